This is an optimization exercise on Yosys and OpenROAD, whose aim is small area and a short achievable clock period, not a production implementation. RTL that was checked went through simulation tests only; none was proved equivalent to the original. Order is by start time. A run may have started before the one above it ended, and the first run may already hold edits. Not every run is shown, and edits may drop behaviour that the tests do not exercise. For runs 2 and 3, only the layout was checked, not whether the RTL still works. No driver is modelled on the clock port, so clocking that relies on it looks cheaper here than on a real chip. No activity file was given, so power comes from the tool's default toggle rates.

## flow/design.v

```verilog
module ALU(                              
    input [31:0]  Input1,
    input [31:0]  Input2,
    input [3:0]   Ctrl,                   
    output        Zero,                   
    output reg [31:0] result
    );
    always @(*)
        case(Ctrl[3:0])
            4'b0000: result = Input1 & Input2;           
            4'b0001: result = Input1 | Input2;           
            4'b0010: result = Input1 + Input2;           
            4'b0110: result = Input1 - Input2;           
            4'b0111:                                     
               begin
                   if(Input1 < Input2)
                      result = 32'd1;
                  else result = 32'd0;
               end
            4'b1111:
                result = Input1 ^ Input2;                
            default: result = 32'b0;
        endcase
    assign Zero = (result == 0);
 endmodule
module Extender(
    input [15:0]  shortNum,                
    input [1:0]   EXTOp,                   
    output reg [31:0] result               
    );
    always@(*)
        if(EXTOp == 2'b00)                   
            result = {16'b0 , shortNum};
        else if(EXTOp == 2'b10)              
            result = {{16{shortNum[15]}},shortNum};
        else if(EXTOp == 2'b01)              
            result = {shortNum,16'b0};
        else
            result = {16'b0 , shortNum};
endmodule
module Reg_Mux(                 
	input [4:0]  R,             
	input [4:0]  W,             
	input        ctrl,          
	output reg [4:0] result
);
	always @(*)
		if(ctrl == 1'b0)
			result = R;
		else
			result = W;
endmodule
module Mux(                     
	input [31:0]  Input1,
	input [31:0]  Input2,
	input         Ctrl,
	output reg [31:0] Output
);
	always @(*)
		if(Ctrl == 1'b0)
			Output = Input1;
		else
			Output = Input2;
endmodule
module RegFile(
    input [4:0] Rreg1,                 
    input [4:0] Rreg2,                 
    input [4:0] Wreg,                  
    input [31:0] Wdata,                
    input Wenable,                     
    input clk,
    input rst,
    output [31:0] Rdata1,
    output [31:0] Rdata2
    );
    reg [31:0] Registers[31:0];        
    integer i;
    always @(posedge clk or posedge rst)
    begin
        if(rst)
            for(i=0;i<32;i=i+1)
                Registers[i] <= 32'b0;
        else if(Wenable)
            Registers[Wreg] <= Wdata;
    end
    assign Rdata1 = (Rreg1 != 0)? Registers[Rreg1] : 0;
    assign Rdata2 = (Rreg2 != 0)? Registers[Rreg2] : 0;
endmodule
module PC(NPC,PC,CLK,RST);
	input [31:2] NPC;                  
	input        CLK;
	input        RST;
	output [31:2] PC;                  
	reg [31:2] PC;
	always @(posedge CLK or posedge RST)
	begin
		if(RST)
			PC <= 30'h0c00;            
		else
			PC <= NPC;
	end
endmodule
module ALUControl(
    input [1:0] ALUop,
    input [5:0] funct,
    output reg [3:0] ALUCtrl
);
    parameter LW = 2'b00, Branch = 2'b01, R = 2'b10;
    parameter And = 4'b0000,
            Or  = 4'b0001,
            Add = 4'b0010,
            Sub = 4'b0110,
            Slt = 4'b0111,
            Nor = 4'b1111,
            Zer = 4'b1000;
    always @(*)
        begin
            if(ALUop == LW)  
                ALUCtrl = Add;
            else if(ALUop == 2'b11)  
                ALUCtrl = Or;
            else if(ALUop == Branch)
                ALUCtrl = Sub;
            else
            begin
                case(funct[3:0])
                4'b0000: ALUCtrl = Add;
                4'b0010: ALUCtrl = Sub;
                4'b0100: ALUCtrl = And;
                4'b0101: ALUCtrl = Or;
                4'b0110: ALUCtrl = Nor;      
                4'b1010: ALUCtrl = Slt;
                default: ALUCtrl = Zer;      
                endcase
            end
        end
endmodule
module Controller(
    input [31:26] Instruction,
    output reg [1:0] WB,
    output reg [2:0] M,
    output reg [3:0] EX,
    output reg [1:0] EXTOp
);
    parameter R_ = 6'b000000,
    Addi_ = 6'b001000,
    Addiu_ = 6'b001001,
    Lui_ = 6'b001111,
    Lw_ = 6'b100011,
    Sw_ = 6'b101011,
    Branch_ = 6'b000100,
    Ori_ = 6'b001101;
    always @(*)
        begin
            WB = 2'b00;
            M = 3'b000;
            EX = 4'b0000;
            EXTOp = 2'b00;
            case(Instruction)
            R_:      begin WB = 2'b01; EX = 4'b1001; end
            Addi_:   begin WB = 2'b01; EX = 4'b0010; EXTOp = 2'b10; end
            Addiu_:  begin WB = 2'b01; EX = 4'b0010; EXTOp = 2'b10; end
            Lui_:    begin WB = 2'b01; EX = 4'b1110; EXTOp = 2'b01; end
            Ori_:    begin WB = 2'b01; EX = 4'b1110; EXTOp = 2'b00; end
            Lw_:     begin WB = 2'b11; M = 3'b010; EX = 4'b0010; EXTOp = 2'b10; end
            Sw_:     begin M = 3'b100; EX = 4'b0010; EXTOp = 2'b10; end
            Branch_: begin M = 3'b001; EX = 4'b0100; EXTOp = 2'b10; end
            default: ;
            endcase
        end
endmodule
module IF_ID(
    input clk,
    input rst,
    input [31:2] PC_4_,
    input [31:0] Instructions_OUT_,
    output reg [31:2] PC_4,
    output reg [31:0] Instructions_OUT
    );
    always @(posedge clk)
        PC_4 <= PC_4_;
    always @(posedge clk or posedge rst)
        if (rst)
            Instructions_OUT <= 32'b0;           
        else
            Instructions_OUT <= Instructions_OUT_;
endmodule
module ID_EX(
    input clk,
    input rst,
    input [31:2] PC_4_,
    input [31:0] ReadData1_,
    input [31:0] ReadData2_,
    input [31:0] extended_offset_,
    input [20:16] WriteChoice1_,
    input [15:11] WriteChoice2_,
    input [1:0] WB_,
    input [2:0] M_,
    input [3:0] EX_,
    input [5:0] funct_,
    output reg [31:2] PC_4,
    output reg [31:0] ReadData1,
    output reg [31:0] ReadData2,
    output reg [31:0] extended_offset,
    output reg [20:16] WriteChoice1,
    output reg [15:11] WriteChoice2,
    output reg [1:0] WB,
    output reg [2:0] M,
    output reg RegDst,
    output reg ALUSrc,
    output reg [1:0] ALUOp,
    output reg [5:0] funct
    );
    always@(posedge clk)
    begin
        PC_4 <= PC_4_;
        ReadData1 <= ReadData1_;
        ReadData2 <= ReadData2_;
        extended_offset <= extended_offset_;
        WriteChoice1 <= WriteChoice1_;
        WriteChoice2 <= WriteChoice2_;
        funct <= funct_;
        RegDst <= EX_[0];
        ALUSrc <= EX_[1];
        ALUOp <= EX_[3:2];
    end
    always@(posedge clk or posedge rst)
        if (rst) begin
            WB <= 2'b0;
            M <= 3'b0;
        end else begin
            WB <= WB_;
            M <= M_;
        end
endmodule
module EX_MEM(
    input clk,
    input rst,
    input [31:2] PC_4,
    input [31:0] immediate,
    input Zero_,
    input [31:0] ALU_result_,
    input [31:0] ReadData2_,
    input [4:0] Write_Destination_,
    input [1:0] WB_,
    input [2:0] M_,
    output reg [31:2] Branch_dst,
    output reg Zero,
    output reg [31:0] ALU_result,
    output reg [31:0] ReadData2,
    output reg [4:0] Write_Destination,
    output reg [1:0] WB,
    output reg Branch,
    output reg MemWrite,
    output reg MemRead
);
    always @(posedge clk)
        begin
            Branch_dst <= PC_4 + immediate[29:0];    
            Zero <= Zero_;
            ALU_result <= ALU_result_;
            ReadData2 <= ReadData2_;
            Write_Destination <= Write_Destination_;
        end
    always @(posedge clk or posedge rst)
        if (rst) begin
            WB <= 2'b0;
            Branch <= 1'b0;
            MemRead <= 1'b0;
            MemWrite <= 1'b0;
        end else begin
            WB <= WB_;
            Branch <= M_[0];
            MemRead <= M_[1];
            MemWrite <= M_[2];
        end
endmodule
module MEM_WB(
    input clk,
    input rst,
    input [31:0] ReadData_,
    input [31:0] ALU_Result_,
    input [4:0] Write_Destination_,
    input [1:0] WB,
    output reg [31:0] ReadData,
    output reg [31:0] ALU_Result,
    output reg [4:0] Write_Destination,
    output reg RegWrite,
    output reg MemtoReg
    );
    always @(posedge clk)
    begin
        ReadData <= ReadData_;
        ALU_Result <= ALU_Result_;
        Write_Destination <= Write_Destination_;
        MemtoReg <= WB[1];
    end
    always @(posedge clk or posedge rst)
        if (rst)
            RegWrite <= 1'b0;
        else
            RegWrite <= WB[0];
endmodule
module DataPath(
    input CLK,
    input RST,
    output [31:0] imem_addr,
    input  [31:0] imem_rdata,
    output [31:0] dmem_addr,
    output [31:0] dmem_wdata,
    output        dmem_we,
    output        dmem_re,
    input  [31:0] dmem_rdata
    );
    wire [31:2] PC;
    wire [31:2] NPC_if;
    wire [31:2] NPC_next;
    wire [31:2] NPC_id;
    wire [31:0] Instruction_id;
    wire [31:0] ReadData1_id;
    wire [31:0] ReadData2_id;
    wire [31:0] Bigoffset_id;
    wire [1:0] WB_id;
    wire [2:0] M_id;
    wire [3:0] EX_id;
    wire [1:0] EXTOp;
    wire [31:2] NPC_ex;
    wire [31:0] ReadData1_ex;
    wire [31:0] ReadData2_ex;
    wire [31:0] Bigoffset_ex;
    wire [1:0] WB_ex;
    wire [2:0] M_ex;
    wire [5:0] funct_ex;
    wire RegDst;
    wire ALUSrc;
    wire [1:0] ALUOp;
    wire [3:0] ALUCtrl;
    wire Zero_ex;
    wire [31:0] ALU_result_ex;
    wire [31:0] ALUInput2;
    wire [4:0] RegDst_1;
    wire [4:0] RegDst_2;
    wire [4:0] WriteRegister_ex;
    wire [1:0] WB_mem;
    wire Branch;
    wire MemWrite;
    wire MemRead;
    wire PCSrc;
    wire Zero_mem;
    wire [31:2] NPC_mem;
    wire [31:0] ALU_result_mem;
    wire [31:0] ReadData2_mem;
    wire [4:0] WriteRegister_mem;
    wire [31:0] ReadData_wb;
    wire [31:0] ALU_result_wb;
    wire [31:0] WriteData_wb;
    wire [4:0] WriteRegister_wb;
    wire RegWrite;
    wire MemtoReg;
    assign NPC_if = PC + 30'd1;
    Mux30 mux_pc(.Input1(NPC_if), .Input2(NPC_mem), .Ctrl(PCSrc), .Output(NPC_next));
    PC pc(.NPC(NPC_next),.PC(PC),.CLK(CLK),.RST(RST));
    assign imem_addr = {PC, 2'b00};
    IF_ID if_id(.clk(CLK), .rst(RST), .PC_4_(NPC_if), .Instructions_OUT_(imem_rdata), .PC_4(NPC_id), .Instructions_OUT(Instruction_id));
    Controller controller(.Instruction(Instruction_id[31:26]), .WB(WB_id), .M(M_id), .EX(EX_id), .EXTOp(EXTOp));
    RegFile regfile(.Rreg1(Instruction_id[25:21]), .Rreg2(Instruction_id[20:16]), .Wreg(WriteRegister_wb), .Wdata(WriteData_wb),
                    .Wenable(RegWrite), .clk(CLK), .rst(RST), .Rdata1(ReadData1_id), .Rdata2(ReadData2_id));
    Extender extender(.shortNum(Instruction_id[15:0]), .EXTOp(EXTOp), .result(Bigoffset_id));
    ID_EX id_ex(.clk(CLK), .rst(RST), .PC_4_(NPC_id), .ReadData1_(ReadData1_id), .ReadData2_(ReadData2_id), .extended_offset_(Bigoffset_id),
                .WriteChoice1_(Instruction_id[20:16]), .WriteChoice2_(Instruction_id[15:11]), .WB_(WB_id), .M_(M_id), .EX_(EX_id),
                .funct_(Instruction_id[5:0]),
                .PC_4(NPC_ex), .ReadData1(ReadData1_ex), .ReadData2(ReadData2_ex), .extended_offset(Bigoffset_ex),
                .WriteChoice1(RegDst_1), .WriteChoice2(RegDst_2), .WB(WB_ex), .M(M_ex),
                .RegDst(RegDst), .ALUSrc(ALUSrc), .ALUOp(ALUOp), .funct(funct_ex));
    ALUControl alucontrol(.ALUop(ALUOp), .funct(funct_ex), .ALUCtrl(ALUCtrl));
    Mux mux_alu(.Input1(ReadData2_ex), .Input2(Bigoffset_ex), .Ctrl(ALUSrc), .Output(ALUInput2));
    ALU alu(.Input1(ReadData1_ex), .Input2(ALUInput2), .Ctrl(ALUCtrl), .Zero(Zero_ex), .result(ALU_result_ex));
    Reg_Mux mux_regdst(.R(RegDst_1), .W(RegDst_2), .ctrl(RegDst), .result(WriteRegister_ex));
    EX_MEM ex_mem(.clk(CLK), .rst(RST), .PC_4(NPC_ex), .immediate(Bigoffset_ex), .Zero_(Zero_ex), .ALU_result_(ALU_result_ex),
                  .ReadData2_(ReadData2_ex), .Write_Destination_(WriteRegister_ex), .WB_(WB_ex), .M_(M_ex),
                  .Branch_dst(NPC_mem), .Zero(Zero_mem), .ALU_result(ALU_result_mem), .ReadData2(ReadData2_mem),
                  .Write_Destination(WriteRegister_mem), .WB(WB_mem), .Branch(Branch), .MemWrite(MemWrite), .MemRead(MemRead));
    assign PCSrc = Branch & Zero_mem;
    assign dmem_addr = ALU_result_mem;
    assign dmem_wdata = ReadData2_mem;
    assign dmem_we = MemWrite;
    assign dmem_re = MemRead;
    MEM_WB mem_wb(.clk(CLK), .rst(RST), .ReadData_(dmem_rdata), .ALU_Result_(ALU_result_mem), .Write_Destination_(WriteRegister_mem), .WB(WB_mem),
                  .ReadData(ReadData_wb), .ALU_Result(ALU_result_wb), .Write_Destination(WriteRegister_wb), .RegWrite(RegWrite), .MemtoReg(MemtoReg));
    Mux mux_writedata(.Input1(ALU_result_wb), .Input2(ReadData_wb), .Ctrl(MemtoReg), .Output(WriteData_wb));
endmodule
module Mux30(
	input [31:2]  Input1,
	input [31:2]  Input2,
	input         Ctrl,
	output [31:2] Output
);
	assign Output = Ctrl ? Input2 : Input1;
endmodule
module mips(
    input clk,
    input rst,
    output [31:0] imem_addr,
    input  [31:0] imem_rdata,
    output [31:0] dmem_addr,
    output [31:0] dmem_wdata,
    output        dmem_we,
    output        dmem_re,
    input  [31:0] dmem_rdata
);
    DataPath datapath(.CLK(clk), .RST(rst),
        .imem_addr(imem_addr), .imem_rdata(imem_rdata),
        .dmem_addr(dmem_addr), .dmem_wdata(dmem_wdata), .dmem_we(dmem_we), .dmem_re(dmem_re),
        .dmem_rdata(dmem_rdata));
endmodule
```

## flow/run.sh

```bash
#!/bin/bash
# synth_recipe.tcl (not shown) runs the flow's synth.tcl, then flattens the netlist and writes it again
# the make line also repeats each setting of config.mk as NAME=value (left out here)
make -C /OpenROAD-flow-scripts/flow DESIGN_CONFIG=/design/flow/config.mk WORK_HOME=/design/flow/orfs CLKGATE_MAP_FILE= SYNTH_SCRIPT=/design/flow/synth_recipe.tcl finish
```

## flow/config.mk

```make
export PLATFORM = sky130hd
export DESIGN_NAME = mips
export DESIGN_NICKNAME = mips
export VERILOG_FILES = /design/flow/design.v
export SDC_FILE = /design/flow/constraint.sdc
export NUM_CORES = 8
export LEC_CHECK = 0
export CAP_MARGIN = 20
export CORE_MARGIN = 2
export CORE_UTILIZATION = 35
export SLEW_MARGIN = 20
```

## flow/constraint.sdc

```tcl
create_clock -name core_clock -period 6.2 [get_ports {clk}]
set_input_delay 1.2400 -clock core_clock [delete_from_list [all_inputs] [get_ports {clk}]]
set_output_delay 1.2400 -clock core_clock [all_outputs]
set_load 0.01 [all_outputs]
```

==> results.sh, run 1 <==
export IMPL_status="complete, no violations"
export IMPL_postCtsSetupRepairBufs=0
export IMPL_ys_ff_latch=1409
export IMPL_synth_edf_count=0
export IMPL_ioPinCount=164
export IMPL_io_buffers=161
export IMPL_syn_inst=6562
export IMPL_drt_iter0_markers=9497
export IMPL_final_common_cell="dfrtp_1"
export IMPL_cp_data_arrival_time_ns=5.89
export IMPL_globalRoute_totalOverflow=0
export IMPL_grt_start_max_net_pins=143
export IMPL_clk_latency_ns=0.83
export IMPL_slowest_delay_ns=0.55
export IMPL_holdBufCountCts=0
export IMPL_setup_viol=0
export IMPL_cp_end_kind="flop"
export IMPL_cts_clk_slew_worst_paths_ns=0.06
export IMPL_dieArea_um2=184000
export IMPL_placed_area_um2=67900
export IMPL_grtUsageTotal_pct=32.0
export IMPL_synthSimpleGateAreaFrac_pct=12.9
export IMPL_fin_skew_ns=0.0272
export IMPL_p_leak_uw=0.0312
export IMPL_post_drt_wl_per_cell_um=33.7
export IMPL_slew_viol_final=0
export IMPL_cp_top_family="simple AND/OR/NAND/NOR gates"
export IMPL_cts_sinks=1409
export IMPL_relSlewSlack_pct=12.7
export IMPL_hold_path_class="flop to flop"
export IMPL_tightest_slew_ns=1.31
export IMPL_worst_path_buf_inv=1
export IMPL_period_share_pct=83.6
export IMPL_worstPathRequired_ns=6.91
export IMPL_cp_slowest_cell="buf_4"
export IMPL_grt_pass1_vias=55406
export IMPL_final_nets=6695
export IMPL_core_area_um2=179000
export IMPL_synth_adder_area_share_pct=2.77
export IMPL_path_cells="buf_4 -> mux2i_1 -> ha_1 -> nor2b_1 -> nand3_1 -> a211oi_1 -> nor2_1 -> xnor2_1 -> a221o_1 -> nor4_1 -> nand4b_1 -> nor4b_2 -> nand4bb_1 -> nor4b_2"
export IMPL_drc=0
export IMPL_timing_critical_path_mode_cell="nor4b_2"
export IMPL_drive_gt1_share_pct=9.42
export IMPL_area_delta_synth_final_pct=15.7
export IMPL_vias=58357
export IMPL_finalCriticalPeriod_ns=5.18
export IMPL_synth_cell_types=99
export IMPL_synth_xor_area_share_pct=0.942
export IMPL_vias_per_cell=6.49
export IMPL_hpwl_mm=175
export IMPL_synth_compound_area_share_pct=24.6
export IMPL_synth_top_family_by_area="compound AO/OA/AOI/OAI gates"
export IMPL_synthMuxAreaShare_pct=1.67
export IMPL_synth_warnings=13
export IMPL_stdcell_area_um2=73100
export IMPL_root_buffer="clkbuf_16"
export IMPL_num_rows=155
export IMPL_synth_top_flop_cell="dfrtp_1"
export IMPL_clockBufferDepth=3
export IMPL_cts_tree="yes"
export IMPL_die_y_um=429
export IMPL_drt_first_pass_iters=12
export IMPL_drt_wl_total_mm=303
export IMPL_start_kind="flop"
export IMPL_gp_congestion=0.939
export IMPL_power_density_nw_per_um2=338
export IMPL_crit_type="flop to flop"
export IMPL_netlist_area_um2=63200
export IMPL_grt_pass1_wl_mm=423
export IMPL_layout_common_cells="1,063 x dfrtp_1, 639 x nor2_1, 631 x a21oi_1"
export IMPL_ys_seq_area_share_pct=53.1
export IMPL_die_w_um=429
export IMPL_whs_ns=0.323
export IMPL_final_setup_tns_ns=0
export IMPL_cts_buffers=150
export IMPL_h_tree_depth=4
export IMPL_async_flop_share_pct=75.6
export IMPL_worst_path_max_fanout=24
export IMPL_grt_antenna_before_repair=31
export IMPL_max_freq_ghz=0.193
export IMPL_ant_nets=0
export IMPL_synth_avg_cell_area_um2=9.63
export IMPL_start_util_pct=35.3
export IMPL_ir_drop_mv=0.216
export IMPL_post_cts_resized=0
export IMPL_finalHoldViolations=0
export IMPL_cap_violations=0
export IMPL_rsz0062_at_grt="false"
-- routing by layer --
layer | vias up | part of all wire (%) | GRT usage [%]
met4 | 36 | 7.5 | 19.3
met5 | - | 0.091 | 0.963
met3 | 1457 | 15 | 13.1
li1 | 23967 | - | -
met2 | 4656 | 41 | 46.5
met1 | 28241 | 36 | 39.6
-- cells by family (layout without fill, tap and decap cells) --
| group | count (synthesis) | after routing |
|---|---|---|
| xor gates and xnor gates | 68 | 68 |
| other | 1 | 29 |
| adders and majority gates | 138 | 138 |
| muxes | 101 | 101 |
| DFF | 1409 | 1409 |
| buffers and inverters | 674 | 726 |
| and+or+nand+nor | 1814 | 1814 |
| AOI/OAI and AO/OA | 2357 | 2357 |
-- synthesized netlist by cell type (all sizes together) (34+ instances only) --
cell type / count / area [um^2]
nor2: 713 / 2680
ha: 135 / 1690
clkbuf: 507 / 1900
xnor2: 49 / 429
a221oi: 146 / 1280
inv: 120 / 450
a21oi: 632 / 3170
nand3: 181 / 906
a222oi: 67 / 671
buf: 47 / 205
mux2: 34 / 383
dfxtp: 344 / 6890
nand4: 119 / 744
nand2: 549 / 2060
dfrtp: 1063 / 26600
a22o: 138 / 1210
o21ai: 517 / 2590
a21o: 47 / 354
mux2i: 67 / 671
a22oi: 626 / 4700
or4: 58 / 439
-- final cells by class --
type	instances	area, um^2
multi-input combinational	4480	27900
timing repair buffer	330	3080
tap	2355	2950
antenna	27	67.6
clock buffer	204	4260
inverter	120	454
fill	17259	106000
sequential	1409	33500
clock inverter	72	822
-- state kept, by name (all words and copies together) (netlist names), 2 cells and up --
register / count
datapath.id_ex.ReadData1: 32
datapath.ex_mem.WB: 2
datapath.ex_mem.ReadData2: 32
datapath.ex_mem.ALU_result: 32
datapath.id_ex.WriteChoice1: 5
datapath.id_ex.ALUOp: 2
datapath.id_ex.ReadData2: 32
datapath.id_ex.PC_4: 30
datapath.if_id.Instructions_OUT: 32
datapath.ex_mem.Branch_dst: 30
datapath.id_ex.extended_offset: 32
datapath.if_id.PC_4: 30
datapath.regfile.Registers: 992
datapath.id_ex.WriteChoice2: 5
datapath.mem_wb.ReadData: 32
datapath.id_ex.WB: 2
datapath.id_ex.M: 3
datapath.id_ex.funct: 4
datapath.mem_wb.ALU_Result: 32
datapath.pc.PC: 30
datapath.ex_mem.Write_Destination: 5
datapath.mem_wb.Write_Destination: 5
-- stage by stage --
stage	utilization (%)	worst slack, ns	total power [uW]	std cells
after floorplan	-	-9.73	13400	6563
after global placement	37.9	1.17	15200	8690
after detailed placement	37.9	1.02	15300	8691
after CTS	40.8	0.992	24600	8967
after global routing	40.8	0.779	25500	8983
final	40.8	1.02	24700	8997
-- where the power goes --
| part | switching, uW | internal (uW) |
|---|---|---|
| logic | 2710 | 1430 |
| clock network | 4040 | 5400 |
| registers | 987 | 10200 |
| total | 7730 | 17000 |
-- worst paths after layout --
check / depth (start not counted) / start / to / slack (ns)
worst min-delay path: 0 / datapath.if_id.PC_4[22]$_DFF_P_ / datapath.id_ex.PC_4[22]$_DFF_P_ / 0.32
worst max-delay path: 14 / datapath.id_ex.ALUSrc$_DFF_P_ / datapath.ex_mem.Zero$_DFF_P_ / 1.02
worst max register to register: 14 / datapath.id_ex.ALUSrc$_DFF_P_ / datapath.ex_mem.Zero$_DFF_P_ / 1.02
worst min register to register: 0 / datapath.if_id.PC_4[22]$_DFF_P_ / datapath.id_ex.PC_4[22]$_DFF_P_ / 0.32
max in group asynchronous: 3 / rst / datapath.if_id.Instructions_OUT[29]$_DFF_PP0_ / 3.83
min in group asynchronous: 2 / rst / datapath.regfile.Registers[2][12]$_DFFE_PP0P_ / 0.95
==> run 2, diff against run 1 <==
==> flow/design.v (replaced) <==
module mips(
    input clk,
    input rst,
    output [31:0] imem_addr,
    input  [31:0] imem_rdata,
    output [31:0] dmem_addr,
    output [31:0] dmem_wdata,
    output        dmem_we,
    output        dmem_re,
    input  [31:0] dmem_rdata
);
    reg  [31:2] pc;
    wire [31:2] pc_inc = pc + 30'd1;
    reg  [31:0] m_res;           
    reg         m_taken;
    always @(posedge clk or posedge rst)
        if (rst) pc <= 30'h0c00;
        else     pc <= m_taken ? m_res[31:2] : pc_inc;
    assign imem_addr = {pc, 2'b00};
    reg [31:0] ir;
    reg [31:2] d_pc1;
    always @(posedge clk or posedge rst)
        if (rst) ir <= 32'b0;
        else     ir <= imem_rdata;
    always @(posedge clk)
        d_pc1 <= pc_inc;
    wire [5:0] op = ir[31:26];
    wire [4:0] rs = ir[25:21];
    wire [4:0] rt = ir[20:16];
    wire [4:0] rd = ir[15:11];
    wire [15:0] imm = ir[15:0];
    wire [3:0] fn = ir[3:0];
    wire is_r    = (op == 6'h00);
    wire is_addi = (op == 6'h08) | (op == 6'h09);
    wire is_ori  = (op == 6'h0d);
    wire is_lui  = (op == 6'h0f);
    wire is_lw   = (op == 6'h23);
    wire is_sw   = (op == 6'h2b);
    wire is_beq  = (op == 6'h04);
    wire [31:0] sext = {{16{imm[15]}}, imm};
    wire [31:2] br_tgt = d_pc1 + sext[29:0];
    wire [31:0] x_id = is_beq ? {br_tgt, 2'b00} :
                       is_ori ? {16'b0, imm} :
                       is_lui ? {imm, 16'b0} : sext;
    reg  [31:0] rf [1:31];
    reg  [31:1] rf_v;
    reg  [31:0] w_data;
    reg  [4:0]  w_dst;
    reg         w_we;
    integer i;
    always @(posedge clk)
        for (i = 1; i < 32; i = i + 1)
            if (w_we && w_dst == i) rf[i] <= w_data;
    always @(posedge clk or posedge rst)
        if (rst) rf_v <= 31'b0;
        else for (i = 1; i < 32; i = i + 1)
            if (w_we && w_dst == i) rf_v[i] <= 1'b1;
    reg [31:0] rs_val, rt_val;
    always @(*) begin
        rs_val = 32'b0;
        rt_val = 32'b0;
        for (i = 1; i < 32; i = i + 1) begin
            if (rs == i && rf_v[i]) rs_val = rs_val | rf[i];
            if (rt == i && rf_v[i]) rt_val = rt_val | rf[i];
        end
    end
    reg [31:0] e_a, e_b, e_x;
    reg [4:0]  e_dst;
    reg        e_imm, e_sub, e_arith, e_and, e_or, e_xor, e_slt, e_pass;
    reg        e_we, e_re, e_rw, e_br;
    always @(posedge clk) begin
        e_a   <= rs_val;
        e_b   <= rt_val;
        e_x   <= x_id;
        e_dst <= is_r ? rd : rt;
        e_imm <= ~is_r;
        e_sub <= is_r & ((fn == 4'b0010) | (fn == 4'b1010));
        e_arith <= (is_r & ((fn == 4'b0000) | (fn == 4'b0010))) | is_addi | is_lw | is_sw;
        e_and <= is_r & (fn == 4'b0100);
        e_or  <= (is_r & (fn == 4'b0101)) | is_ori | is_lui;
        e_xor <= is_r & (fn == 4'b0110);
        e_slt <= is_r & (fn == 4'b1010);
        e_pass <= is_beq;
    end
    always @(posedge clk or posedge rst)
        if (rst) begin
            e_we <= 1'b0; e_re <= 1'b0; e_rw <= 1'b0; e_br <= 1'b0;
        end else begin
            e_we <= is_sw;
            e_re <= is_lw;
            e_rw <= is_r | is_addi | is_ori | is_lui | is_lw;
            e_br <= is_beq;
        end
    wire [31:0] opb = e_imm ? e_x : e_b;
    wire [32:0] sum = {1'b0, e_a} + {1'b0, opb ^ {32{e_sub}}} + {32'b0, e_sub};
    wire        ltu = ~sum[32];
    wire [31:0] res = ({32{e_arith}} & sum[31:0]) |
                      ({32{e_and}} & (e_a & opb)) |
                      ({32{e_or}}  & (e_a | opb)) |
                      ({32{e_xor}} & (e_a ^ opb)) |
                      {31'b0, e_slt & ltu} |
                      ({32{e_pass}} & e_x);
    wire        eq = (e_a == e_b);
    reg [31:0] m_sd;
    reg [4:0]  m_dst;
    reg        m_we, m_re, m_rw;
    always @(posedge clk) begin
        m_res <= res;
        m_sd  <= e_b;
        m_dst <= e_dst;
    end
    always @(posedge clk or posedge rst)
        if (rst) begin
            m_we <= 1'b0; m_re <= 1'b0; m_rw <= 1'b0; m_taken <= 1'b0;
        end else begin
            m_we <= e_we; m_re <= e_re; m_rw <= e_rw; m_taken <= e_br & eq;
        end
    assign dmem_addr  = m_res;
    assign dmem_wdata = m_sd;
    assign dmem_we    = m_we;
    assign dmem_re    = m_re;
    always @(posedge clk) begin
        w_data <= m_re ? dmem_rdata : m_res;
        w_dst  <= m_dst;
    end
    always @(posedge clk or posedge rst)
        if (rst) w_we <= 1'b0;
        else     w_we <= m_rw;
endmodule
--- a/flow/config.mk
+++ b/flow/config.mk
@@ -7,2 +7,3 @@
 export LEC_CHECK = 0
+export ABC_CLOCK_PERIOD_IN_PS = 2600
 export CAP_MARGIN = 20
@@ -10,2 +11,3 @@
 export CORE_UTILIZATION = 35
+export SETUP_SLACK_MARGIN = 3.5
 export SLEW_MARGIN = 20
==> run 2 against run 1 <==
  * Highest routed layer unchanged
  * Still clean
  * Fmax up 61%
  * Core utilization rose by 2.5 points
  * Wire length shrank 9.6%
  * Register-to-register slack improved by 2.0 ns
  * Clock-buffer cell count down 19
  * First-iteration DRC count is 18% higher
  * Critical path type unchanged
  * Hold slack better by 0.0032 ns
  * Synthesized area shrank 11%
==> results.sh, run 2 <==
export IMPL_final_nets=4648
export IMPL_vias=47114
export IMPL_hpwl_mm=143
export IMPL_placed_area_um2=61000
export IMPL_synth_common_cells="992 x edfxtp_1, 580 x a22oi_1, 265 x clkbuf_1, 250 x nand3_1, 245 x dfxtp_1"
export IMPL_cap_violations=0
export IMPL_cts_buffers=138
export IMPL_globalRoute_totalOverflow=0
export IMPL_cts_sinks=1339
export IMPL_hold_path_class="flop to flop"
export IMPL_drt_iter0_markers=11253
export IMPL_post_drt_wl_per_cell_um=40.5
export IMPL_die_w_um=406
export IMPL_ir_drop_mv=0.305
export IMPL_whs_ns=0.326
export IMPL_crit_type="flop to flop"
export IMPL_clk_latency_ns=0.81
export IMPL_drt_first_pass_iters=14
export IMPL_io_buffers=161
export IMPL_cp_data_arrival_time_ns=3.94
export IMPL_grtUsageTotal_pct=32.0
export IMPL_drc=0
export IMPL_power_density_nw_per_um2=293
export IMPL_ys_seq_area_share_pct=66.0
export IMPL_h_tree_depth=4
export IMPL_final_common_cell="edfxtp_1"
export IMPL_relSlewSlack_pct=19.7
export IMPL_synth_top_area_share_pct=52.8
export IMPL_clockBufferDepth=3
export IMPL_largest_register_ffs=992
export IMPL_num_rows=147
export IMPL_worst_path_max_fanout=6
export IMPL_ioPinCount=164
export IMPL_max_freq_ghz=0.311
export IMPL_regMostFlops="rf"
export IMPL_status="complete, no violations"
export IMPL_synth_area_leader_cell="edfxtp_1"
export IMPL_tightest_slew_ns=1.20
export IMPL_gp_congestion=0.968
export IMPL_setup_viol=0
export IMPL_grt_start_max_net_pins=58
export IMPL_rsz0062_at_grt="true"
export IMPL_finalCriticalPeriod_ns=3.22
export IMPL_synth_top_flop_cell="edfxtp_1"
export IMPL_slew_viol_final=0
export IMPL_layout_common_cells="992 x edfxtp_1, 580 x a22oi_1, 256 x buf_4"
export IMPL_r2r_start="e_imm$_DFF_P_"
export IMPL_vias_per_cell=6.96
export IMPL_start_kind="flop"
export IMPL_synth_cell_types=72
export IMPL_synth_edf_count=992
export IMPL_cts_tree="yes"
export IMPL_synth_warnings=2
export IMPL_async_flop_share_pct=7.62
export IMPL_worstPathRequired_ns=6.92
export IMPL_synth_avg_cell_area_um2=13.8
export IMPL_yosysMostFrequentCell="edfxtp_1"
export IMPL_ff2ff_setup_slack_ns=2.98
export IMPL_period_share_pct=51.9
export IMPL_drive_gt1_share_pct=22.7
export IMPL_r2r_cells=14
export IMPL_grt_pass1_vias=43800
export IMPL_n_fill_cell=14373
export IMPL_syn_inst=4101
export IMPL_grt_pass1_wl_mm=361
export IMPL_stdcell_area_um2=69500
export IMPL_drt_wl_total_mm=274
export IMPL_finalHoldViolations=0
export IMPL_min_to="m_dst[2]$_DFF_P_"
export IMPL_hold_depth=0
export IMPL_start_util_pct=35.2
export IMPL_worstReg2RegEnd="m_res[29]$_DFF_P_"
export IMPL_cts_clk_slew_worst_paths_ns=0.06
export IMPL_ys_ff_latch=1339
export IMPL_die_y_um=406
export IMPL_fin_skew_ns=0.0471
export IMPL_area_delta_synth_final_pct=23.2
export IMPL_root_buffer="clkbuf_16"
export IMPL_synth_area_top_cells="edfxtp_1 53%, dfxtp_1 8.7%, a22oi_1 7.7%, dfrtp_1 4.4%, a221oi_1 2.8%"
export IMPL_grt_antenna_before_repair=31
export IMPL_dieArea_um2=164000
export IMPL_cp_end_kind="flop"
export IMPL_core_area_um2=160000
export IMPL_netlist_area_um2=56400
export IMPL_ant_nets=0
export IMPL_p_leak_uw=0.0251
export IMPL_final_setup_tns_ns=0
export IMPL_hp_start="e_dst[2]$_DFF_P_"
## run 2: worst max path at each step
stage	from	endpoint	slack (ns)	depth (start not counted)
after detailed placement	e_imm$_DFF_P_	m_res[25]$_DFF_P_	2.03	12
after floorplan	e_imm$_DFF_P_	m_res[29]$_DFF_P_	3.19	14
after CTS	e_imm$_DFF_P_	m_res[27]$_DFF_P_	3.06	13
after global placement	e_imm$_DFF_P_	m_res[25]$_DFF_P_	2.03	12
final	e_imm$_DFF_P_	m_res[29]$_DFF_P_	2.98	14
after global routing	e_imm$_DFF_P_	m_res[25]$_DFF_P_	2.86	13
## run 2: metal layers
metal  track usage (%)  wire length (um)  vias up
li1                  -                 -    17422
met1              36.6             88000    22595
met2              45.0            109000     5403
met3              18.0             50300     1664
met4              22.0             26300       30
met5              1.19               516        -
## run 2: per-stage QoR
stage                     cells  total power (uW)  utilization [%]  setup slack, ns
after CTS                  6641             20100             42.4             3.06
after detailed placement   6236             11500             38.1             2.03
after global placement     6234             11500             38.0             2.03
after global routing       6745             20800             43.3             2.86
after floorplan            4102             10900                -             3.19
final                      6768             20300             43.3             2.98
## run 2: worst max-delay path: stages (launching register included)
cell	delay, ns
dfxtp_4	0.40
buf_4	0.13
buf_12	0.13
mux2i_4	0.24
xnor2_1	0.15
ha_1	0.28
a21o_1	0.20
nand2_1	0.09
a21oi_2	0.07
or4_1	0.41
a31oi_2	0.23
o21ai_4	0.13
nor4b_4	0.15
or4_1	0.46
nand3_1	0.08
## run 2: final cells by class
class                           instances  area [um^2]  area share, %
Multi-Input combinational cell       2384        19500           28.0
Sequential cell                      1339        37400           53.7
Clock buffer                          185         3880           5.58
Tap cell                             2160         2700           3.89
Clock inverter                         72          808           1.16
Inverter                               92          349          0.502
Timing Repair Buffer                  500         4840           6.96
Antenna cell                           36         90.1          0.130
## run 2: report_power, final
group          switching [uW]  internal (uW)
Clock                    3730           4950
Combinational             859            683
Sequential                318           9810
Total                    4910          15400
## run 2: repair_timing
item | in CTS | in global routing
endpoints found under the setup margin | 432 | 170
pin swaps | 77 | 69
buffers inserted | 138 | 86
gates resized for setup | 455 | 183
cloned | 10 | 4
hold buffers | 0 | 0
## run 2: logic make-up after synthesis
group	Yosys count	synth area share (%)
AOI/OAI and AO/OA	1275	17.4
xor gates and xnor gates	140	2.17
adders and majority gates	127	2.84
buffers and inverters	392	2.63
DFF	1339	66.0
muxes	101	1.96
other	1	0.00665
and+or+nand+nor	726	6.95
==> run 3, diff against run 2 <==
--- a/flow/design.v
+++ b/flow/design.v
@@ -11,2 +11,3 @@
 );
+    integer i;
     reg  [31:2] pc;
@@ -21,2 +22,4 @@
     reg [31:2] d_pc1;
+    reg [3:0]  d_rs_lo, d_rt_lo;
+    reg [7:0]  d_rs_hi, d_rt_hi;
     always @(posedge clk or posedge rst)
@@ -24,6 +27,14 @@
         else     ir <= imem_rdata;
-    always @(posedge clk)
+    always @(posedge clk) begin
         d_pc1 <= pc_inc;
+        for (i = 0; i < 4; i = i + 1) begin
+            d_rs_lo[i] <= (imem_rdata[22:21] == i);
+            d_rt_lo[i] <= (imem_rdata[17:16] == i);
+        end
+        for (i = 0; i < 8; i = i + 1) begin
+            d_rs_hi[i] <= (imem_rdata[25:23] == i);
+            d_rt_hi[i] <= (imem_rdata[20:18] == i);
+        end
+    end
     wire [5:0] op = ir[31:26];
-    wire [4:0] rs = ir[25:21];
     wire [4:0] rt = ir[20:16];
@@ -39,2 +50,3 @@
     wire is_beq  = (op == 6'h04);
+    wire r_sub   = is_r & ((fn == 4'b0010) | (fn == 4'b1010));
     wire [31:0] sext = {{16{imm[15]}}, imm};
@@ -47,12 +59,14 @@
     reg  [31:0] w_data;
-    reg  [4:0]  w_dst;
-    reg         w_we;
-    integer i;
-    always @(posedge clk)
-        for (i = 1; i < 32; i = i + 1)
-            if (w_we && w_dst == i) rf[i] <= w_data;
+    reg  [3:0]  w_lo;            
+    reg  [7:0]  w_hi;            
+    wire [31:1] w_en;
+    genvar g;
+    generate for (g = 1; g < 32; g = g + 1) begin : wr
+        assign w_en[g] = w_lo[g % 4] & w_hi[g / 4];
+        always @(posedge clk)
+            if (w_en[g]) rf[g] <= w_data;
+    end endgenerate
     always @(posedge clk or posedge rst)
         if (rst) rf_v <= 31'b0;
-        else for (i = 1; i < 32; i = i + 1)
-            if (w_we && w_dst == i) rf_v[i] <= 1'b1;
+        else     rf_v <= rf_v | w_en;
     reg [31:0] rs_val, rt_val;
@@ -62,9 +76,10 @@
         for (i = 1; i < 32; i = i + 1) begin
-            if (rs == i && rf_v[i]) rs_val = rs_val | rf[i];
-            if (rt == i && rf_v[i]) rt_val = rt_val | rf[i];
+            rs_val = rs_val | ({32{d_rs_lo[i % 4] & d_rs_hi[i / 4] & rf_v[i]}} & rf[i]);
+            rt_val = rt_val | ({32{d_rt_lo[i % 4] & d_rt_hi[i / 4] & rf_v[i]}} & rf[i]);
         end
     end
-    reg [31:0] e_a, e_b, e_x;
+    wire [31:0] opb_id = r_sub ? ~rt_val : (is_r ? rt_val : x_id);
+    reg [31:0] e_a, e_b, e_o;
     reg [4:0]  e_dst;
-    reg        e_imm, e_sub, e_arith, e_and, e_or, e_xor, e_slt, e_pass;
+    reg        e_sub, e_arith, e_and, e_or, e_xor, e_slt, e_pass;
     reg        e_we, e_re, e_rw, e_br;
@@ -73,6 +88,5 @@
         e_b   <= rt_val;
-        e_x   <= x_id;
+        e_o   <= opb_id;
         e_dst <= is_r ? rd : rt;
-        e_imm <= ~is_r;
-        e_sub <= is_r & ((fn == 4'b0010) | (fn == 4'b1010));
+        e_sub <= r_sub;
         e_arith <= (is_r & ((fn == 4'b0000) | (fn == 4'b0010))) | is_addi | is_lw | is_sw;
@@ -93,11 +107,10 @@
         end
-    wire [31:0] opb = e_imm ? e_x : e_b;
-    wire [32:0] sum = {1'b0, e_a} + {1'b0, opb ^ {32{e_sub}}} + {32'b0, e_sub};
+    wire [32:0] sum = {1'b0, e_a} + {1'b0, e_o} + {32'b0, e_sub};
     wire        ltu = ~sum[32];
     wire [31:0] res = ({32{e_arith}} & sum[31:0]) |
-                      ({32{e_and}} & (e_a & opb)) |
-                      ({32{e_or}}  & (e_a | opb)) |
-                      ({32{e_xor}} & (e_a ^ opb)) |
+                      ({32{e_and}} & (e_a & e_o)) |
+                      ({32{e_or}}  & (e_a | e_o)) |
+                      ({32{e_xor}} & (e_a ^ e_o)) |
                       {31'b0, e_slt & ltu} |
-                      ({32{e_pass}} & e_x);
+                      ({32{e_pass}} & e_o);
     wire        eq = (e_a == e_b);
@@ -123,7 +136,9 @@
         w_data <= m_re ? dmem_rdata : m_res;
-        w_dst  <= m_dst;
+        for (i = 0; i < 4; i = i + 1)
+            w_lo[i] <= (m_dst[1:0] == i);
     end
     always @(posedge clk or posedge rst)
-        if (rst) w_we <= 1'b0;
-        else     w_we <= m_rw;
+        if (rst) w_hi <= 8'b0;
+        else for (i = 0; i < 8; i = i + 1)
+            w_hi[i] <= m_rw & (m_dst[4:2] == i);
 endmodule
==> flow/flow/run.sh (new file) <==
#!/bin/bash
set -euo pipefail
bash standard.sh MATCH_CELL_FOOTPRINT=0 finish > flow_make.log 2>&1
==> flow/standard.sh (new file) <==
#!/bin/bash
# synth_recipe.tcl (not shown) runs the flow's synth.tcl, then flattens the netlist and writes it again
# the make line also repeats each setting of config.mk as NAME=value (left out here)
make -C /OpenROAD-flow-scripts/flow DESIGN_CONFIG=/design/flow/config.mk WORK_HOME=/design/flow/orfs CLKGATE_MAP_FILE= SYNTH_SCRIPT=/design/flow/synth_recipe.tcl "${@:-finish}"
--- a/flow/config.mk
+++ b/flow/config.mk
@@ -7,3 +7,3 @@
 export LEC_CHECK = 0
-export ABC_CLOCK_PERIOD_IN_PS = 2600
+export ABC_CLOCK_PERIOD_IN_PS = 2500
 export CAP_MARGIN = 20
@@ -11,3 +11,3 @@
 export CORE_UTILIZATION = 35
-export SETUP_SLACK_MARGIN = 3.5
+export SETUP_SLACK_MARGIN = 3.7
 export SLEW_MARGIN = 20
removed: flow/run.sh
==> run 3 against run 2 <==
  * Combinational power increased by 15%
  * Still clean
  * Cell area increased by 1.3%
  * Core utilization increased by 0.55 points
  * Die area increased by 0.16%
  * Fmax increased by 13%
  * Global-route usage increased by 0.85 points
  * Non-clock buffer count increased by 29
  * Total power increased by 3.5%
  * Worst setup slack improved by 0.36 ns
  * Sequential cell count increased by 24
  * Clock power increased by 2.9%
==> results.sh, run 3 <==
export IMPL_synth_area_top_cells="edfxtp_1 53%, dfxtp_1 9.5%, a22oi_1 8.6%, dfrtp_1 4.5%, a221oi_1 2.2%"
export IMPL_ant_nets=0
export IMPL_worst_path_buf_inv=2
export IMPL_yosysMostFrequentCell="edfxtp_1"
export IMPL_post_drt_wl_per_cell_um=41.9
export IMPL_final_setup_tns_ns=0
export IMPL_final_nets=4693
export IMPL_cts_tree="yes"
export IMPL_ir_drop_mv=0.319
export IMPL_grtUsageTotal_pct=32.8
export IMPL_p_clk_share_pct=42.4
export IMPL_cap_violations=0
export IMPL_r2r_cells=8
export IMPL_drt_iter0_markers=12801
export IMPL_tightest_slew_ns=1.30
export IMPL_max_freq_ghz=0.350
export IMPL_final_common_cell="edfxtp_1"
export IMPL_place_inst=6269
export IMPL_worst_path_max_fanout=16
export IMPL_vias=48713
export IMPL_critPathLaunch="rf_v[17]$_DFF_PP0_"
export IMPL_num_rows=147
export IMPL_synth_common_cells="992 x edfxtp_1, 646 x a22oi_1, 267 x dfxtp_1, 257 x clkbuf_1, 207 x nand3_1"
export IMPL_clockBufferDepth=3
export IMPL_status="complete, no violations"
export IMPL_gp_congestion=0.964
export IMPL_synth_cell_types=78
export IMPL_clk_latency_ns=0.83
export IMPL_synth_area_leader_cell="edfxtp_1"
export IMPL_power_uw=21100
export IMPL_power_density_nw_per_um2=299
export IMPL_synth_top_area_share_pct=52.7
export IMPL_start_kind="flop"
export IMPL_hpwl_mm=140
export IMPL_p_int_uw=15900
export IMPL_worstPathRequired_ns=6.87
export IMPL_finalHoldViolations=0
export IMPL_ff2ff_setup_slack_ns=3.34
export IMPL_pre_cts_slack_ns=2.57
export IMPL_cp_data_arrival_time_ns=3.53
export IMPL_async_flop_share_pct=7.63
export IMPL_layout_common_cells="992 x edfxtp_1, 633 x a22oi_1, 244 x buf_4"
export IMPL_cp_end_kind="flop"
export IMPL_relSlewSlack_pct=13.5
export IMPL_synth_warnings=2
export IMPL_ys_ff_latch=1363
export IMPL_netSwitchingFraction_pct=24.3
export IMPL_seq_power_share_pct=49.2
export IMPL_start_util_pct=35.2
export IMPL_r2r_start="rf_v[17]$_DFF_PP0_"
export IMPL_ys_seq_area_share_pct=66.8
export IMPL_path_cells="and3_4 -> buf_4 -> clkbuf_16 -> a22oi_2 -> nand3_2 -> or4_4 -> a222oi_1 -> mux2i_1"
export IMPL_combPwrFrac_pct=8.4
export IMPL_worstReg2RegEnd="e_o[5]$_DFF_P_"
export IMPL_hp_start="e_dst[0]$_DFF_P_"
export IMPL_drt_wl_total_mm=286
export IMPL_core_area_um2=160000
export IMPL_h_tree_depth=4
export IMPL_finalNonFillerCells=6822
export IMPL_ioPinCount=164
export IMPL_min_to="m_dst[0]$_DFF_P_"
export IMPL_grt_pass1_vias=44523
export IMPL_cts_buffers=141
export IMPL_fin_ws_ns=3.34
export IMPL_setup_viol=0
export IMPL_io_buffers=161
export IMPL_p_switching_uw=5120
export IMPL_synth_avg_cell_area_um2=13.6
export IMPL_dieArea_um2=165000
export IMPL_synth_top_flop_cell="edfxtp_1"
export IMPL_netlist_area_um2=56500
export IMPL_period_share_pct=46.1
export IMPL_rsz0062_at_grt="true"
export IMPL_cts_sinks=1363
export IMPL_grt_start_max_net_pins=59
export IMPL_fin_skew_ns=0.0443
export IMPL_vias_per_cell=7.14
export IMPL_finalCriticalPeriod_ns=2.86
export IMPL_grt_antenna_before_repair=30
export IMPL_synth_edf_count=992
export IMPL_regMostFlops="rf"
export IMPL_drc=0
export IMPL_root_buffer="clkbuf_16"
export IMPL_cts_clk_slew_worst_paths_ns=0.06
export IMPL_area_delta_synth_final_pct=24.6
export IMPL_die_y_um=406
export IMPL_syn_inst=4142
export IMPL_drive_gt1_share_pct=26.5
export IMPL_p_leak_uw=0.0254
export IMPL_hold_depth=0
export IMPL_slew_viol_final=0
export IMPL_n_fill_cell=14136
export IMPL_largest_register_ffs=992
export IMPL_grt_pass1_wl_mm=370
export IMPL_drt_first_pass_iters=13
export IMPL_cp_top_family="simple AND/OR/NAND/NOR gates"
export IMPL_hold_path_class="flop to flop"
export IMPL_globalRoute_totalOverflow=0
export IMPL_fin_util_pct=43.9
export IMPL_cp_slowest_cell="or4_4"
export IMPL_crit_type="flop to flop"
export IMPL_slowest_delay_ns=0.63
export IMPL_die_w_um=406
[run 3: cell count changes after synthesis, sizes merged, moves of 24 or more]
cell / change
a21oi: +26
a221oi: -38
a22o: -33
a22oi: +66
and2: +28
ha: -31
mux2i: -28
nand2: +28
nand3: -43
nand4: +44
o22ai: -24
xor2: -25
[run 3: cells by family (layout without fill, tap and decap cells)]
logic type                 count (synthesis)  in the layout  share of synthesized area, %
DFF                                     1363           1363                          66.8
AOI/OAI and AO/OA                       1342           1342                          18.0
and+or+nand+nor                          781            789                          7.54
buffers and inverters                    396            893                          2.69
adders and majority gates                 97             97                          2.19
xor gates and xnor gates                  94             94                          1.46
muxes                                     68             68                          1.35
other                                      1             16                       0.00664
[run 3: final cells by class]
type	instances	area [um^2]	share of cell area, %
Sequential cell	1363	38000	53.9
Multi-Input combinational cell	2392	19100	27.2
Timing Repair Buffer	529	5360	7.62
Clock buffer	196	4070	5.79
Tap cell	2160	2700	3.84
Clock inverter	65	752	1.07
Inverter	102	400	0.569
Antenna cell	14	35.0	0.0498
Timing Repair inverter	1	5.00	0.00711
[run 3: power by group through the flow]
stage | registers [uW] | clock network (uW) | logic (uW)
6_report | 10400 | 8930 | 1770
4_1_cts | 10300 | 8900 | 1550
2_1_floorplan | 10400 | 0 | 727
3_5_place_dp | 10500 | 0 | 1280
3_3_place_gp | 10500 | 0 | 1280
5_1_grt | 10400 | 9260 | 1820
[run 3: how the worst max path moves through the flow]
stage | cells after the start | slack [ns] | end
after floorplan | 1 | 3.61 | ir[15]$_DFF_PP0_
after global placement | 8 | 2.64 | e_o[27]$_DFF_P_
after detailed placement | 9 | 2.57 | e_o[10]$_DFF_P_
after CTS | 12 | 3.43 | m_res[23]$_DFF_P_
after global routing | 12 | 3.29 | e_o[31]$_DFF_P_
final | 8 | 3.34 | e_o[5]$_DFF_P_
[run 3: metal layers]
| layer | vias up | track usage, % | wire length, um |
|---|---|---|---|
| met2 | 5821 | 45.3 | 112000 |
| met1 | 23418 | 38.0 | 90500 |
| met5 | - | 1.25 | 827 |
| met4 | 43 | 24.5 | 29800 |
| li1 | 17617 | - | - |
| met3 | 1814 | 17.8 | 52800 |
[run 3: what timing repair did]
action,CTS,global route
buffers inserted,206,52
pin swaps,138,125
gates resized for setup,749,225
setup endpoints to repair,224,162
hold buffers,0,0
cloned,12,8
[run 3: per-stage QoR]
step | instance area (um^2) | hold WS [ns]
after floorplan | 56600 | 0.310
after global placement | 60700 | 0.312
after detailed placement | 60700 | 0.319
after CTS | 68800 | 0.331
after global routing | 70400 | 0.331
final | 70400 | 0.331
==> run 4, diff against run 3 <==
==> flow/design.v (replaced) <==
module mips(
    input clk,
    input rst,
    output [31:0] imem_addr,
    input  [31:0] imem_rdata,
    output [31:0] dmem_addr,
    output [31:0] dmem_wdata,
    output        dmem_we,
    output        dmem_re,
    input  [31:0] dmem_rdata
);
    integer i;
    reg  [31:2] pc;
    wire [31:2] pc_inc = pc + 30'd1;
    reg  [31:0] m_res;           
    reg         m_taken;
    always @(posedge clk or posedge rst)
        if (rst) pc <= 30'h0c00;
        else     pc <= m_taken ? m_res[31:2] : pc_inc;
    assign imem_addr = {pc, 2'b00};
    reg  [31:0] rf [1:31];
    reg  [31:1] rf_v;
    wire [31:1] w_en;
    wire [31:0] w_data;
    genvar g;
    generate for (g = 1; g < 32; g = g + 1) begin : wr
        always @(posedge clk)
            if (w_en[g]) rf[g] <= w_data;
    end endgenerate
    always @(posedge clk or posedge rst)
        if (rst) rf_v <= 31'b0;
        else     rf_v <= rf_v | w_en;
    reg [31:0] rs_val, rt_val;
    always @(*) begin
        rs_val = 32'b0;
        rt_val = 32'b0;
        for (i = 1; i < 32; i = i + 1) begin
            rs_val = rs_val | ({32{(imem_rdata[25:21] == i) & rf_v[i]}} & rf[i]);
            rt_val = rt_val | ({32{(imem_rdata[20:16] == i) & rf_v[i]}} & rf[i]);
        end
    end
    wire [5:0] f_op = imem_rdata[31:26];
    wire       f_r  = (f_op == 6'h00);
    wire       f_sub = f_r & ((imem_rdata[3:0] == 4'b0010) | (imem_rdata[3:0] == 4'b1010));
    reg [31:26] d_op;
    reg [20:0]  d_ir;            
    reg [31:0]  d_a, d_b;        
    reg [31:2]  d_pc1;           
    reg         d_r, d_rn, d_zx, d_hi, d_sx, d_bq;
    always @(posedge clk or posedge rst)
        if (rst) d_op <= 6'h02;  
        else     d_op <= f_op;
    always @(posedge clk) begin
        d_ir  <= imem_rdata[20:0];
        d_a   <= rs_val;
        d_b   <= rt_val;
        d_pc1 <= pc_inc;
        d_r   <= f_r & ~f_sub;                                   
        d_rn  <= f_sub;                                          
        d_zx  <= (f_op == 6'h0d);                                
        d_hi  <= (f_op == 6'h0f);                                
        d_sx  <= (f_op == 6'h08) | (f_op == 6'h09) | (f_op == 6'h23) | (f_op == 6'h2b);  
        d_bq  <= (f_op == 6'h04);                                
    end
    wire [5:0]  op  = d_op;
    wire [4:0]  rt  = d_ir[20:16];
    wire [4:0]  rd  = d_ir[15:11];
    wire [15:0] imm = d_ir[15:0];
    wire [3:0]  fn  = d_ir[3:0];
    wire is_r    = (op == 6'h00);
    wire is_addi = (op == 6'h08) | (op == 6'h09);
    wire is_ori  = (op == 6'h0d);
    wire is_lui  = (op == 6'h0f);
    wire is_lw   = (op == 6'h23);
    wire is_sw   = (op == 6'h2b);
    wire is_beq  = (op == 6'h04);
    wire r_sub   = is_r & ((fn == 4'b0010) | (fn == 4'b1010));
    wire [31:0] sext = {{16{imm[15]}}, imm};
    wire [31:0] opa = d_bq ? {d_pc1, 2'b00} : d_a;
    wire [31:0] opb = ({32{d_r}}  & d_b) |
                      ({32{d_rn}} & ~d_b) |
                      ({32{d_zx}} & {16'b0, imm}) |
                      ({32{d_hi}} & {imm, 16'b0}) |
                      ({32{d_sx}} & sext) |
                      ({32{d_bq}} & {sext[29:0], 2'b00});
    reg [31:0] e_p, e_g, e_b;
    reg [4:0]  e_dst;
    reg        e_sub, e_arith, e_and, e_or, e_xor, e_slt;
    reg        e_we, e_re, e_rw, e_taken;
    always @(posedge clk) begin
        e_p   <= opa ^ opb;
        e_g   <= opa & opb;
        e_b   <= d_b;
        e_dst <= is_r ? rd : rt;
        e_sub <= r_sub;
        e_arith <= (is_r & ((fn == 4'b0000) | (fn == 4'b0010))) | is_addi | is_lw | is_sw | is_beq;
        e_and <= is_r & (fn == 4'b0100);
        e_or  <= (is_r & (fn == 4'b0101)) | is_ori | is_lui;
        e_xor <= is_r & (fn == 4'b0110);
        e_slt <= is_r & (fn == 4'b1010);
    end
    always @(posedge clk or posedge rst)
        if (rst) begin
            e_we <= 1'b0; e_re <= 1'b0; e_rw <= 1'b0; e_taken <= 1'b0;
        end else begin
            e_we <= is_sw;
            e_re <= is_lw;
            e_rw <= is_r | is_addi | is_ori | is_lui | is_lw;
            e_taken <= is_beq & (d_a == d_b);
        end
    wire [32:0] pg_g [0:6];
    wire [32:0] pg_p [0:6];
    assign pg_g[0] = {e_g, e_sub};
    assign pg_p[0] = {e_p, 1'b0};
    genvar lv, bt;
    generate for (lv = 0; lv < 6; lv = lv + 1) begin : ks
        for (bt = 0; bt < 33; bt = bt + 1) begin : b
            if (bt >= (1 << lv)) begin : op
                assign pg_g[lv+1][bt] = pg_g[lv][bt] | (pg_p[lv][bt] & pg_g[lv][bt - (1 << lv)]);
                assign pg_p[lv+1][bt] = pg_p[lv][bt] & pg_p[lv][bt - (1 << lv)];
            end else begin : pass
                assign pg_g[lv+1][bt] = pg_g[lv][bt];
                assign pg_p[lv+1][bt] = pg_p[lv][bt];
            end
        end
    end endgenerate
    wire [32:0] c = pg_g[6];     
    wire [31:0] sum = e_p ^ c[31:0];
    wire        ltu = ~c[32];
    wire [31:0] res = ({32{e_arith}} & sum) |
                      ({32{e_and}} & e_g) |
                      ({32{e_or}}  & (e_p | e_g)) |
                      ({32{e_xor}} & e_p) |
                      {31'b0, e_slt & ltu};
    reg [31:0] m_sd;
    reg [4:0]  m_dst;
    reg        m_we, m_re, m_rw;
    reg        m_mtr;            
    always @(posedge clk) begin
        m_mtr <= e_re;
        m_res <= res;
        m_sd  <= e_b;
        m_dst <= e_dst;
    end
    always @(posedge clk or posedge rst)
        if (rst) begin
            m_we <= 1'b0; m_re <= 1'b0; m_rw <= 1'b0; m_taken <= 1'b0;
        end else begin
            m_we <= e_we; m_re <= e_re; m_rw <= e_rw; m_taken <= e_taken;
        end
    assign dmem_addr  = m_res;
    assign dmem_wdata = m_sd;
    assign dmem_we    = m_we;
    assign dmem_re    = m_re;
    assign w_data = m_mtr ? dmem_rdata : m_res;
    generate for (g = 1; g < 32; g = g + 1) begin : we
        assign w_en[g] = m_rw & (m_dst == g);
    end endgenerate
endmodule
==> flow/flow/run.sh (replaced) <==
#!/bin/bash
# The standard layout (standard.sh: standard synthesis, ORFS steps), with
#  - sizing not restricted to the same cell footprint,
#  - port buffers of a small plain buffer type (the resizer may still size them),
#  - a clock tree with larger sink clusters and no dummy loads.
# make's full output goes to flow_make.log here; ORFS keeps each step's log under orfs/logs.
set -euo pipefail
bash standard.sh \
  MATCH_CELL_FOOTPRINT=0 \
  "BUFFER_PORTS_ARGS=-buffer_cell sky130_fd_sc_hd__buf_2" \
  "CTS_ARGS=-sink_clustering_enable -repair_clock_nets -dont_use_dummy_load -sink_clustering_size 20 -sink_clustering_max_diameter 80" \
  finish > flow_make.log 2>&1
==> run 4 against run 3 <==
  * Die area fell by 4.0%
  * Fmax increased by 5.4%
  * Critical path depth unchanged
  * Sequential share of layout area up 1.0 points
  * Combinational power decreased by about 40%
  * Critical path type is now input pin to flop
  * Critical endpoint is now d_b[29]$_DFF_P_
  * Largest cell class unchanged
  * Largest power group unchanged
==> results.sh, run 4 <==
export IMPL_yosysMostFrequentCell="edfxtp_1"
export IMPL_io_buffers=161
export IMPL_use_met2_pct=50.1
export IMPL_finalCriticalPeriod_ns=2.71
export IMPL_final_common_cell="edfxtp_1"
export IMPL_syn_inst=3782
export IMPL_cts_buffers=80
export IMPL_crit_type="input pin to flop"
export IMPL_synth_area_leader_cell="edfxtp_1"
export IMPL_synth_common_cells="992 x edfxtp_1, 584 x a22oi_1, 298 x dfxtp_1, 264 x nand3_1, 252 x clkbuf_1"
export IMPL_cp_top_family="simple AND/OR/NAND/NOR gates"
export IMPL_die_w_um=398
export IMPL_finalHoldViolations=0
export IMPL_num_rows=144
export IMPL_cp_slowest_cell="or4_1"
export IMPL_worst_path_buf_inv=3
export IMPL_drc=0
export IMPL_drt_iter0_markers=14005
export IMPL_root_buffer="clkbuf_16"
export IMPL_ioPinCount=164
export IMPL_grtUsageTotal_pct=36.5
export IMPL_cts_sinks=1365
export IMPL_final_nets=4414
export IMPL_max_freq_ghz=0.369
export IMPL_cap_violations=0
export IMPL_gp_congestion=0.935
export IMPL_grt_start_max_net_pins=49
export IMPL_netlist_area_um2=54300
export IMPL_drt_wl_total_mm=311
export IMPL_synth_area_top_cells="edfxtp_1 55%, dfxtp_1 11%, a22oi_1 8.1%, dfrtp_1 3.3%, a221oi_1 2.7%"
export IMPL_multi_input_area_um2=17900
export IMPL_ir_drop_mv=0.226
export IMPL_dieArea_um2=158000
export IMPL_whs_ns=0.319
export IMPL_ant_nets=0
export IMPL_status="complete, no violations"
export IMPL_hpwl_mm=143
export IMPL_cts_tree="yes"
export IMPL_vias_per_cell=7.64
export IMPL_post_drt_wl_per_cell_um=48.5
export IMPL_grt_pass1_vias=41972
export IMPL_worst_path_max_fanout=9
export IMPL_worstPathRequired_ns=6.76
export IMPL_path_cells="buf_12 -> and3b_2 -> buf_4 -> and3_4 -> clkbuf_16 -> a222oi_1 -> nand3_1 -> or4_1"
export IMPL_core_area_um2=154000
export IMPL_grtUsageMet1_pct=40.3
export IMPL_synth_edf_count=992
export IMPL_period_share_pct=43.8
export IMPL_n_fill_cell=13316
export IMPL_globalRoute_totalOverflow=0
export IMPL_grt_pass1_wl_mm=386
export IMPL_vias=49007
export IMPL_register_area_um2=37700
export IMPL_relSlewSlack_pct=21.2
export IMPL_clockBufferDepth=3
export IMPL_regMostFlops="rf"
export IMPL_ys_seq_area_share_pct=69.4
export IMPL_final_setup_tns_ns=0
export IMPL_rsz0062_at_grt="true"
export IMPL_h_tree_depth=3
export IMPL_layout_common_cells="992 x edfxtp_1, 499 x a22oi_1, 329 x buf_4"
export IMPL_ys_ff_latch=1365
export IMPL_hold_path_class="flop to flop"
export IMPL_grt_antenna_before_repair=41
export IMPL_synth_avg_cell_area_um2=14.3
export IMPL_use_met3_pct=22.2
export IMPL_synth_warnings=2
export IMPL_slowest_delay_ns=0.52
export IMPL_cp_data_arrival_time_ns=3.28
export IMPL_async_flop_share_pct=5.49
export IMPL_start_kind="input pin"
export IMPL_die_y_um=398
export IMPL_start_util_pct=35.2
export IMPL_synth_top_area_share_pct=54.9
export IMPL_slew_viol_final=0
export IMPL_cp_end_kind="flop"
export IMPL_drt_first_pass_iters=23
export IMPL_setup_viol=0
export IMPL_drive_gt1_share_pct=32.6
export IMPL_cts_clk_slew_worst_paths_ns=0.08
export IMPL_place_inst=5815
export IMPL_top_usage_layer="met2"
export IMPL_clk_latency_ns=0.76
export IMPL_area_delta_synth_final_pct=26.6
export IMPL_power_density_nw_per_um2=244
export IMPL_synth_top_flop_cell="edfxtp_1"
export IMPL_finalNonFillerCells=6413
export IMPL_fin_skew_ns=0.0914
export IMPL_synth_cell_types=66
export IMPL_largest_register_ffs=992
export IMPL_p_leak_uw=0.0251
export IMPL_tightest_slew_ns=1.18
==> run 4: layout make-up <==
cell class / instances / share of cell area, %
well taps: 2044 / 3.72
clock buffers: 80 / 2.92
diodes: 57 / 0.208
repair buffers: 729 / 12.0
multi-input cells: 2119 / 26.1
inverters: 19 / 0.109
flip-flops and latches: 1365 / 55.0
==> run 4: logic make-up after synthesis <==
kind of cell / Yosys count / share of synthesized area [%]
AOI/OAI and AO/OA: 1140 / 16.7
xor gates and xnor gates: 63 / 1.02
adders and majority gates: 34 / 0.784
buffers and inverters: 309 / 2.15
DFF: 1365 / 69.4
muxes: 130 / 2.66
other: 1 / 0.00691
and+or+nand+nor: 740 / 7.28
==> run 4: layer usage <==
metal	vias to the layer above	routed length (um)
met5	-	1350
met4	42	39000
met3	2480	58400
met2	6517	119000
met1	23324	93900
li1	16644	-
==> run 4: metrics by stage <==
stage / area, um^2 / total power, uW / util (%) / setup WS (ns)
2_1_floorplan: 56300 / 10800 / - / 3.32
3_3_place_gp: 58800 / 11300 / 38.2 / 2.36
3_5_place_dp: 58900 / 11300 / 38.2 / 2.32
4_1_cts: 65500 / 16500 / 42.5 / 3.56
5_1_grt: 68500 / 17000 / 44.5 / 3.53
6_report: 68700 / 16700 / 44.6 / 3.49
==> run 4: worst paths after layout <==
path,from,endpoint,slack (ns),cells past startpoint
worst max-delay path,imem_rdata[19],d_b[29]$_DFF_P_,3.49,8
worst min-delay path,e_b[24]$_DFF_P_,m_sd[24]$_DFF_P_,0.32,0
worst max register to register,rf_v[16]$_DFF_PP0_,d_b[9]$_DFF_P_,3.66,5
worst min register to register,e_b[24]$_DFF_P_,m_sd[24]$_DFF_P_,0.32,0
max in group asynchronous,rst,pc[28]$_DFF_PP0_,4.20,3
min in group asynchronous,rst,rf_v[8]$_DFF_PP0_,0.71,2
==> run 4: power by group <==
part	switching (uW)	internal, uW
logic	636	427
clock network	3040	2300
registers	361	9980
total	4040	12700
==> run 4: repair_timing <==
action | 4_1_cts | 5_1_grt
cloned | 45 | 29
pin swaps | 119 | 166
endpoints found under the setup margin | 432 | 187
setup buffers | 217 | 170
gates resized for setup | 431 | 184
hold buffers | 0 | 0
==> run 5, diff against run 4 <==
==> flow/design.v (replaced) <==
module mips(
    input clk,
    input rst,
    output [31:0] imem_addr,
    input  [31:0] imem_rdata,
    output [31:0] dmem_addr,
    output [31:0] dmem_wdata,
    output        dmem_we,
    output        dmem_re,
    input  [31:0] dmem_rdata
);
    integer i;
    reg  [31:2] pc_x;
    wire [31:2] pc = pc_x ^ 30'h0c00;
    wire [31:2] pc_inc = pc + 30'd1;
    reg  [31:0] m_res;           
    reg         m_taken;
    always @(posedge clk or posedge rst)
        if (rst) pc_x <= 30'b0;
        else     pc_x <= (m_taken ? m_res[31:2] : pc_inc) ^ 30'h0c00;
    assign imem_addr = {pc, 2'b00};
    reg  [31:0] rf [1:31];
    reg  [31:1] rf_v;
    wire [31:1] w_en;
    wire [31:0] w_data;
    genvar g;
    generate for (g = 1; g < 32; g = g + 1) begin : wr
        always @(posedge clk)
            if (w_en[g]) rf[g] <= w_data;
    end endgenerate
    always @(posedge clk or posedge rst)
        if (rst) rf_v <= 31'b0;
        else     rf_v <= rf_v | w_en;
    reg [31:0] rs_val, rt_val;
    always @(*) begin
        rs_val = 32'b0;
        rt_val = 32'b0;
        for (i = 1; i < 32; i = i + 1) begin
            rs_val = rs_val | ({32{(imem_rdata[25:21] == i) & rf_v[i]}} & rf[i]);
            rt_val = rt_val | ({32{(imem_rdata[20:16] == i) & rf_v[i]}} & rf[i]);
        end
    end
    wire [5:0] f_op   = imem_rdata[31:26];
    wire [3:0] f_fn   = imem_rdata[3:0];
    wire       f_r    = (f_op == 6'h00);
    wire       f_addi = (f_op == 6'h08) | (f_op == 6'h09);
    wire       f_ori  = (f_op == 6'h0d);
    wire       f_lui  = (f_op == 6'h0f);
    wire       f_lw   = (f_op == 6'h23);
    wire       f_sw   = (f_op == 6'h2b);
    wire       f_beq  = (f_op == 6'h04);
    wire       f_sub  = f_r & ((f_fn == 4'b0010) | (f_fn == 4'b1010));
    reg [31:0]  d_a, d_b;        
    reg [31:2]  d_pc1;           
    reg [15:0]  d_imm;
    reg [4:0]   d_dst;           
    reg         d_r, d_rn, d_zx, d_hi, d_sx;     
    reg         d_arith, d_and, d_or, d_xor, d_slt;
    reg         d_we, d_re, d_rw, d_bq;          
    always @(posedge clk) begin
        d_a     <= rs_val;
        d_b     <= rt_val;
        d_pc1   <= pc_inc;
        d_imm   <= imem_rdata[15:0];
        d_dst   <= f_r ? imem_rdata[15:11] : imem_rdata[20:16];
        d_r     <= f_r & ~f_sub;                     
        d_rn    <= f_sub;                            
        d_zx    <= f_ori;                            
        d_hi    <= f_lui;                            
        d_sx    <= f_addi | f_lw | f_sw;             
        d_arith <= (f_r & ((f_fn == 4'b0000) | (f_fn == 4'b0010))) | f_addi | f_lw | f_sw | f_beq;
        d_and   <= f_r & (f_fn == 4'b0100);
        d_or    <= (f_r & (f_fn == 4'b0101)) | f_ori | f_lui;
        d_xor   <= f_r & (f_fn == 4'b0110);
        d_slt   <= f_r & (f_fn == 4'b1010);
    end
    always @(posedge clk or posedge rst)
        if (rst) begin
            d_we <= 1'b0; d_re <= 1'b0; d_rw <= 1'b0; d_bq <= 1'b0;
        end else begin
            d_we <= f_sw;
            d_re <= f_lw;
            d_rw <= f_r | f_addi | f_ori | f_lui | f_lw;
            d_bq <= f_beq;                           
        end
    wire [15:0] imm  = d_imm;
    wire [31:0] sext = {{16{imm[15]}}, imm};
    wire [31:0] opa = d_bq ? {d_pc1, 2'b00} : d_a;
    wire [31:0] opb = ({32{d_r}}  & d_b) |
                      ({32{d_rn}} & ~d_b) |
                      ({32{d_zx}} & {16'b0, imm}) |
                      ({32{d_hi}} & {imm, 16'b0}) |
                      ({32{d_sx}} & sext) |
                      ({32{d_bq}} & {sext[29:0], 2'b00});
    reg [31:0] e_p, e_g, e_b;
    reg [4:0]  e_dst;
    reg        e_sub, e_arith, e_and, e_or, e_xor, e_slt;
    reg        e_we, e_re, e_rw, e_taken;
    always @(posedge clk) begin
        e_p   <= opa ^ opb;
        e_g   <= {opa[31:1] & opb[31:1], (opa[0] & opb[0]) | ((opa[0] ^ opb[0]) & d_rn)};
        e_b   <= d_b;
        e_dst <= d_dst;
        e_sub <= d_rn;
        e_arith <= d_arith;
        e_and <= d_and;
        e_or  <= d_or;
        e_xor <= d_xor;
        e_slt <= d_slt;
    end
    always @(posedge clk or posedge rst)
        if (rst) begin
            e_we <= 1'b0; e_re <= 1'b0; e_rw <= 1'b0; e_taken <= 1'b0;
        end else begin
            e_we <= d_we;
            e_re <= d_re;
            e_rw <= d_rw;
            e_taken <= d_bq & (d_a == d_b);
        end
    wire [31:0] pg_g [0:5];
    wire [31:0] pg_p [0:5];
    assign pg_g[0] = e_g;
    assign pg_p[0] = e_p;
    genvar lv, bt;
    generate for (lv = 0; lv < 5; lv = lv + 1) begin : ks
        for (bt = 0; bt < 32; bt = bt + 1) begin : b
            if (bt >= (1 << lv)) begin : op
                assign pg_g[lv+1][bt] = pg_g[lv][bt] | (pg_p[lv][bt] & pg_g[lv][bt - (1 << lv)]);
                assign pg_p[lv+1][bt] = pg_p[lv][bt] & pg_p[lv][bt - (1 << lv)];
            end else begin : pass
                assign pg_g[lv+1][bt] = pg_g[lv][bt];
                assign pg_p[lv+1][bt] = pg_p[lv][bt];
            end
        end
    end endgenerate
    wire [32:0] c = {pg_g[5], e_sub};    
    wire [31:0] sum = e_p ^ c[31:0];
    wire        ltu = ~c[32];
    wire [31:0] res = ({32{e_arith}} & sum) |
                      ({32{e_and}} & e_g) |
                      ({32{e_or}}  & (e_p | e_g)) |
                      ({32{e_xor}} & e_p) |
                      {31'b0, e_slt & ltu};
    reg [31:0] m_sd;
    reg [3:0]  m_wlo;            
    reg [7:0]  m_whi;            
    reg        m_we, m_re;
    reg        m_mtr;            
    always @(posedge clk) begin
        m_mtr <= e_re;
        m_res <= res;
        m_sd  <= e_b;
        for (i = 0; i < 4; i = i + 1)
            m_wlo[i] <= (e_dst[1:0] == i);
    end
    always @(posedge clk or posedge rst)
        if (rst) begin
            m_we <= 1'b0; m_re <= 1'b0; m_whi <= 8'b0; m_taken <= 1'b0;
        end else begin
            m_we <= e_we; m_re <= e_re; m_taken <= e_taken;
            for (i = 0; i < 8; i = i + 1)
                m_whi[i] <= e_rw & (e_dst[4:2] == i);
        end
    assign dmem_addr  = m_res;
    assign dmem_wdata = m_sd;
    assign dmem_we    = m_we;
    assign dmem_re    = m_re;
    assign w_data = m_mtr ? dmem_rdata : m_res;
    generate for (g = 1; g < 32; g = g + 1) begin : we
        assign w_en[g] = m_wlo[g % 4] & m_whi[g / 4];
    end endgenerate
endmodule
==> flow/flow/run.sh (replaced) <==
#!/bin/bash
# Layout flow: standard.sh (standard synthesis and ORFS steps) run in
# three parts so that the setup-repair target differs per stage:
#  - synthesis, floorplan, placement: no extra setup margin (no early upsizing
#    before the wires are known),
#  - CTS and everything after: repair aiming for SETUP_MARGIN ns of slack, with
#    extra repair passes after CTS (post_cts.tcl).
# Other changes from the standard flow: sizing not restricted to the same cell
# footprint, small plain port buffers (resized as needed), lower placement
# density, and a clock tree with larger sink clusters and no dummy loads.
# Each make's full output goes to a log here; ORFS keeps each step's log
# under orfs/logs.
set -euo pipefail
SETUP_MARGIN=3.55
here=$(pwd)
common=(
  MATCH_CELL_FOOTPRINT=0
  "BUFFER_PORTS_ARGS=-buffer_cell sky130_fd_sc_hd__buf_2"
  PLACE_DENSITY=0.5
  "CTS_ARGS=-sink_clustering_enable -repair_clock_nets -dont_use_dummy_load -sink_clustering_size 20 -sink_clustering_max_diameter 80"
  POST_CTS_TCL="$here/flow/post_cts.tcl"
)
bash standard.sh "${common[@]}" SETUP_SLACK_MARGIN=0 place > flow_make_place.log 2>&1
bash standard.sh "${common[@]}" SETUP_SLACK_MARGIN=$SETUP_MARGIN cts > flow_make_cts.log 2>&1
bash standard.sh "${common[@]}" SETUP_SLACK_MARGIN=$SETUP_MARGIN finish > flow_make_finish.log 2>&1
==> flow/flow/post_cts.tcl (new file) <==
# extra setup-repair passes after the standard CTS repair: each pass often
# finds improvements the previous one stopped short of
for {set i 0} {$i < 4} {incr i} {
  set before [sta::worst_slack -max]
  repair_timing_helper -setup
  set after [sta::worst_slack -max]
  puts "post-CTS repair pass $i: WNS $before -> $after"
  if {$after - $before < 0.005} { break }
}
set result [catch { detailed_placement } msg]
if { $result != 0 } {
  error "Detailed placement failed after the extra repair: $msg"
}
check_placement -verbose
--- a/flow/config.mk
+++ b/flow/config.mk
@@ -7,3 +7,2 @@
 export LEC_CHECK = 0
-export ABC_CLOCK_PERIOD_IN_PS = 2500
 export CAP_MARGIN = 20
@@ -11,3 +10,2 @@
 export CORE_UTILIZATION = 35
-export SETUP_SLACK_MARGIN = 3.7
 export SLEW_MARGIN = 20
==> run 5 against run 4 <==
  * Largest power group unchanged
  * Core utilization shrank 3.8 points
  * Die area grew 0.76%
  * Critical path depth is the same
  * First-iteration DRC count shrank 25%
==> results.sh, run 5 <==
export IMPL_rsz0062_at_grt="true"
export IMPL_hpwl_mm=149
export IMPL_n_fill_cell=14161
export IMPL_seq_power_share_pct=62.4
export IMPL_worst_path_buf_inv=2
export IMPL_die_w_um=399
export IMPL_worstReg2RegEnd="m_res[0]$_DFF_P_"
export IMPL_vias=44010
export IMPL_ys_ff_latch=1373
export IMPL_synth_area_top_cells="edfxtp_1 54%, dfxtp_1 11%, a22oi_1 7.9%, dfrtp_1 3.7%, a221oi_1 2.6%"
export IMPL_finalCriticalPeriod_ns=2.74
export IMPL_num_rows=145
export IMPL_hold_depth=0
export IMPL_slowest_delay_ns=0.53
export IMPL_drc=0
export IMPL_final_common_cell="edfxtp_1"
export IMPL_r2r_cells=9
export IMPL_synth_edf_count=992
export IMPL_yosysMostFrequentCell="edfxtp_1"
export IMPL_drt_wl_total_mm=284
export IMPL_vias_per_cell=7.20
export IMPL_ff2ff_setup_slack_ns=3.61
export IMPL_layout_common_cells="992 x edfxtp_1, 570 x a22oi_1, 282 x dfxtp_1"
export IMPL_crit_type="input pin to flop"
export IMPL_p_int_uw=12800
export IMPL_cp_top_family="simple AND/OR/NAND/NOR gates"
export IMPL_tightest_slew_ns=1.35
export IMPL_area_delta_synth_final_pct=16.0
export IMPL_netlist_area_um2=54700
export IMPL_core_area_um2=156000
export IMPL_synth_top_flop_cell="edfxtp_1"
export IMPL_p_switching_uw=3970
export IMPL_final_nets=4134
export IMPL_synth_cell_types=69
export IMPL_syn_inst=3798
export IMPL_cap_violations=0
export IMPL_cts_clk_slew_worst_paths_ns=0.08
export IMPL_p_leak_uw=0.0231
export IMPL_cts_tree="yes"
export IMPL_grt_pass1_wl_mm=365
export IMPL_worstPathRequired_ns=6.78
export IMPL_fin_skew_ns=0.0712
export IMPL_async_flop_share_pct=5.83
export IMPL_clk_latency_ns=0.76
export IMPL_path_cells="buf_2 -> and2_4 -> and3_2 -> buf_12 -> a22o_1 -> a221oi_2 -> nand3_1 -> or4_1"
export IMPL_start_util_pct=35.1
export IMPL_ir_drop_mv=0.208
export IMPL_drt_first_pass_iters=10
export IMPL_gp_congestion=0.921
export IMPL_multi_input_area_um2=16300
export IMPL_register_area_um2=37900
export IMPL_hold_path_class="flop to flop"
export IMPL_synth_top_area_share_pct=54.5
export IMPL_p_clk_share_pct=32.2
export IMPL_grtUsageTotal_pct=34.1
export IMPL_largest_register_ffs=992
export IMPL_dieArea_um2=159000
export IMPL_cp_data_arrival_time_ns=3.32
export IMPL_r2r_start="e_g[0]$_DFF_P_"
export IMPL_netSwitchingFraction_pct=23.7
export IMPL_io_buffers=161
export IMPL_synth_area_leader_cell="edfxtp_1"
export IMPL_relSlewSlack_pct=9.78
export IMPL_grt_pass1_vias=40117
export IMPL_finalHoldViolations=0
export IMPL_setup_viol=0
export IMPL_combPwrFrac_pct=5.4
export IMPL_ioPinCount=164
export IMPL_ant_nets=0
export IMPL_power_uw=16700
export IMPL_max_freq_ghz=0.366
export IMPL_status="complete, no violations"
export IMPL_hp_start="e_b[11]$_DFF_P_"
export IMPL_drt_iter0_markers=10478
export IMPL_cp_slowest_cell="or4_1"
export IMPL_final_setup_tns_ns=0
export IMPL_whs_ns=0.316
export IMPL_ys_seq_area_share_pct=69.2
export IMPL_grt_antenna_before_repair=26
export IMPL_synth_warnings=2
export IMPL_start_kind="input pin"
export IMPL_grt_start_max_net_pins=50
export IMPL_regMostFlops="rf"
export IMPL_die_y_um=399
export IMPL_power_density_nw_per_um2=264
export IMPL_post_drt_wl_per_cell_um=46.5
export IMPL_globalRoute_totalOverflow=0
export IMPL_worst_path_max_fanout=33
export IMPL_cp_end_kind="flop"
export IMPL_synth_avg_cell_area_um2=14.4
export IMPL_drive_gt1_share_pct=22.5
export IMPL_fin_util_pct=40.7
export IMPL_min_to="m_sd[11]$_DFF_P_"
export IMPL_period_share_pct=44.1
export IMPL_synth_common_cells="992 x edfxtp_1, 573 x a22oi_1, 301 x dfxtp_1, 265 x nand3_1, 242 x clkbuf_1"
export IMPL_cts_sinks=1373
export IMPL_slew_viol_final=0
==> run 5: changes by cell type in the layout (fill, tap and decap cells not counted), sizes merged, moves of 26 or more <==
cell / previous run / this run
nor2: 75 / 43
clkbuf: 129 / 103
and2: 8 / 36
buf: 680 / 447
nand2: 100 / 69
diode: 57 / 19
==> run 5: power groups by stage <==
stage | sequential, uW | clock (uW) | combinational (uW)
after floorplan | 10400 | 0 | 491
after global placement | 10600 | 0 | 797
after detailed placement | 10600 | 0 | 804
after global routing | 10400 | 5710 | 950
final | 10400 | 5400 | 908
==> run 5: through the flow <==
| step | area (um^2) | cells | setup slack, ns |
|---|---|---|---|
| 3_3_place_gp | 57900 | 5828 | 2.32 |
| 3_5_place_dp | 58000 | 5830 | 2.34 |
| 5_1_grt | 63400 | 6091 | 3.48 |
| 2_1_floorplan | 54700 | 3799 | 2.91 |
| 6_report | 63400 | 6109 | 3.46 |
==> run 5: worst max path at each step <==
stage	slack, ns	startpoint	depth (start not counted)	end
2_1_floorplan	2.91	rst	1	d_bq$_DFF_PP0_
3_3_place_gp	2.32	imem_rdata[25]	8	d_a[24]$_DFF_P_
3_5_place_dp	2.34	imem_rdata[25]	8	d_a[20]$_DFF_P_
5_1_grt	3.48	imem_rdata[17]	8	d_b[15]$_DFF_P_
6_report	3.46	imem_rdata[16]	8	d_b[31]$_DFF_P_
==> run 5: metal layers <==
layer	up-vias	track usage, %	share of wire [%]
met5	-	0	0.089
met4	18	23.6	9.2
met3	1454	14.0	16
met2	4934	50.9	42
met1	21633	40.0	33
li1	15971	-	-
==> run 5: cells by family after synthesis <==
family	Yosys count	share of synthesized area, %
AND/OR/NAND/NOR	707	7.17
XOR/XNOR	63	1.01
buffers and inverters	344	2.61
multiplexers	128	2.59
adder cells (fa/ha/maj)	34	0.778
AO/OA/AOI/OAI	1148	16.7
other	1	0.00686
flip-flops	1373	69.2
==> run 5: final cells by class <==
class | count | share of cell area (%)
Clock buffer | 82 | 3.24
Inverter | 24 | 0.146
Antenna cell | 19 | 0.0750
Sequential cell | 1373 | 59.7
Multi-Input combinational cell | 2085 | 25.7
Tap cell | 2058 | 4.06
Timing Repair Buffer | 468 | 7.06
==> run 6, diff against run 5 <==
--- a/flow/design.v
+++ b/flow/design.v
@@ -33,9 +33,13 @@
         else     rf_v <= rf_v | w_en;
-    reg [31:0] rs_val, rt_val;
+    reg [31:0] rs_lo, rs_hi, rt_lo, rt_hi;
     always @(*) begin
-        rs_val = 32'b0;
-        rt_val = 32'b0;
-        for (i = 1; i < 32; i = i + 1) begin
-            rs_val = rs_val | ({32{(imem_rdata[25:21] == i) & rf_v[i]}} & rf[i]);
-            rt_val = rt_val | ({32{(imem_rdata[20:16] == i) & rf_v[i]}} & rf[i]);
+        rs_lo = 32'b0; rs_hi = 32'b0;
+        rt_lo = 32'b0; rt_hi = 32'b0;
+        for (i = 1; i < 17; i = i + 1) begin
+            rs_lo = rs_lo | ({32{(imem_rdata[25:21] == i) & rf_v[i]}} & rf[i]);
+            rt_lo = rt_lo | ({32{(imem_rdata[20:16] == i) & rf_v[i]}} & rf[i]);
+        end
+        for (i = 17; i < 32; i = i + 1) begin
+            rs_hi = rs_hi | ({32{(imem_rdata[25:21] == i) & rf_v[i]}} & rf[i]);
+            rt_hi = rt_hi | ({32{(imem_rdata[20:16] == i) & rf_v[i]}} & rf[i]);
         end
@@ -52,3 +56,3 @@
     wire       f_sub  = f_r & ((f_fn == 4'b0010) | (f_fn == 4'b1010));
-    reg [31:0]  d_a, d_b;        
+    reg [31:0]  d_a0, d_a1, d_b0, d_b1;  
     reg [31:2]  d_pc1;           
@@ -60,4 +64,6 @@
     always @(posedge clk) begin
-        d_a     <= rs_val;
-        d_b     <= rt_val;
+        d_a0    <= rs_lo;
+        d_a1    <= rs_hi;
+        d_b0    <= rt_lo;
+        d_b1    <= rt_hi;
         d_pc1   <= pc_inc;
@@ -85,2 +91,4 @@
         end
+    wire [31:0] d_a = d_a0 | d_a1;
+    wire [31:0] d_b = d_b0 | d_b1;
     wire [15:0] imm  = d_imm;
@@ -138,7 +146,6 @@
     wire        ltu = ~c[32];
-    wire [31:0] res = ({32{e_arith}} & sum) |
-                      ({32{e_and}} & e_g) |
-                      ({32{e_or}}  & (e_p | e_g)) |
-                      ({32{e_xor}} & e_p) |
-                      {31'b0, e_slt & ltu};
+    wire [31:0] lres = ({32{e_and}} & e_g) |
+                       ({32{e_or}}  & (e_p | e_g)) |
+                       ({32{e_xor}} & e_p) |
+                       {31'b0, e_slt & ltu};
     reg [31:0] m_sd;
@@ -148,5 +155,9 @@
     reg        m_mtr;            
+    reg [31:0] m_lres;           
+    reg        m_ar;             
     always @(posedge clk) begin
         m_mtr <= e_re;
-        m_res <= res;
+        m_res <= sum;
+        m_lres <= lres;
+        m_ar  <= e_arith;
         m_sd  <= e_b;
@@ -167,3 +178,3 @@
     assign dmem_re    = m_re;
-    assign w_data = m_mtr ? dmem_rdata : m_res;
+    assign w_data = m_mtr ? dmem_rdata : (({32{m_ar}} & m_res) | m_lres);
     generate for (g = 1; g < 32; g = g + 1) begin : we
--- a/flow/flow/run.sh
+++ b/flow/flow/run.sh
@@ -3,6 +3,8 @@
 # three parts so that the setup-repair target differs per stage:
-#  - synthesis, floorplan, placement: no extra setup margin (no early upsizing
+#  - synthesis, floorplan, placement: no extra setup margin (no upsizing
 #    before the wires are known),
-#  - CTS and everything after: repair aiming for SETUP_MARGIN ns of slack, with
-#    extra repair passes after CTS (post_cts.tcl).
+#  - CTS and everything after: repair aiming for SETUP_MARGIN ns of slack,
+#    with extra repair passes after CTS (post_cts.tcl). During the CTS and
+#    global-route repairs the input delay is raised by 0.1 ns
+#    (tighten_inputs.tcl) and put back afterwards (restore_inputs.tcl).
 # Other changes from the standard flow: sizing not restricted to the same cell
@@ -13,4 +15,4 @@
 set -euo pipefail
-SETUP_MARGIN=3.55
-here=$(pwd)
+SETUP_MARGIN=3.6
+f=$(pwd)/flow
 common=(
@@ -20,3 +22,6 @@
   "CTS_ARGS=-sink_clustering_enable -repair_clock_nets -dont_use_dummy_load -sink_clustering_size 20 -sink_clustering_max_diameter 80"
-  POST_CTS_TCL="$here/flow/post_cts.tcl"
+  PRE_CTS_TCL="$f/tighten_inputs.tcl"
+  POST_CTS_TCL="$f/post_cts.tcl"
+  PRE_GLOBAL_ROUTE_TCL="$f/tighten_inputs.tcl"
+  POST_GLOBAL_ROUTE_TCL="$f/restore_inputs.tcl"
 )
--- a/flow/flow/post_cts.tcl
+++ b/flow/flow/post_cts.tcl
@@ -1,3 +1,3 @@
-# extra setup-repair passes after the standard CTS repair: each pass often
-# finds improvements the previous one stopped short of
+# Extra setup-repair passes after the standard CTS repair: each pass often
+# finds improvements the previous one stopped short of.
 for {set i 0} {$i < 4} {incr i} {
@@ -14 +14,2 @@
 check_placement -verbose
+source [file join [file dirname [info script]] restore_inputs.tcl]
==> flow/flow/restore_inputs.tcl (new file) <==
# The design's input delay (20% of the 6.2 ns period), as in constraint.sdc.
set_input_delay 1.24 -clock core_clock [delete_from_list [all_inputs] [get_ports clk]]
==> flow/flow/tighten_inputs.tcl (new file) <==
# Sourced before a step's timing repair: ask for 0.1 ns more on the paths
# from the inputs than the constraints do (the register-read paths from
# imem_rdata lose about that much once routed). restore_inputs.tcl puts the
# constraint back before the step writes its SDC.
set_input_delay 1.34 -clock core_clock [delete_from_list [all_inputs] [get_ports clk]]
==> run 6 against run 5 <==
  * Total power rose by 5.8%
  * Sequential power up 6%
  * Clock skew shrank 0.0096 ns
  * Hold slack better by 0.0032 ns
  * Sequential cell count is 97 higher
  * Critical endpoint is now e_taken$_DFF_PP0_
==> results.sh, run 6 <==
export IMPL_ir_drop_mv=0.234
export IMPL_ant_nets=0
export IMPL_post_drt_wl_per_cell_um=36.4
export IMPL_layout_common_cells="992 x edfxtp_1, 395 x dfxtp_1, 349 x a22o_1"
export IMPL_die_w_um=409
export IMPL_start_util_pct=35.2
export IMPL_path_cells="nor2_1 -> xnor2_1 -> nand4_1 -> nor4_2 -> nand4_1 -> nor4_2"
export IMPL_grt_antenna_before_repair=15
export IMPL_synth_common_cells="992 x edfxtp_1, 398 x dfxtp_1, 349 x a22o_1, 320 x a221oi_1, 275 x a22oi_1"
export IMPL_cap_violations=0
export IMPL_die_y_um=409
export IMPL_drc=0
export IMPL_cp_data_arrival_time_ns=3.17
export IMPL_cts_sinks=1470
export IMPL_synth_warnings=2
export IMPL_synth_area_top_cells="edfxtp_1 52%, dfxtp_1 14%, a22o_1 5.3%, a221oi_1 4.9%, a22oi_1 3.6%"
export IMPL_synth_adder_area_share_pct=0.743
export IMPL_cp_end_kind="flop"
export IMPL_cts_tree="yes"
export IMPL_async_flop_share_pct=5.44
export IMPL_regMostFlops="rf"
export IMPL_ioPinCount=164
export IMPL_hpwl_mm=132
export IMPL_finalNonFillerCells=6280
export IMPL_drt_wl_total_mm=229
export IMPL_synth_top_area_share_pct=52.0
export IMPL_synth_edf_count=992
export IMPL_period_share_pct=42.0
export IMPL_max_freq_ghz=0.384
export IMPL_grt_pass1_vias=39273
export IMPL_vias_per_cell=6.50
export IMPL_area_delta_synth_final_pct=11.1
export IMPL_synth_top_flop_cell="edfxtp_1"
export IMPL_yosysMostFrequentCell="edfxtp_1"
export IMPL_grt_pass1_wl_mm=311
export IMPL_power_density_nw_per_um2=278
export IMPL_dieArea_um2=167000
export IMPL_slowest_delay_ns=0.50
export IMPL_worstPathRequired_ns=6.77
export IMPL_synthMuxAreaShare_pct=0.983
export IMPL_relSlewSlack_pct=25.2
export IMPL_final_setup_tns_ns=0
export IMPL_p_leak_uw=0.0225
export IMPL_synth_xor_area_share_pct=1.37
export IMPL_hold_path_class="flop to flop"
export IMPL_status="complete, no violations"
export IMPL_drt_iter0_markers=7234
export IMPL_core_area_um2=163000
export IMPL_syn_inst=4020
export IMPL_vias=40836
export IMPL_netlist_area_um2=57300
export IMPL_n_fill_cell=15238
export IMPL_drt_first_pass_iters=9
export IMPL_tightest_slew_ns=1.12
export IMPL_fin_skew_ns=0.0616
export IMPL_gp_congestion=0.884
export IMPL_cts_clk_slew_worst_paths_ns=0.09
export IMPL_finalCriticalPeriod_ns=2.60
export IMPL_place_inst=6131
export IMPL_clk_latency_ns=0.74
export IMPL_synth_area_leader_cell="edfxtp_1"
export IMPL_globalRoute_totalOverflow=0
export IMPL_start_kind="flop"
export IMPL_grtUsageTotal_pct=26.4
export IMPL_synth_avg_cell_area_um2=14.2
export IMPL_grt_start_max_net_pins=66
export IMPL_slew_viol_final=0
export IMPL_drive_gt1_share_pct=16.6
export IMPL_largest_register_ffs=992
export IMPL_finalHoldViolations=0
export IMPL_num_rows=148
export IMPL_ys_seq_area_share_pct=69.4
export IMPL_whs_ns=0.319
export IMPL_synthSimpleGateAreaFrac_pct=7.16
export IMPL_synth_cell_types=82
export IMPL_final_common_cell="edfxtp_1"
export IMPL_io_buffers=161
export IMPL_final_nets=4197
export IMPL_synth_top_family_by_area="compound AO/OA/AOI/OAI gates"
export IMPL_cp_slowest_cell="nor4_2"
export IMPL_crit_type="flop to flop"
export IMPL_ys_ff_latch=1470
export IMPL_worst_path_max_fanout=3
export IMPL_setup_viol=0
export IMPL_synth_compound_area_share_pct=17.2
[run 6: cell count changes after synthesis, moves of 56 or more]
cell / previous run / this run
or4_1: 63 / 1
nand3_1: 265 / 49
buf_2: 12 / 77
nand4_1: 39 / 143
a22o_1: 164 / 349
inv_1: 23 / 79
nor2_1: 43 / 104
dfxtp_1: 301 / 398
mux2_2: 107 / 34
a21oi_1: 42 / 103
a22oi_1: 573 / 275
a221oi_1: 164 / 320
[run 6: metrics by stage]
stage | total power, uW | util [%] | instance area, um^2 | setup WS, ns
floorplan | 11600 | - | 57300 | 2.91
global placement | 12200 | 37.2 | 60500 | 2.44
detailed placement | 12200 | 37.2 | 60500 | 2.44
finish | 17700 | 39.2 | 63700 | 3.60
[run 6: path summary, 6_finish.rpt]
| kind | from | endpoint | slack, ns | depth (start not counted) |
|---|---|---|---|---|
| max | d_b0[3]$_DFF_P_ | e_taken$_DFF_PP0_ | 3.60 | 6 |
| min | d_re$_DFF_PP0_ | e_re$_DFF_PP0_ | 0.32 | 0 |
| max reg2reg | d_b0[3]$_DFF_P_ | e_taken$_DFF_PP0_ | 3.60 | 6 |
| min reg2reg | d_re$_DFF_PP0_ | e_re$_DFF_PP0_ | 0.32 | 0 |
| max in group asynchronous | rst | pc_x[14]$_DFF_PP0_ | 4.41 | 3 |
| min in group asynchronous | rst | e_taken$_DFF_PP0_ | 0.57 | 2 |
[run 6: layer usage]
| metal | share of wire (%) | routed length [um] | GRT usage (%) |
|---|---|---|---|
| met1 | 39 | 88700 | 35.3 |
| met3 | 13 | 29400 | 7.93 |
| met2 | 43 | 98200 | 39.3 |
| met4 | 5.5 | 12500 | 12.5 |
| met5 | 0.030 | 68 | 0 |
[run 6: power by group]
group	internal [uW]	switching [uW]
registers	10700	321
logic	374	667
clock network	2540	3120
total	13600	4110
[run 6: critical path, delay by kind of cell, from the launching register on]
kind | cells | cell delay, ns
and+or+nand+nor | 5 | 1.83
DFF | 1 | 0.42
xor gates and xnor gates | 1 | 0.19
[run 6: logic make-up after synthesis]
kind of cell	after synthesis
and+or+nand+nor	734
AOI/OAI and AO/OA	1220
xor gates and xnor gates	85
adders and majority gates	34
buffers and inverters	424
DFF	1470
muxes	52
other	1
[run 6: cell type report]
cell class	instances	area [um^2]	area share, %
Inverter	79	299	0.470
Tap cell	2175	2720	4.27
Clock buffer	89	2230	3.50
Sequential cell	1470	39800	62.5
Antenna cell	10	25.0	0.0393
Timing Repair Buffer	321	2220	3.49
Multi-Input combinational cell	2136	16400	25.7
==> run 7, diff against run 6 <==
--- a/flow/design.v
+++ b/flow/design.v
@@ -146,6 +146,7 @@
     wire        ltu = ~c[32];
-    wire [31:0] lres = ({32{e_and}} & e_g) |
-                       ({32{e_or}}  & (e_p | e_g)) |
-                       ({32{e_xor}} & e_p) |
-                       {31'b0, e_slt & ltu};
+    wire [31:0] res = ({32{e_arith}} & sum) |
+                      ({32{e_and}} & e_g) |
+                      ({32{e_or}}  & (e_p | e_g)) |
+                      ({32{e_xor}} & e_p) |
+                      {31'b0, e_slt & ltu};
     reg [31:0] m_sd;
@@ -155,9 +156,5 @@
     reg        m_mtr;            
-    reg [31:0] m_lres;           
-    reg        m_ar;             
     always @(posedge clk) begin
         m_mtr <= e_re;
-        m_res <= sum;
-        m_lres <= lres;
-        m_ar  <= e_arith;
+        m_res <= res;
         m_sd  <= e_b;
@@ -178,3 +175,3 @@
     assign dmem_re    = m_re;
-    assign w_data = m_mtr ? dmem_rdata : (({32{m_ar}} & m_res) | m_lres);
+    assign w_data = m_mtr ? dmem_rdata : m_res;
     generate for (g = 1; g < 32; g = g + 1) begin : we
==> run 7 against run 6 <==
  * Clock skew fell by 0.0070 ns
  * Fmax fell by 1.8%
  * Cell area fell by 1.5%
  * Hold slack improved by 0.012 ns
  * Synthesized area fell by 1.9%
  * Core utilization barely moved
  * Sequential share of layout area barely moved
  * Worst setup slack got worse by 0.047 ns
  * Critical path depth fell by 1
  * Clock power fell by 3%
  * Critical path type unchanged
  * Largest power group unchanged
==> results.sh, run 7 <==
export IMPL_cts_sinks=1437
export IMPL_drt_iter0_markers=8036
export IMPL_cp_slowest_cell="nor2_1"
export IMPL_tightest_slew_ns=1.32
export IMPL_cap_violations=0
export IMPL_worstReg2RegEnd="e_taken$_DFF_PP0_"
export IMPL_synth_warnings=2
export IMPL_syn_inst=3930
export IMPL_netlist_area_um2=56200
export IMPL_area_delta_synth_final_pct=11.5
export IMPL_synth_adder_area_share_pct=0.757
export IMPL_synth_common_cells="992 x edfxtp_1, 365 x dfxtp_1, 321 x a221oi_1, 321 x a22o_1, 272 x a22oi_1"
export IMPL_synth_cell_types=71
export IMPL_largest_register_ffs=992
export IMPL_max_freq_ghz=0.377
export IMPL_synth_compound_area_share_pct=17.1
export IMPL_cts_clk_slew_worst_paths_ns=0.08
export IMPL_die_w_um=405
export IMPL_io_buffers=161
export IMPL_ir_drop_mv=0.211
export IMPL_layout_common_cells="992 x edfxtp_1, 344 x dfxtp_1, 321 x a22o_1"
export IMPL_ioPinCount=164
export IMPL_path_cells="nor2_1 -> xor2_1 -> nor4_2 -> nand4_1 -> nor4_2"
export IMPL_drt_first_pass_iters=7
export IMPL_synth_area_leader_cell="edfxtp_1"
export IMPL_worstPathRequired_ns=6.78
export IMPL_timing_critical_path_mode_cell="nor4_2"
export IMPL_vias=40939
export IMPL_worst_path_max_fanout=4
export IMPL_cts_tree="yes"
export IMPL_r2r_cells=5
export IMPL_final_common_cell="edfxtp_1"
export IMPL_synth_top_family_by_area="compound AO/OA/AOI/OAI gates"
export IMPL_grt_pass1_wl_mm=318
export IMPL_ant_nets=0
export IMPL_synth_top_flop_cell="edfxtp_1"
export IMPL_dieArea_um2=164000
export IMPL_finalNonFillerCells=6126
export IMPL_ys_seq_area_share_pct=69.5
export IMPL_setup_viol=0
export IMPL_cp_top_family="simple AND/OR/NAND/NOR gates"
export IMPL_worst_path_buf_inv=0
export IMPL_synthSimpleGateAreaFrac_pct=7.00
export IMPL_grt_pass1_vias=38605
export IMPL_drt_wl_total_mm=239
export IMPL_synth_area_top_cells="edfxtp_1 53%, dfxtp_1 13%, a221oi_1 5.0%, a22o_1 5.0%, a22oi_1 3.6%"
export IMPL_fin_skew_ns=0.0546
export IMPL_synthMuxAreaShare_pct=1.60
export IMPL_synth_edf_count=992
export IMPL_vias_per_cell=6.68
export IMPL_grt_start_max_net_pins=53
export IMPL_regMostFlops="rf"
export IMPL_finalCriticalPeriod_ns=2.65
export IMPL_start_util_pct=35.1
export IMPL_drc=0
export IMPL_async_flop_share_pct=5.57
export IMPL_slowest_delay_ns=0.67
export IMPL_globalRoute_totalOverflow=0
export IMPL_slew_viol_final=0
export IMPL_start_kind="flop"
export IMPL_yosysMostFrequentCell="edfxtp_1"
export IMPL_power_density_nw_per_um2=276
export IMPL_synth_top_area_share_pct=53.0
export IMPL_ff2ff_setup_slack_ns=3.55
export IMPL_hpwl_mm=138
export IMPL_hold_depth=0
export IMPL_finalHoldViolations=0
export IMPL_drive_gt1_share_pct=17.8
export IMPL_post_drt_wl_per_cell_um=39.1
export IMPL_grtUsageTotal_pct=28.0
export IMPL_core_area_um2=160000
export IMPL_die_y_um=405
export IMPL_r2r_start="d_b0[11]$_DFF_P_"
export IMPL_hold_path_class="flop to flop"
export IMPL_grt_antenna_before_repair=20
export IMPL_p_leak_uw=0.0222
export IMPL_clk_latency_ns=0.73
export IMPL_place_inst=5947
export IMPL_gp_congestion=0.914
export IMPL_final_nets=4138
export IMPL_cp_end_kind="flop"
export IMPL_period_share_pct=42.7
export IMPL_num_rows=147
export IMPL_ys_ff_latch=1437
export IMPL_synth_xor_area_share_pct=0.982
export IMPL_relSlewSlack_pct=11.6
export IMPL_hp_start="d_or$_DFF_P_"
export IMPL_min_to="e_or$_DFF_P_"
export IMPL_synth_avg_cell_area_um2=14.3
export IMPL_status="complete, no violations"
export IMPL_crit_type="flop to flop"
export IMPL_final_setup_tns_ns=0
export IMPL_n_fill_cell=14798
export IMPL_cp_data_arrival_time_ns=3.23
[run 7: cell count changes after synthesis, moves of 9 or more]
cell and delta:
xnor2_1 -14, mux2_2 +31, buf_2 -62, nor2_1 +9
a21oi_1 -43, a22o_1 -28, a221o_1 +12, a21o_1 +14
and4_1 -10, clkbuf_1 +40, dfxtp_1 -33, o21ai_0 -19
[run 7: worst max-delay path by stage]
stage | cells past startpoint | from | endpoint
floorplan | 1 | rst | d_bq$_DFF_PP0_
global placement | 8 | imem_rdata[24] | d_a1[2]$_DFF_P_
detailed placement | 8 | imem_rdata[24] | d_a1[2]$_DFF_P_
finish | 5 | d_b0[11]$_DFF_P_ | e_taken$_DFF_PP0_
[run 7: cell type report]
class | count | area, um^2 | area share [%]
Multi-Input combinational cell | 2096 | 16100 | 25.7
Tap cell | 2086 | 2610 | 4.16
Inverter | 78 | 295 | 0.471
Sequential cell | 1437 | 39200 | 62.5
Antenna cell | 4 | 10.0 | 0.0160
Clock buffer | 85 | 2130 | 3.39
Timing Repair Buffer | 340 | 2370 | 3.78
[run 7: metal layers]
metal  GRT usage [%]  vias to the layer above  wire length, um
met5               0                        -              101
met4            13.9                       16            13200
met3            8.08                      693            33200
met2            42.1                     3557           103000
met1            36.8                    20599            89600
li1                -                    16074                -
[run 7: report_power, final]
group / switching [uW] / internal (uW) / total (uW)
logic: 739 / 334 / 1070
registers: 271 / 10500 / 10800
clock network: 3060 / 2430 / 5490
total: 4070 / 13200 / 17300
[run 7: per-stage QoR]
| stage | utilization [%] | cell area, um^2 | worst slack, ns | total power [uW] | hold WS, ns |
|---|---|---|---|---|---|
| floorplan | - | 56200 | 2.91 | 11400 | 0.310 |
| global placement | 37.0 | 59100 | 2.49 | 11900 | 0.312 |
| detailed placement | 37.0 | 59100 | 2.51 | 11900 | 0.313 |
| finish | 39.2 | 62700 | 3.55 | 17300 | 0.331 |
[run 7: worst register-to-register path: cells and delay by family, from the launching register on]
family / cells / cell delay [ns]
AND/OR/NAND/NOR: 4 / 1.86
flip-flops: 1 / 0.38
XOR/XNOR: 1 / 0.28
[run 7: cell families (layout without fill, tap and decap cells)]
group / after synthesis / after routing
other: 1 / 6
XOR/XNOR: 63 / 63
multiplexers: 82 / 82
flip-flops: 1437 / 1437
buffers and inverters: 407 / 503
AND/OR/NAND/NOR: 736 / 745
adder cells (fa/ha/maj): 34 / 34
AO/OA/AOI/OAI: 1170 / 1170
==> run 8, diff against run 7 <==
--- a/flow/design.v
+++ b/flow/design.v
@@ -105,3 +105,4 @@
     reg        e_sub, e_arith, e_and, e_or, e_xor, e_slt;
-    reg        e_we, e_re, e_rw, e_taken;
+    reg        e_we, e_re, e_rw, e_br;
+    reg [3:0]  e_eq;             
     always @(posedge clk) begin
@@ -117,2 +118,4 @@
         e_slt <= d_slt;
+        for (i = 0; i < 4; i = i + 1)
+            e_eq[i] <= (d_a[8*i +: 8] == d_b[8*i +: 8]);
     end
@@ -120,3 +123,3 @@
         if (rst) begin
-            e_we <= 1'b0; e_re <= 1'b0; e_rw <= 1'b0; e_taken <= 1'b0;
+            e_we <= 1'b0; e_re <= 1'b0; e_rw <= 1'b0; e_br <= 1'b0;
         end else begin
@@ -125,3 +128,3 @@
             e_rw <= d_rw;
-            e_taken <= d_bq & (d_a == d_b);
+            e_br <= d_bq;
         end
@@ -167,3 +170,3 @@
         end else begin
-            m_we <= e_we; m_re <= e_re; m_taken <= e_taken;
+            m_we <= e_we; m_re <= e_re; m_taken <= e_br & (&e_eq);
             for (i = 0; i < 8; i = i + 1)
--- a/flow/flow/run.sh
+++ b/flow/flow/run.sh
@@ -7,3 +7,3 @@
 #    with extra repair passes after CTS (post_cts.tcl). During the CTS and
-#    global-route repairs the input delay is raised by 0.1 ns
+#    global-route repairs the input delay is raised by 0.2 ns
 #    (tighten_inputs.tcl) and put back afterwards (restore_inputs.tcl).
@@ -11,3 +11,5 @@
 # footprint, small plain port buffers (resized as needed), lower placement
-# density, and a clock tree with larger sink clusters and no dummy loads.
+# density, a clock tree with larger sink clusters and no dummy loads, and
+# larger input buffers on imem_rdata[25:16] (input_buffers.tcl, before the
+# post-placement repair).
 # Each make's full output goes to a log here; ORFS keeps each step's log
@@ -26,2 +28,3 @@
   POST_GLOBAL_ROUTE_TCL="$f/restore_inputs.tcl"
+  PRE_RESIZE_TCL="$f/input_buffers.tcl"
 )
==> flow/flow/input_buffers.tcl (new file) <==
# Stronger input buffers on the instruction's register-address bits (rs and
# rt, imem_rdata[25:16]): each drives the register-select decoders.
foreach i {16 17 18 19 20 21 22 23 24 25} {
  set net [get_nets "imem_rdata\[$i\]"]
  foreach pin [get_pins -of_objects $net -filter "direction == input"] {
    set inst [get_cells -of_objects $pin]
    set master [get_property $inst ref_name]
    if {[string match "sky130_fd_sc_hd__*buf*" $master]} {
      replace_cell $inst sky130_fd_sc_hd__buf_8
      puts "input buffer [get_full_name $inst] on imem_rdata\[$i\]: $master -> buf_8"
    }
  }
}
==> flow/flow/tighten_inputs.tcl (replaced) <==
# Sourced before a step's timing repair: ask for 0.2 ns more on the paths
# from the inputs than the constraints do (the register-read paths from
# imem_rdata lose at least 0.1 ns once routed). restore_inputs.tcl puts the
# constraint back before the step writes its SDC.
set_input_delay 1.44 -clock core_clock [delete_from_list [all_inputs] [get_ports clk]]
==> run 8 against run 7 <==
  * Clock power grew 0.9%
  * Global-route usage shrank 0.93 points
  * Critical path type is now flop to output pin
  * Die area rose by 0.54%
  * Hold slack about the same
  * Cell count increased by 1.3%
  * Non-clock buffer count grew 2
  * Critical path depth shrank 4
==> results.sh, run 8 <==
export IMPL_ff2ff_setup_slack_ns=3.65
export IMPL_synth_cell_types=82
export IMPL_ys_seq_area_share_pct=69.3
export IMPL_cts_sinks=1441
export IMPL_synth_avg_cell_area_um2=14.4
export IMPL_hpwl_mm=131
export IMPL_start_kind="flop"
export IMPL_drc=0
export IMPL_setup_viol=0
export IMPL_drt_first_pass_iters=10
export IMPL_gp_congestion=0.879
export IMPL_finalNonFillerCells=6207
export IMPL_drive_gt1_share_pct=17.9
export IMPL_worst_path_buf_inv=1
export IMPL_synth_area_leader_cell="edfxtp_1"
export IMPL_layout_common_cells="992 x edfxtp_1, 352 x dfxtp_1, 320 x a221oi_1"
export IMPL_final_nets=4147
export IMPL_ant_nets=0
export IMPL_globalRoute_totalOverflow=0
export IMPL_crit_type="flop to output pin"
export IMPL_regMostFlops="rf"
export IMPL_cp_end_kind="output pin"
export IMPL_cts_clk_slew_worst_paths_ns=0.09
export IMPL_synth_top_area_share_pct=52.7
export IMPL_die_y_um=406
export IMPL_path_cells="buf_2"
export IMPL_netlist_area_um2=56500
export IMPL_async_flop_share_pct=5.55
export IMPL_cp_top_family="flip-flops"
export IMPL_stdcell_area_um2=63100
export IMPL_synth_top_flop_cell="edfxtp_1"
export IMPL_worstPathRequired_ns=4.96
export IMPL_power_density_nw_per_um2=275
export IMPL_vias=40778
export IMPL_whs_ns=0.330
export IMPL_p_leak_uw=0.0224
export IMPL_finalHoldViolations=0
export IMPL_clk_latency_ns=0.73
export IMPL_slowest_delay_ns=0.44
export IMPL_fin_util_pct=39.3
export IMPL_period_share_pct=41.2
export IMPL_dieArea_um2=165000
export IMPL_num_rows=147
export IMPL_core_area_um2=160000
export IMPL_grt_pass1_wl_mm=311
export IMPL_synth_area_top_cells="edfxtp_1 53%, dfxtp_1 13%, a221oi_1 5.0%, a22o_1 4.9%, a22oi_1 3.7%"
export IMPL_cap_violations=0
export IMPL_status="complete, no violations"
export IMPL_place_inst=6022
export IMPL_ioPinCount=164
export IMPL_io_buffers=161
export IMPL_synth_warnings=2
export IMPL_max_freq_ghz=0.391
export IMPL_cp_data_arrival_time_ns=1.32
export IMPL_placed_area_um2=59600
export IMPL_relSlewSlack_pct=24.6
export IMPL_syn_inst=3933
export IMPL_start_util_pct=35.2
export IMPL_yosysMostFrequentCell="edfxtp_1"
export IMPL_slew_viol_final=0
export IMPL_final_common_cell="edfxtp_1"
export IMPL_area_delta_synth_final_pct=11.6
export IMPL_vias_per_cell=6.57
export IMPL_grt_antenna_before_repair=9
export IMPL_tightest_slew_ns=1.13
export IMPL_drt_iter0_markers=8144
export IMPL_synth_edf_count=992
export IMPL_cp_slowest_cell="dfxtp_4"
export IMPL_finalCriticalPeriod_ns=2.56
export IMPL_grtUsageTotal_pct=27.0
export IMPL_hold_path_class="flop to flop"
export IMPL_synth_common_cells="992 x edfxtp_1, 369 x dfxtp_1, 321 x a221oi_1, 319 x a22o_1, 275 x a22oi_1"
export IMPL_cts_tree="yes"
export IMPL_post_drt_wl_per_cell_um=37.5
export IMPL_ys_ff_latch=1441
export IMPL_drt_wl_total_mm=233
export IMPL_grt_start_max_net_pins=47
export IMPL_fin_skew_ns=0.0533
export IMPL_ir_drop_mv=0.208
export IMPL_largest_register_ffs=992
export IMPL_grt_pass1_vias=38515
export IMPL_worst_path_max_fanout=3
export IMPL_final_setup_tns_ns=0
export IMPL_die_w_um=406
-- run 8: changes by cell type after synthesis, moves of 6 or more --
cell,before,now
a21oi_1,60,68
and3_1,133,140
buf_1,22,15
buf_2,15,38
clkbuf_1,260,241
nand2_1,127,119
nand3_2,0,8
nor2b_1,14,8
xnor2_2,0,10
xor2_1,16,5
-- run 8: cells by family after synthesis --
| family | Yosys count | share of synthesized area (%) |
|---|---|---|
| compound gates | 1169 | 17.0 |
| xor+xnor | 62 | 1.09 |
| fa+ha+maj | 34 | 0.753 |
| buf+inv | 403 | 3.00 |
| flops | 1441 | 69.3 |
| mux | 83 | 1.61 |
| other cells | 1 | 0.00663 |
| simple gates | 740 | 7.17 |
-- run 8: path summary, 6_finish.rpt --
check,from,to,cells after the start
worst max-delay path,m_res[18]$_DFF_P_,dmem_addr[18],1
worst min-delay path,e_b[25]$_DFF_P_,m_sd[25]$_DFF_P_,0
worst max register to register,e_g[0]$_DFF_P_,m_res[0]$_DFF_P_,10
worst min register to register,e_b[25]$_DFF_P_,m_sd[25]$_DFF_P_,0
max in group asynchronous,rst,rf_v[16]$_DFF_PP0_,3
min in group asynchronous,rst,e_rw$_DFF_PP0_,2
-- run 8: metrics by stage --
stage,power (uW),setup slack [ns]
floorplan,11400,2.91
global placement,11900,2.52
detailed placement,11900,2.62
finish,17400,3.64
-- run 8: power breakdown --
group / internal, uW / leakage, uW / switching (uW)
clock: 2440 / 0.00105 / 3100
sequential: 10500 / 0.0136 / 270
combinational: 337 / 0.00782 / 685
total: 13300 / 0.0224 / 4060
-- run 8: cell type report --
| class | instances | area, um^2 |
|---|---|---|
| inverters | 73 | 277 |
| repair buffers | 342 | 2510 |
| clock buffers | 85 | 2130 |
| flip-flops and latches | 1441 | 39200 |
| fillers | 14934 | 97300 |
| well taps | 2160 | 2700 |
| multi-input cells | 2104 | 16200 |
| diodes | 2 | 5.00 |
-- run 8: worst register-to-register path, delay by kind of cell, from the launching register on --
family / cells / cell delay (ns)
compound gates: 6 / 1.43
fa+ha+maj: 1 / 0.23
buf+inv: 1 / 0.16
flops: 1 / 0.38
simple gates: 2 / 0.27
-- run 8: metal layers --
layer | track usage [%] | part of all wire [%] | vias to the layer above
met5 | 0 | 0.015 | -
met4 | 10.2 | 4.5 | 6
met3 | 8.33 | 14 | 708
met2 | 40.3 | 43 | 3533
met1 | 36.9 | 39 | 20402
li1 | - | - | 16129
==> run 9, diff against run 8 <==
--- a/flow/design.v
+++ b/flow/design.v
@@ -23,2 +23,3 @@
     reg  [31:1] rf_v;
+    reg  [31:1] rf_vn;           
     wire [31:1] w_en;
@@ -33,2 +34,5 @@
         else     rf_v <= rf_v | w_en;
+    always @(posedge clk or posedge rst)
+        if (rst) rf_vn <= {31{1'b1}};
+        else     rf_vn <= rf_vn & ~w_en;
     reg [31:0] rs_lo, rs_hi, rt_lo, rt_hi;
@@ -37,9 +41,14 @@
         rt_lo = 32'b0; rt_hi = 32'b0;
-        for (i = 1; i < 17; i = i + 1) begin
-            rs_lo = rs_lo | ({32{(imem_rdata[25:21] == i) & rf_v[i]}} & rf[i]);
-            rt_lo = rt_lo | ({32{(imem_rdata[20:16] == i) & rf_v[i]}} & rf[i]);
-        end
-        for (i = 17; i < 32; i = i + 1) begin
-            rs_hi = rs_hi | ({32{(imem_rdata[25:21] == i) & rf_v[i]}} & rf[i]);
-            rt_hi = rt_hi | ({32{(imem_rdata[20:16] == i) & rf_v[i]}} & rf[i]);
+        for (i = 1; i < 32; i = i + 1) begin
+            if (i < 17) begin
+                rs_lo[15:0]  = rs_lo[15:0]  | ({16{(imem_rdata[25:21] == i) &  rf_v[i]}}  & rf[i][15:0]);
+                rs_lo[31:16] = rs_lo[31:16] | ({16{(imem_rdata[25:21] == i) & ~rf_vn[i]}} & rf[i][31:16]);
+                rt_lo[15:0]  = rt_lo[15:0]  | ({16{(imem_rdata[20:16] == i) &  rf_v[i]}}  & rf[i][15:0]);
+                rt_lo[31:16] = rt_lo[31:16] | ({16{(imem_rdata[20:16] == i) & ~rf_vn[i]}} & rf[i][31:16]);
+            end else begin
+                rs_hi[15:0]  = rs_hi[15:0]  | ({16{(imem_rdata[25:21] == i) &  rf_v[i]}}  & rf[i][15:0]);
+                rs_hi[31:16] = rs_hi[31:16] | ({16{(imem_rdata[25:21] == i) & ~rf_vn[i]}} & rf[i][31:16]);
+                rt_hi[15:0]  = rt_hi[15:0]  | ({16{(imem_rdata[20:16] == i) &  rf_v[i]}}  & rf[i][15:0]);
+                rt_hi[31:16] = rt_hi[31:16] | ({16{(imem_rdata[20:16] == i) & ~rf_vn[i]}} & rf[i][31:16]);
+            end
         end
==> run 9 against run 8 <==
  * Still clean
  * Critical path depth unchanged
  * Sequential power is essentially flat
  * Clock-buffer cell count is 3 higher
  * Hold slack worse by 0.026 ns
  * Cell count up 4.2%
  * Critical endpoint is now dmem_we
  * Largest power group unchanged
  * Highest routed layer unchanged
==> results.sh, run 9 <==
export IMPL_post_drt_wl_per_cell_um=36.3
export IMPL_cp_top_family="flip-flops"
export IMPL_slowest_delay_ns=0.49
export IMPL_cp_slowest_cell="dfrtp_2"
export IMPL_synth_area_top_cells="edfxtp_1 52%, dfxtp_1 13%, a22o_1 4.8%, a221oi_1 4.8%, a22oi_1 3.6%"
export IMPL_final_nets=4376
export IMPL_hpwl_mm=136
export IMPL_synth_cell_types=75
export IMPL_placed_area_um2=61500
export IMPL_ant_nets=0
export IMPL_power_density_nw_per_um2=280
export IMPL_synth_edf_count=992
export IMPL_max_freq_ghz=0.384
export IMPL_p_switching_uw=4280
export IMPL_final_setup_tns_ns=0
export IMPL_n_fill_cell=15316
export IMPL_seq_power_share_pct=61.5
export IMPL_critPathLaunch="m_we$_DFF_PP0_"
export IMPL_area_delta_synth_final_pct=11.7
export IMPL_grt_pass1_vias=40121
export IMPL_status="complete, no violations"
export IMPL_r2r_cells=8
export IMPL_grtUsageTotal_pct=27.0
export IMPL_fin_ws_ns=3.59
export IMPL_synth_area_leader_cell="edfxtp_1"
export IMPL_tightest_slew_ns=1.18
export IMPL_grt_start_max_net_pins=46
export IMPL_final_common_cell="edfxtp_1"
export IMPL_hp_start="e_b[31]$_DFF_P_"
export IMPL_cp_end_kind="output pin"
export IMPL_syn_inst=4091
export IMPL_crit_type="flop to output pin"
export IMPL_relSlewSlack_pct=21.4
export IMPL_ioPinCount=164
export IMPL_die_w_um=410
export IMPL_async_flop_share_pct=7.54
export IMPL_grt_pass1_wl_mm=318
export IMPL_synth_top_flop_cell="edfxtp_1"
export IMPL_vias=41868
export IMPL_cts_clk_slew_worst_paths_ns=0.08
export IMPL_p_leak_uw=0.0230
export IMPL_pre_cts_slack_ns=2.53
export IMPL_largest_register_ffs=992
export IMPL_start_kind="flop"
export IMPL_synth_avg_cell_area_um2=14.1
export IMPL_clk_latency_ns=0.73
export IMPL_start_util_pct=35.1
export IMPL_cp_data_arrival_time_ns=1.37
export IMPL_cp_depth=1
export IMPL_cap_violations=0
export IMPL_p_clk_share_pct=31.5
export IMPL_slew_viol_final=0
export IMPL_setup_viol=0
export IMPL_gp_congestion=0.906
export IMPL_synth_common_cells="992 x edfxtp_1, 369 x dfxtp_1, 319 x a22o_1, 318 x a221oi_1, 278 x a22oi_1"
export IMPL_netlist_area_um2=57700
export IMPL_cts_tree="yes"
export IMPL_whs_ns=0.305
export IMPL_power_uw=18000
export IMPL_finalHoldViolations=0
export IMPL_finalCriticalPeriod_ns=2.61
export IMPL_grt_antenna_before_repair=16
export IMPL_worst_path_buf_inv=1
export IMPL_drt_wl_total_mm=235
export IMPL_dieArea_um2=168000
export IMPL_ys_ff_latch=1472
export IMPL_synth_top_area_share_pct=51.6
export IMPL_yosysMostFrequentCell="edfxtp_1"
export IMPL_core_area_um2=164000
export IMPL_stdcell_area_um2=64500
export IMPL_r2r_start="pc_x[5]$_DFF_PP0_"
export IMPL_hold_path_class="flop to flop"
export IMPL_drt_iter0_markers=7859
export IMPL_hold_depth=0
export IMPL_path_cells="buf_6"
export IMPL_netSwitchingFraction_pct=23.7
export IMPL_p_int_uw=13800
export IMPL_ff2ff_setup_slack_ns=3.62
export IMPL_layout_common_cells="992 x edfxtp_1, 362 x dfxtp_1, 319 x a22o_1"
export IMPL_vias_per_cell=6.47
export IMPL_die_y_um=410
export IMPL_drc=0
export IMPL_ys_seq_area_share_pct=69.3
export IMPL_drive_gt1_share_pct=16.9
export IMPL_io_buffers=161
export IMPL_globalRoute_totalOverflow=0
export IMPL_regMostFlops="rf"
export IMPL_worst_path_max_fanout=1
export IMPL_combPwrFrac_pct=6.9
export IMPL_ir_drop_mv=0.218
export IMPL_drt_first_pass_iters=9
export IMPL_cts_sinks=1472
export IMPL_fin_skew_ns=0.0752
export IMPL_worstPathRequired_ns=4.96
export IMPL_synth_warnings=2
export IMPL_period_share_pct=42.1
export IMPL_num_rows=149
-- run 9: cell types whose count changed after synthesis, moves of 10 or more --
cell / before / now
nand2_1: 119 / 183
nor2b_1: 8 / 40
clkbuf_1: 241 / 203
xnor2_2: 10 / 0
dfstp_2: 0 / 31
nor2_1: 110 / 182
-- run 9: path summary, 6_finish.rpt --
kind / to
max in group asynchronous: rf_v[6]$_DFF_PP0_
min: m_sd[31]$_DFF_P_
max reg2reg: pc_x[29]$_DFF_PP0_
max: dmem_we
min reg2reg: m_sd[31]$_DFF_P_
min in group asynchronous: pc_x[18]$_DFF_PP0_
-- run 9: logic make-up (layout without fill, tap and decap cells) --
logic type	count (synthesis)	count (layout)	synth area share [%]
other	1	7	0.00650
XOR/XNOR	62	62	0.941
flip-flops	1472	1472	69.3
adder cells (fa/ha/maj)	34	34	0.737
multiplexers	83	83	1.58
buffers and inverters	360	542	2.63
AND/OR/NAND/NOR	906	906	8.15
AO/OA/AOI/OAI	1173	1173	16.7
-- run 9: power by group through the flow --
| stage | Clock, uW | Sequential (uW) | Combinational, uW |
|---|---|---|---|
| after floorplan | 0 | 11200 | 678 |
| after global placement | 0 | 11300 | 1160 |
| after detailed placement | 0 | 11300 | 1170 |
| final | 5690 | 11100 | 1250 |
-- run 9: final cells by class --
class / instances / area (um^2) / share of cell area [%]
Tap cell: 2189 / 2740 / 4.25
Multi-Input combinational cell: 2260 / 16600 / 25.7
Timing Repair Buffer: 376 / 2650 / 4.11
Clock buffer: 88 / 2200 / 3.42
Antenna cell: 5 / 12.5 / 0.0194
Sequential cell: 1472 / 40000 / 62.1
Inverter: 78 / 295 / 0.458
-- run 9: through the flow --
stage | std cells | utilization [%]
6_report | 6468 | 39.2
2_1_floorplan | 4092 | -
3_5_place_dp | 6330 | 37.4
3_3_place_gp | 6330 | 37.3
-- run 9: per-layer routing --
layer  up-vias  GRT usage [%]  routed length (um)
li1      16757              -                   -
met1     21088           37.1               91900
met2      3346           40.1              102000
met3       671           6.39               28200
met4         6           12.5               12200
met5         -              0                  30
==> run 10, diff against run 9 <==
--- a/flow/design.v
+++ b/flow/design.v
@@ -12,4 +12,4 @@
     integer i;
-    reg  [31:2] pc_x;
-    wire [31:2] pc = pc_x ^ 30'h0c00;
+    reg  [31:2] pc_o;
+    reg  [31:2] pc;
     wire [31:2] pc_inc = pc + 30'd1;
@@ -17,6 +17,9 @@
     reg         m_taken;
+    wire [31:2] pc_next = m_taken ? m_res[31:2] : pc_inc;
     always @(posedge clk or posedge rst)
-        if (rst) pc_x <= 30'b0;
-        else     pc_x <= (m_taken ? m_res[31:2] : pc_inc) ^ 30'h0c00;
-    assign imem_addr = {pc, 2'b00};
+        if (rst) pc_o <= 30'b0;
+        else     pc_o <= pc_next ^ 30'h0c00;
+    always @(posedge clk)
+        pc <= rst ? 30'h0c00 : pc_next;
+    assign imem_addr = {pc_o ^ 30'h0c00, 2'b00};
     reg  [31:0] rf [1:31];
@@ -158,7 +161,6 @@
     wire        ltu = ~c[32];
-    wire [31:0] res = ({32{e_arith}} & sum) |
-                      ({32{e_and}} & e_g) |
-                      ({32{e_or}}  & (e_p | e_g)) |
-                      ({32{e_xor}} & e_p) |
-                      {31'b0, e_slt & ltu};
+    wire [31:0] lres = ({32{e_and}} & e_g) |
+                       ({32{e_or}}  & (e_p | e_g)) |
+                       ({32{e_xor}} & e_p) |
+                       {31'b0, e_slt & ltu};
     reg [31:0] m_sd;
@@ -168,5 +170,9 @@
     reg        m_mtr;            
+    reg [31:0] m_lres;           
+    reg        m_ar;             
     always @(posedge clk) begin
         m_mtr <= e_re;
-        m_res <= res;
+        m_res <= sum;
+        m_lres <= lres;
+        m_ar  <= e_arith;
         m_sd  <= e_b;
@@ -187,3 +193,3 @@
     assign dmem_re    = m_re;
-    assign w_data = m_mtr ? dmem_rdata : m_res;
+    assign w_data = m_mtr ? dmem_rdata : (({32{m_ar}} & m_res) | m_lres);
     generate for (g = 1; g < 32; g = g + 1) begin : we
--- a/flow/flow/run.sh
+++ b/flow/flow/run.sh
@@ -17,3 +17,3 @@
 set -euo pipefail
-SETUP_MARGIN=3.6
+SETUP_MARGIN=3.7
 f=$(pwd)/flow
==> run 10 against run 9 <==
  * Sequential cell count is 63 higher
  * Via count is 0.76% lower
  * Hold slack better by 0.022 ns
  * Combinational power is 24% lower
  * Worst setup slack better by 0.13 ns
  * Register-to-register slack better by 0.10 ns
  * Sequential power hardly changed
  * Core utilization is 0.19 points higher
  * First-iteration DRC count is 13% lower
  * Global-route usage is 1.9 points lower
  * Critical endpoint is now m_res[31]$_DFF_P_
  * Largest cell class unchanged
  * Highest routed layer unchanged
==> results.sh, run 10 <==
export IMPL_status="complete, no violations"
export IMPL_num_rows=150
export IMPL_top_usage_layer="met2"
export IMPL_drc=0
export IMPL_largest_register_ffs=992
export IMPL_use_met2_pct=38.8
export IMPL_area_delta_synth_final_pct=11.5
export IMPL_ioPinCount=164
export IMPL_period_share_pct=39.9
export IMPL_clk_latency_ns=0.75
export IMPL_pre_cts_slack_ns=2.12
export IMPL_async_flop_share_pct=7.23
export IMPL_cts_tree="yes"
export IMPL_core_area_um2=168000
export IMPL_drt_iter0_markers=6836
export IMPL_post_drt_wl_per_cell_um=34.1
export IMPL_register_area_um2=41300
export IMPL_setup_viol=0
export IMPL_cts_sinks=1535
export IMPL_power_uw=18000
export IMPL_start_util_pct=35.3
export IMPL_grt_antenna_before_repair=7
export IMPL_slowest_delay_ns=0.70
export IMPL_crit_type="flop to flop"
export IMPL_worst_path_max_fanout=5
export IMPL_ys_ff_latch=1535
export IMPL_grt_start_max_net_pins=83
export IMPL_p_leak_uw=0.0237
export IMPL_slew_viol_final=0
export IMPL_final_setup_tns_ns=0
export IMPL_finalHoldViolations=0
export IMPL_n_fill_cell=15557
export IMPL_grtUsageTotal_pct=25.1
export IMPL_drt_wl_total_mm=224
export IMPL_cp_slowest_cell="o311ai_1"
export IMPL_synth_area_leader_cell="edfxtp_1"
export IMPL_start_kind="flop"
export IMPL_synth_cell_types=79
export IMPL_finalCriticalPeriod_ns=2.48
export IMPL_synth_top_area_share_pct=50.3
export IMPL_die_w_um=415
export IMPL_ys_seq_area_share_pct=69.7
export IMPL_grt_pass1_wl_mm=308
export IMPL_cp_end_kind="flop"
export IMPL_ant_nets=0
export IMPL_synth_warnings=2
export IMPL_cts_clk_slew_worst_paths_ns=0.09
export IMPL_cap_violations=0
export IMPL_die_y_um=415
export IMPL_drt_first_pass_iters=7
export IMPL_regMostFlops="rf"
export IMPL_final_nets=4479
export IMPL_use_met3_pct=7.09
export IMPL_grtUsageMet1_pct=32.8
export IMPL_worstPathRequired_ns=6.79
export IMPL_hold_path_class="flop to flop"
export IMPL_drive_gt1_share_pct=16.3
export IMPL_layout_common_cells="992 x edfxtp_1, 401 x dfxtp_1, 341 x a22oi_1"
export IMPL_gp_congestion=0.901
export IMPL_globalRoute_totalOverflow=0
export IMPL_synth_common_cells="992 x edfxtp_1, 432 x dfxtp_1, 341 x a22oi_1, 317 x a22o_1, 286 x a221oi_1"
export IMPL_netlist_area_um2=59200
export IMPL_cp_data_arrival_time_ns=3.07
export IMPL_fin_ws_ns=3.72
export IMPL_vias_per_cell=6.31
export IMPL_path_cells="a211oi_1 -> o21ai_2 -> o21a_1 -> o311ai_1 -> a31o_2 -> o21ai_1 -> xor2_1"
export IMPL_io_buffers=161
export IMPL_ir_drop_mv=0.174
export IMPL_synth_avg_cell_area_um2=14.0
export IMPL_multi_input_area_um2=16900
export IMPL_syn_inst=4217
export IMPL_max_freq_ghz=0.404
export IMPL_grt_pass1_vias=40287
export IMPL_hpwl_mm=132
export IMPL_synth_area_top_cells="edfxtp_1 50%, dfxtp_1 15%, a22o_1 4.7%, a22oi_1 4.3%, a221oi_1 4.2%"
export IMPL_synth_edf_count=992
export IMPL_synth_top_flop_cell="edfxtp_1"
export IMPL_relSlewSlack_pct=33.8
export IMPL_fin_skew_ns=0.0825
export IMPL_dieArea_um2=173000
export IMPL_yosysMostFrequentCell="edfxtp_1"
export IMPL_vias=41550
export IMPL_power_density_nw_per_um2=273
export IMPL_tightest_slew_ns=0.990
export IMPL_final_common_cell="edfxtp_1"
[run 10: layout make-up]
type	count	share of cell area, %
repair buffers	344	3.72
diodes	8	0.0303
multi-input cells	2318	25.6
clock buffers	88	3.33
inverters	92	0.531
well taps	2204	4.18
flip-flops and latches	1535	62.6
[run 10: path summary, 6_finish.rpt]
| path | depth (start not counted) | end | from | slack [ns] |
|---|---|---|---|---|
| max | 7 | m_res[31]$_DFF_P_ | e_g[0]$_DFF_P_ | 3.72 |
| min | 0 | e_and$_DFF_P_ | d_and$_DFF_P_ | 0.33 |
| max reg2reg | 7 | m_res[31]$_DFF_P_ | e_g[0]$_DFF_P_ | 3.72 |
| min reg2reg | 0 | e_and$_DFF_P_ | d_and$_DFF_P_ | 0.33 |
| max in group asynchronous | 3 | rf_v[3]$_DFF_PP0_ | rst | 4.18 |
| min in group asynchronous | 2 | pc_o[29]$_DFF_PP0_ | rst | 0.71 |
[run 10: routing by layer]
metal,wire [um],vias to the layer above,part of all wire (%)
li1,-,17068,-
met4,10500,4,4.7
met2,99200,3111,44
met5,25,-,0.011
met1,86700,20703,39
met3,28000,664,12
[run 10: metrics by stage]
stage	instance area [um^2]	hold slack [ns]	cells	utilization, %
3_3_place_gp	62900	0.312	6466	37.5
3_5_place_dp	63000	0.312	6466	37.6
6_report	66000	0.327	6589	39.4
2_1_floorplan	59200	0.310	4218	-
[run 10: cells by family (layout without fill, tap and decap cells)]
group	after synthesis	in the layout	synth area share, %
AND/OR/NAND/NOR	932	932	8.31
XOR/XNOR	88	88	1.30
multiplexers	48	48	0.877
other	1	10	0.00633
adder cells (fa/ha/maj)	34	34	0.718
AO/OA/AOI/OAI	1214	1214	16.4
buffers and inverters	365	524	2.74
flip-flops	1535	1535	69.7
[run 10: power by group]
part           total, uW  internal (uW)  leakage [uW]  switching [uW]
logic                948            326       0.00787             622
registers          11400          11100        0.0147             249
clock network       5730           2520       0.00108            3210
total              18000          13900        0.0237            4080
[run 10: worst max-delay path, delay by kind of cell (launching register included)]
kind            cells  cell delay, ns
compound gates      6            1.86
xor+xnor            1            0.16
flops               1            0.36
==> run 11, diff against run 10 <==
--- a/flow/flow/run.sh
+++ b/flow/flow/run.sh
@@ -6,3 +6,4 @@
 #  - CTS and everything after: repair aiming for SETUP_MARGIN ns of slack,
-#    with extra repair passes after CTS (post_cts.tcl). During the CTS and
+#    with extra repair passes after CTS (post_cts.tcl) and after global
+#    routing (post_grt.tcl). During the CTS and
 #    global-route repairs the input delay is raised by 0.2 ns
@@ -27,3 +28,3 @@
   PRE_GLOBAL_ROUTE_TCL="$f/tighten_inputs.tcl"
-  POST_GLOBAL_ROUTE_TCL="$f/restore_inputs.tcl"
+  POST_GLOBAL_ROUTE_TCL="$f/post_grt.tcl"
   PRE_RESIZE_TCL="$f/input_buffers.tcl"
==> flow/flow/post_grt.tcl (new file) <==
# Extra setup-repair passes on global-route parasitics after the standard
# global-route repair, keeping the routing in step the way global_route.tcl
# does for its own repair; then the design's input delay is put back.
for {set i 0} {$i < 3} {incr i} {
  set before [sta::worst_slack -max]
  global_route -start_incremental
  repair_timing_helper -setup
  detailed_placement
  global_route -end_incremental
  estimate_parasitics -global_routing
  set after [sta::worst_slack -max]
  puts "post-GRT repair pass $i: WNS $before -> $after"
  if {$after - $before < 0.005} { break }
}
source [file join [file dirname [info script]] restore_inputs.tcl]
==> run 11 against run 10 <==
  * Via count increased by 0.20%
  * Sequential power about the same
  * Cell count about the same
  * Worst setup slack better by 0.013 ns
  * Core utilization about the same
  * Highest routed layer unchanged
  * Largest cell class unchanged
  * Still clean on timing, DRC and antenna
  * Combinational power about the same
  * Sequential share of layout area is 0.055 points lower
  * Total power barely moved
  * Synthesized area stayed put
==> results.sh, run 11 <==
export IMPL_status="complete, no violations"
export IMPL_clk_latency_ns=0.75
export IMPL_cp_data_arrival_time_ns=1.22
export IMPL_grt_start_max_net_pins=83
export IMPL_synth_cell_types=79
export IMPL_grt_pass1_vias=40287
export IMPL_cp_slowest_cell="dfrtp_1"
export IMPL_path_cells="inv_1 -> buf_2"
export IMPL_cts_clk_slew_worst_paths_ns=0.08
export IMPL_largest_register_ffs=992
export IMPL_start_kind="flop"
export IMPL_p_leak_uw=0.0237
export IMPL_start_util_pct=35.3
export IMPL_grt_pass1_wl_mm=308
export IMPL_dieArea_um2=173000
export IMPL_slew_viol_final=0
export IMPL_core_area_um2=168000
export IMPL_layout_common_cells="992 x edfxtp_1, 401 x dfxtp_1, 341 x a22oi_1"
export IMPL_drt_wl_total_mm=224
export IMPL_hpwl_mm=132
export IMPL_synth_edf_count=992
export IMPL_crit_type="flop to output pin"
export IMPL_io_buffers=161
export IMPL_grtUsageTotal_pct=25.1
export IMPL_synth_area_top_cells="edfxtp_1 50%, dfxtp_1 15%, a22o_1 4.7%, a22oi_1 4.3%, a221oi_1 4.2%"
export IMPL_ir_drop_mv=0.175
export IMPL_worstPathRequired_ns=4.96
export IMPL_final_nets=4484
export IMPL_netlist_area_um2=59200
export IMPL_die_w_um=415
export IMPL_cp_top_family="flip-flops"
export IMPL_cp_end_kind="output pin"
export IMPL_fin_skew_ns=0.0822
export IMPL_drc=0
export IMPL_worst_path_max_fanout=1
export IMPL_finalHoldViolations=0
export IMPL_setup_viol=0
export IMPL_final_setup_tns_ns=0
export IMPL_regMostFlops="rf"
export IMPL_synth_warnings=2
export IMPL_ant_nets=0
export IMPL_final_common_cell="edfxtp_1"
export IMPL_tightest_slew_ns=0.983
export IMPL_max_freq_ghz=0.406
export IMPL_grt_antenna_before_repair=7
export IMPL_ioPinCount=164
export IMPL_cts_sinks=1535
export IMPL_ys_ff_latch=1535
export IMPL_die_y_um=415
export IMPL_num_rows=150
export IMPL_cts_tree="yes"
export IMPL_n_fill_cell=15561
export IMPL_synth_avg_cell_area_um2=14.0
export IMPL_yosysMostFrequentCell="edfxtp_1"
export IMPL_async_flop_share_pct=7.23
export IMPL_area_delta_synth_final_pct=11.6
export IMPL_drt_iter0_markers=6844
export IMPL_hold_path_class="flop to flop"
export IMPL_drt_first_pass_iters=14
export IMPL_synth_common_cells="992 x edfxtp_1, 432 x dfxtp_1, 341 x a22oi_1, 317 x a22o_1, 286 x a221oi_1"
export IMPL_relSlewSlack_pct=34.2
export IMPL_synth_top_area_share_pct=50.3
export IMPL_vias=41635
export IMPL_power_density_nw_per_um2=273
export IMPL_synth_area_leader_cell="edfxtp_1"
export IMPL_syn_inst=4217
export IMPL_drive_gt1_share_pct=16.5
export IMPL_slowest_delay_ns=0.36
export IMPL_gp_congestion=0.901
export IMPL_cap_violations=0
export IMPL_power_uw=18000
export IMPL_ys_seq_area_share_pct=69.7
export IMPL_post_drt_wl_per_cell_um=34.1
export IMPL_synth_top_flop_cell="edfxtp_1"
export IMPL_fin_util_pct=39.4
export IMPL_worst_path_buf_inv=2
export IMPL_finalCriticalPeriod_ns=2.46
export IMPL_period_share_pct=39.7
export IMPL_vias_per_cell=6.32
export IMPL_globalRoute_totalOverflow=0
[run 11: cell type report]
type                            count  area (um^2)  share of cell area [%]
Sequential cell                  1535        41300                    62.5
Antenna cell                        6         15.0                  0.0227
Timing Repair Buffer              349         2500                    3.78
Inverter                           92          350                   0.530
Clock buffer                       88         2200                    3.33
Multi-Input combinational cell   2318        17000                    25.7
Tap cell                         2204         2760                    4.17
[run 11: worst paths after layout]
path | start | slack, ns | endpoint | depth (start not counted)
max in group asynchronous | rst | 4.18 | rf_v[14]$_DFF_PP0_ | 3
min in group asynchronous | rst | 0.71 | pc_o[29]$_DFF_PP0_ | 2
setup reg to reg | e_g[0]$_DFF_P_ | 3.75 | m_res[31]$_DFF_P_ | 7
hold reg to reg | d_and$_DFF_P_ | 0.33 | e_and$_DFF_P_ | 0
setup / recovery | pc_o[12]$_DFF_PP0_ | 3.74 | imem_addr[12] | 2
hold / removal | d_and$_DFF_P_ | 0.33 | e_and$_DFF_P_ | 0
[run 11: metal layers]
layer  share of wire (%)  track usage (%)  vias up
li1                    -                -    17076
met1                  38             32.8    20785
met2                  44             38.8     3101
met3                  13             7.09      669
met4                 4.7             10.8        4
met5               0.011                0        -
[run 11: report_power, final]
group / internal (uW) / switching (uW)
Clock: 2520 / 3220
Combinational: 326 / 621
Sequential: 11100 / 249
Total: 14000 / 4090
[run 11: logic make-up (layout without fill, tap and decap cells)]
kind of cell	Yosys count	count (layout)	synth area share [%]
DFF	1535	1535	69.7
AOI/OAI and AO/OA	1214	1214	16.4
and+or+nand+nor	932	932	8.31
buffers and inverters	365	529	2.74
xor gates and xnor gates	88	88	1.30
muxes	48	48	0.877
adders and majority gates	34	34	0.718
other	1	8	0.00633
[run 11: stage by stage]
step / setup slack [ns] / instance area (um^2) / cells / hold slack, ns
detailed placement: 2.12 / 63000 / 6466 / 0.312
global placement: 2.18 / 62900 / 6466 / 0.312
finish: 3.74 / 66100 / 6592 / 0.329
floorplan: 0.487 / 59200 / 4218 / 0.310

## separate check: timing with driven ports
No port has a modelled driver above. Below, the same layouts with a new extraction and two added sets of constraints.
Step 1 (the two cells are an assumption about what drives the block):
set clk [get_ports {clk}]
set_driving_cell -lib_cell sky130_fd_sc_hd__clkbuf_16 $clk
set_driving_cell -lib_cell sky130_fd_sc_hd__buf_2 [delete_from_list [all_inputs] $clk]
Step 2 times the ports against the registers' clock, not the clock port: input delays grow and output delays shrink by t, the midpoint of the rising clock arrivals with the driver on.
Slacks: ideal ports / drivers / drivers and shift; pairs: ideal ports / drivers.
run | shift t [ns] | setup slack, ns | hold slack, ns | worst setup path at the end
run 1 | 0.903 | 1.016 / 1.016 / 1.016 | 0.323 / 0.323 / 0.323 | register to register
run 2 | 0.869 | 2.980 / 2.980 / 2.980 | 0.326 / 0.326 / 0.326 | register to register
run 3 | 0.895 | 3.341 / 3.341 / 3.341 | 0.331 / 0.331 / 0.331 | register to register
run 4 | 0.781 | 3.487 / 3.501 / 2.726 | 0.319 / 0.319 / 0.319 | input to register
run 5 | 0.795 | 3.464 / 3.476 / 2.733 | 0.316 / 0.316 / 0.316 | input to register
run 6 | 0.775 | 3.597 / 3.535 / 2.760 | 0.319 / 0.319 / 0.319 | input to register
run 7 | 0.778 | 3.551 / 3.540 / 2.909 | 0.331 / 0.331 / 0.331 | input to register
run 8 | 0.800 | 3.643 / 3.530 / 2.730 | 0.330 / 0.330 / 0.330 | input to register
run 9 | 0.775 | 3.593 / 3.511 / 2.920 | 0.305 / 0.305 / 0.305 | input to register
run 10 | 0.790 | 3.724 / 3.655 / 2.954 | 0.327 / 0.327 / 0.327 | input to register
run 11 | 0.792 | 3.738 / 3.652 / 3.020 | 0.329 / 0.329 / 0.329 | input to register
After both steps every run listed still meets setup and hold. The setup slack of run 8, which loses most, moves by -0.113 ns with the drivers and by -0.913 ns with both steps.
